From an optimization exercise on the open Yosys and OpenROAD flow, aimed at small area; shortcuts taken in it are not production practice.
Only simulation tests tie the RTL to the original design; equivalence was not proved.
Runs are listed by start time; runs that overlapped did not see each other's results, and the first one shown may already differ from the original design.
Some runs may be left out. An edit can pass the tests and still lose a function that they never use.
No driver is modelled on the clock port, so clocking that relies on it looks cheaper here than on a real chip.
Power figures rest on the tool's default switching activity, not on a simulated workload.

`flow/run.sh`:
```
#!/bin/bash
# synth_recipe.tcl (not shown) runs the flow's synth.tcl, then flattens the netlist and writes it again
# the make line also repeats each setting of config.mk as NAME=value (left out here)
make -C /OpenROAD-flow-scripts/flow DESIGN_CONFIG=/design/flow/config.mk WORK_HOME=/design/flow/orfs CLKGATE_MAP_FILE= SYNTH_SCRIPT=/design/flow/synth_recipe.tcl finish
```
`flow/config.mk`:
```
export PLATFORM = sky130hd
export DESIGN_NAME = BASYS3
export DESIGN_NICKNAME = BASYS3
export VERILOG_FILES = /design/flow/design.v
export SDC_FILE = /design/flow/constraint.sdc
export NUM_CORES = 4
export LEC_CHECK = 0
export CAP_MARGIN = 20
export CORE_MARGIN = 2
export CORE_UTILIZATION = 40
export SLEW_MARGIN = 20
```
`flow/constraint.sdc`:
```
create_clock -name core_clock -period 10.0 [get_ports {CLK}]
set_input_delay 2.0000 -clock core_clock [delete_from_list [all_inputs] [get_ports {CLK}]]
set_output_delay 2.0000 -clock core_clock [all_outputs]
set_load 0.01 [all_outputs]
```
`flow/design.v`:
```
module BASYS3(CLK,rst,OCP,IPS,IR,COLOR,SQUARE, RESET, ENCOL,ENPWM, CTRLF, CTRLR, CLICK_LEFT, CLICK_RIGHT,
    RED,GRN,BLU,S0,S1,S2,S3, LED, PWMA,PWMB,PWMSERVO, DIR1,DIR2,DIR3,DIR4, RELAY, ENABLE,seg,
    REG_LEDS);
input CLK, rst, OCP, IPS, IR, COLOR,SQUARE, RESET, ENCOL, ENPWM, CTRLF, CTRLR, CLICK_LEFT, CLICK_RIGHT;
output RED,GRN,BLU,S0,S1,S2,S3, PWMA,PWMB,PWMSERVO, RELAY, DIR1,DIR2,DIR3,DIR4;
output [3:0] ENABLE;
output [6:0] seg;
output wire [6:0] LED;
output wire [8:0] REG_LEDS;
wire OCSIG,IPSSIG,IRSIG, OUTA,OUTB, REDDIG,GRNDIG,BLUDIG,REDTCS,GRNTCS,BLUTCS,REDin,GRNin,BLUin, FOUND,FINISH, kHzTICK;
wire ENABLECOL;
PULLDOWN_INVERTER MASTER_BOARD(OCP, OCSIG, IPS, IPSSIG, IR, IRSIG);    
OCRES RES(CLK, rst, OCSIG, RELAY);                 
PWM_GENERATOR MOTORA(CLK, rst, OUTA,FOUND,FINISH);  
PWM_GENERATOR MOTORB(CLK, rst, OUTB,FOUND,FINISH);  
DIRECTION_CONTROLLER CONTROLLER(CLK, rst, IPSSIG,IRSIG, CTRLF, CTRLR,DIR1,DIR2,DIR3,DIR4, CLICK_LEFT, CLICK_RIGHT);     
assign ENABLECOL = ENCOL;
HZ_COUNTER TCS3200(ENABLECOL,CLK, rst, SQUARE, S0,S1,S2,S3, REDTCS,GRNTCS,BLUTCS);
COLORSEN DIGICOL(ENABLECOL, CLK, rst, COLOR, RED,GRN,BLU, REDDIG,GRNDIG,BLUDIG);
assign REDin = REDTCS & REDDIG;
assign GRNin = GRNTCS & GRNDIG;
assign BLUin = BLUTCS & BLUDIG;
SHIFT_REG FLIP_CHAIN(CLK, rst, REDin,GRNin,BLUin,FOUND,FINISH, REG_LEDS, RESET);  
SERVO CLOCK_TOW(FOUND,CLK, rst, REDin,GRNin,BLUin,PWMSERVO);     
CLK_WIZ100K kCLK(CLK, rst, kHzTICK);
SEVENSEG DISPLAY(CLK, rst, kHzTICK, REDin, GRNin, BLUin, ENABLE, seg, FOUND);    
assign PWMA = ((OUTA & ENPWM) | ((CTRLF | CTRLR) & OUTA)) & ~OCSIG;    
assign PWMB = ((OUTB & ENPWM) | ((CTRLF | CTRLR) & OUTB)) & ~OCSIG;    
assign LED = {FOUND,FINISH,SQUARE,IRSIG,IPSSIG,OCSIG,COLOR};
endmodule
module PULLDOWN_INVERTER(OCIN, OCOUT, IPSIN,IPSOUT, IRIN,IROUT);
    input OCIN, IPSIN, IRIN;
    output OCOUT, IPSOUT,IROUT;
    assign OCOUT = ~OCIN;
    assign IPSOUT= ~IPSIN;
    assign IROUT = IRIN;
endmodule
module OCRES(CLK, rst, OCsig, RES);
input OCsig, CLK, rst;
output reg RES;
reg [15:0] DELAY;
reg [15:0] d;
always @(posedge CLK) begin
    if (rst) begin
        DELAY <= 0;
        RES <= 0;
    end else begin
        d = DELAY;
        if (OCsig) begin
            d = d +1;    
        end
        if (d >= 18311)  begin 
           RES <= 1;  
           d = d +1;  
        end
        else begin
           RES <= 0;  
        end
        DELAY <= d;
    end
end
endmodule
module PWM_GENERATOR(CLK, rst, PWM, FOUND, FINISH);
    input CLK, rst, FOUND, FINISH;
    output reg PWM;
    reg [11:0] COUNTER;
    reg [11:0] c;
    localparam WIDTH = 2000;
    always @(posedge CLK) begin
        if (rst)
            COUNTER <= 0;
        else begin
            c = COUNTER +1;
            if (c >= 4000)
                c = 0;
            COUNTER <= c;
        end
    end
    always @(posedge CLK) begin
        if (rst)
            PWM <= 0;
        else if (FOUND || FINISH)
            PWM <= 0;
        else if (COUNTER <= WIDTH)
            PWM <= 1;
        else
            PWM <= 0;
    end
endmodule
module COLORSEN(EN, CLK, rst, EXT,RED,GRN,BLU,R_out,G_out,B_out);
    input CLK, rst, EXT, EN;
    output reg RED,GRN,BLU, R_out,G_out,B_out;
    reg [2:0] COLOROUT;  
    reg [11:0] DELAY;    
    reg [11:0] d;
    always @(posedge CLK) begin
        if (rst) begin
            COLOROUT <= 0;
            DELAY <= 0;
        end
        else if (EN) begin
            d = DELAY +1;
            if (d >= 1831) begin
                COLOROUT <= COLOROUT +1;
                d = 0;
            end
            DELAY <= d;
        end
        else begin
            COLOROUT <= 0;
            DELAY <= 0;
        end
    end
    always @(posedge CLK) begin
        if (rst) begin
            {RED, GRN, BLU} <= 3'B000;
            {R_out, G_out, B_out} <= 3'B000;
        end
        else case (COLOROUT)
            3'B000: begin
            {RED, GRN, BLU} <= 3'B000;
            {R_out, G_out, B_out} <= 3'B000;
            end
            3'B001: begin
            {RED, GRN, BLU} <= 3'B100;
            if (EXT)
               R_out <= 1;
            end
            3'B011: begin
            {RED, GRN, BLU} <= 3'B010;
            if (EXT)
               G_out <= 1;
            end
            3'B101: begin
            {RED, GRN, BLU} <= 3'B001;
            if (EXT)
               B_out <= 1;
            end
            3'B111: begin
            {RED, GRN, BLU} <= 3'B000;
            end
            default:{RED, GRN, BLU} <= 3'B000;
        endcase
    end
endmodule
module CLK_WIZ100K(CLKin, rst, TICK);
    input CLKin, rst;
    output reg TICK;
    reg CLKOUT;
    reg [4:0] oscillator;
    reg [4:0] o;
    always @(posedge CLKin) begin
        if (rst) begin
            oscillator <= 0;
            CLKOUT <= 0;
            TICK <= 0;
        end else begin
            o = oscillator +1;
            TICK <= 0;
            if (o >= 16) begin
                CLKOUT <= ~CLKOUT;
                TICK <= ~CLKOUT;
                o = 0;
            end
            oscillator <= o;
        end
    end
endmodule
module SEVENSEG(CLK, rst, TICK, RED, GRN, BLU, ENABLE, seg, FOUND);
    input CLK, rst, TICK, FOUND;
    input RED, BLU, GRN;
    output reg[3:0] ENABLE;
    output reg [6:0] seg;
 reg [7:0] dig_delay;
 reg [7:0] dd;
 localparam dash = 7'b0111111;
 localparam H=  7'b0001001;
 localparam R = 7'b1001110;
 localparam E = 7'b0000110;
 localparam D = 7'b0100001;
 localparam B = 7'b0000011;
 localparam L = 7'b1000111;
 localparam U = 7'b1000001;
 localparam G = 7'b0010000;
 localparam N = 7'b1001000;
 localparam first = 4'B1110;
 localparam second =4'B1101;
 localparam third = 4'B1011;
 localparam fourth =4'B0111;
 always @(posedge CLK) begin
    if (rst)
        dig_delay <= 0;
    else if (TICK) begin
        dd = dig_delay +1;
        if (dd >=196)
            dd =0;
        dig_delay <= dd;
    end
 end
 always @(posedge CLK) begin
    if (rst) begin
        ENABLE <= 4'B1111;    
        seg <= dash;
    end
    else if (TICK) begin
        case({FOUND, RED, GRN, BLU})
            4'b0100: begin
             if (dig_delay <=49) begin
                 ENABLE <= fourth;
                 seg <= R;
             end
             else if (dig_delay <=98) begin
                 ENABLE <= third;
                 seg <= E;
             end
             else if (dig_delay <=147) begin
                 ENABLE <= second;
                 seg <= D;
             end
             else begin
                 ENABLE <= first;
                 seg <= dash;
             end
            end
            4'b0010:  begin
             if (dig_delay <=49) begin
                 ENABLE <= fourth;
                 seg <= G;
             end
             else if (dig_delay <= 98) begin
                 ENABLE <= third;
                 seg <= R;
             end
             else if (dig_delay <= 147) begin
                 ENABLE <= second;
                 seg <= N;
             end
             else begin
                 ENABLE <= first;
                 seg <= dash;
             end
            end
            4'b0001:   begin
             if (dig_delay <=49) begin
                 ENABLE <= fourth;
                 seg <= B;
             end
             else if (dig_delay <= 98) begin
                 ENABLE <= third;
                 seg <= L;
             end
             else if (dig_delay <= 147) begin
                 ENABLE <= second;
                 seg <= U;
             end
             else begin
                 ENABLE <= first;
                 seg <= E;
             end
            end
            4'b1100, 4'b1010, 4'b1001:   begin
             if (dig_delay <=49) begin
                 ENABLE <= fourth;
                 seg <= H;
             end
             else if (dig_delay <= 98) begin
                 ENABLE <= third;
                 seg <= E;
             end
             else if (dig_delay <= 147) begin
                 ENABLE <= second;
                 seg <= R;
             end
             else begin
                 ENABLE <= first;
                 seg <= E;
             end
            end
            default: begin
             ENABLE <= 4'B0000;   
             seg <= dash;     
            end
        endcase
    end
 end
endmodule
module SERVO(EN, CLK, rst, RED,GRN,BLU, PWMSERVO);
    input EN, CLK, rst, RED,GRN,BLU;
    output reg PWMSERVO;
    reg [14:0] COUNT;
    reg [14:0] c;
    reg [12:0] WIDTH;
    always @(*) begin
        case ({EN, RED, GRN, BLU})
            4'B1100: WIDTH = 3906; 
            4'B1010: WIDTH = 1484; 
            4'B1001: WIDTH = 703;  
            default: WIDTH = 0; 
        endcase
    end
    always @(posedge CLK) begin
        if (rst) begin
            COUNT <= 0;
            PWMSERVO <= 0;
        end else begin
            c = COUNT +1;
            if (c < {2'b00, WIDTH}) begin
                PWMSERVO <= 1;
            end
            else begin
                PWMSERVO <= 0;
                if (c >= 31250)
                    c = 0;   
            end
            COUNT <= c;
        end
    end
endmodule
module SHIFT_REG(CLK, rst, RED,GRN,BLU,FOUND,FINISH, FF_OUT, RESET);
    input CLK, rst, RED, GRN, BLU, RESET;  
    output reg FOUND, FINISH;  
    output reg [8:0] FF_OUT;  
    reg [2:0] FF2;
    reg [2:0] FF3;
    reg [2:0] FF4;   
    reg [2:0] FILL;  
    reg [15:0] WAIT;
    reg [15:0] w;
    reg [2:0] f1, f2, f3, f4, fl;
    reg fo, fi;
    always @(posedge CLK) begin
        if (rst)
            WAIT <= 0;
        else begin
            if (FOUND)
                w = WAIT +1;
            else
                w = 0;
            if (w >= 61035)
                w = 0;
            WAIT <= w;
        end
    end
    always @(posedge CLK) begin
        if (rst) begin
            FF2 <= 0; FF3 <= 0; FF4 <= 0; FILL <= 0;
            FOUND <= 0; FINISH <= 0; FF_OUT <= 0;
        end else begin
        f2 = FF2; f3 = FF3; f4 = FF4; fl = FILL; fo = FOUND; fi = FINISH;
        case({RED, GRN, BLU})
            3'b100: f1 = 3'b100;
            3'b010: f1 = 3'b010;
            3'b001: f1 = 3'b001;
            default:f1 = 3'b000;
        endcase
        if (RESET) begin
            f4 = 0;
            f3 = 0;
            f2 = 0;
            f1 = 0;
            fl = 0;
            fi = 0;
            fo = 0;
            end
        if (fl<3 && f1 != f2 && f1 != f3 && f1 !=f4) begin
            fl = fl +1;
            f4 = f3;
            f3 = f2;
            f2 = f1;
        end
        else if (fl>=3) begin
            if(f1 == f4 && f1 !=0) begin
                fo=1;
                fl = fl+1;
                f4 = f3;
                f3 = f2;
                f2 = 0;
            end
            if (WAIT >= 54932)
                fo = 0;
            if (fl >=6) begin
                fl = 6;    
                fi = 1;  
            end
        end
        FF2 <= f2; FF3 <= f3; FF4 <= f4; FILL <= fl; FOUND <= fo; FINISH <= fi;
        FF_OUT <= {f2, f3, f4};
        end
    end
endmodule
module DIRECTION_CONTROLLER(CLK, rst, IPS,IR, btnu, btnd, DIR1,DIR2,DIR3,DIR4, LEFTBUMP, RIGHTBUMP);
    input CLK, rst, IPS, IR, btnu,btnd, LEFTBUMP, RIGHTBUMP;
    output reg DIR1, DIR2, DIR3, DIR4;
    reg STARTA, STARTB;
    reg [15:0] DELAY;
    reg sa, sb;
    reg [15:0] d;
    always @(posedge CLK) begin
        if (rst) begin
            DELAY <= 0;
            STARTA <= 0;
            STARTB <= 0;
        end else begin
            sa = STARTA; sb = STARTB; d = DELAY;
            if (IPS | ~LEFTBUMP)
                sa = 1;
            if (IR | ~RIGHTBUMP)
                sb = 1;
            if (sa || sb)
                d = d+1;
            if (d >= 61035) begin
                d =0;
                sa = 0;
                sb = 0;
            end
            STARTA <= sa; STARTB <= sb; DELAY <= d;
        end
    end
    always @(posedge CLK) begin
        if (rst)
            {DIR1,DIR2,DIR3,DIR4} <= 4'B1001;     
        else case ({STARTA, STARTB, btnu, btnd})
            4'B1000: begin
                if (DELAY<=24414)
                {DIR1,DIR2,DIR3,DIR4} <= 4'B0110;         
                else if (DELAY <= 51880)
                {DIR1,DIR2,DIR3,DIR4} <= 4'B1010;         
                else
                {DIR1,DIR2,DIR3,DIR4} <= 4'B1001;         
            end
            4'B1100: begin
                if (DELAY<=24414)
                {DIR1,DIR2,DIR3,DIR4} <= 4'B0110;         
                else if (DELAY <= 51880)
                {DIR1,DIR2,DIR3,DIR4} <= 4'B0101;         
                else
                {DIR1,DIR2,DIR3,DIR4} <= 4'B1001;         
            end
            4'B1001: {DIR1,DIR2,DIR3,DIR4} <= 4'B0110;     
            4'B0010: {DIR1,DIR2,DIR3,DIR4} <= 4'B1001;     
            4'B0001: {DIR1,DIR2,DIR3,DIR4} <= 4'B0110;     
            4'B0100: begin
                if (DELAY<=18311)
                {DIR1,DIR2,DIR3,DIR4} <= 4'B0110;         
                else if (DELAY <= 54932)
                {DIR1,DIR2,DIR3,DIR4} <= 4'B0101;         
                else
                {DIR1,DIR2,DIR3,DIR4} <= 4'B1001;         
            end
            default: {DIR1,DIR2,DIR3,DIR4} <= 4'B1001;     
        endcase
    end
endmodule
module HZ_COUNTER(EN, CLK, rst, TOGGLE, S0,S1,S2,S3, RED,GRN,BLU);
    input CLK, rst, TOGGLE, EN;
    output reg S0,S1,S2,S3;  
    output reg RED, GRN, BLU;   
    reg old_sig;         
    reg [11:0] DELAY;    
    reg [11:0] d;
    reg [2:0] COLOROUT;  
    reg [15:0] red;      
    reg [15:0] grn;      
    reg [15:0] blu;      
    always @(posedge CLK) begin
        if (rst) begin
            DELAY <= 0;
            old_sig <= 0;
            COLOROUT <= 0;
        end
        else if (EN) begin
            d = DELAY +1;
            if (d >=1831) begin
                COLOROUT <= COLOROUT +1;
                d = 0;
            end
            DELAY <= d;
            old_sig <= TOGGLE;
        end
        else begin
            DELAY <= 0;
            old_sig <= 0;
            COLOROUT <= 0;
        end
    end
    always @(posedge CLK) begin
        if (rst) begin
            red <= 0;
            grn <= 0;
            blu <= 0;
            {S0, S1} <= 2'B00;    
            {S2, S3} <= 2'B00;    
            {RED, GRN, BLU} <= 3'B000;
        end
        else case (COLOROUT)
            3'B000: begin
                red <= 0;
                grn <= 0;
                blu <= 0;
                {S0, S1} <= 2'B00;  
                {RED, GRN, BLU} <= 3'B000;
            end
            3'B001: begin
                {S2, S3} <= 2'B00;    
                {S0, S1} <= 2'B10;    
                if (TOGGLE != old_sig)
                    red <= red +1;
            end
            3'B011: begin
                {S2, S3} <= 2'B11;    
                {S0, S1} <= 2'B10;    
                if (TOGGLE != old_sig)
                    grn <= grn +1;
            end
            3'B101: begin
                {S2, S3} <= 2'B01;    
                {S0, S1} <= 2'B10;    
                if (TOGGLE != old_sig)
                    blu <= blu +1;
            end
            3'B111: begin
                if(red > grn && red > blu && red >1000 && grn<800) begin
                    {RED, GRN, BLU} <= 3'B100;
                end
                else if(blu > grn && blu > 650) begin
                    {RED, GRN, BLU} <= 3'B001;
                end
                else if(grn> 500 && grn>blu && red <1000) begin
                    {RED, GRN, BLU} <= 3'B010;
                end
                else
                    {RED, GRN, BLU} <= 3'B000;
            end
            default: {S0, S1} <= 2'B00;   
            endcase
    end
endmodule
```
==> flow_metrics.py, run 1 <==
metrics = {
    "detailed_routing": {
        "wl_per_cell_um": 15.0,
        "drt_first_pass_iters": 6,
        "route.antenna.remaining_nets": 0,
        "initialDrtViolationCount": 720,
        "viasPerCell": 5.47,
        "wirelength_um": 33600,
        "vias": 12200,
        "drc": 0,
    },
    "grt": {
        "grt_overflow_total": 0,
        "grt_pass1_wl_um": 56200,
        "track_usage_pct": 18.3,
        "antenna_found_initial": 0,
        "grt_pass1_vias": 11400,
        "grtUsageMet1_pct": 24.9,
        "top_usage_layer": "met2",
        "use_met3_pct": 2.59,
        "grt_max_degree": 69,
        "met2_usage_pct": 30.1,
    },
    "yosys": {
        "synthCells": 1754,
        "synth_warnings": 9,
        "synth_top_flop_cell": "dfxtp_1",
        "yosys.area.top_type": "dfxtp_1",
        "syn_area_um2": 14000,
        "yosysSeqAreaShare_pct": 32.6,
        "synth_seq_cells": 228,
        "yosys.area.top_type_share_pct": 32.6,
        "synth.area.top_cells": "dfxtp_1 33%, ha_1 8.5%, nor2_1 5.8%",
        "avgSynthCellArea_um2": 7.98,
        "yosysUniqueCellTypes": 93,
        "async_reset_ff_share_pct": 0,
        "synth_edf_count": 0,
    },
    "timing": {
        "min_period_over_period_pct": 56.2,
        "setup_viol": 0,
        "slew_violations": 0,
        "tightestPinTransition_ps": 1010,
        "period_needed_ps": 5620,
        "finalHoldViolCount": 0,
        "max_freq_mhz": 178,
        "fin_tns_setup_ps": 0,
        "rsz0062_at_grt": "no",
        "finClkSkew_ps": 14.6,
        "relSlewSlack_pct": 32.0,
        "hold_slack_ps": 444,
    },
    "worst_setup_path": {
        "worstPathArrival_ps": 3620,
        "crit_required_ps": 8000,
        "worstPathMaxFanout": 14,
        "start_kind": "primary input",
        "worstSetupPathType": "primary input to output port",
        "cpMostUsedCell": "clkdlybuf4s50_1",
        "cp-end-kind": "output port",
        "cpMaxStageDelayCell": "clkdlybuf4s50_1",
        "path_cells": "clkdlybuf4s50_1, o311a_1, clkdlybuf4s50_1",
        "r2r_slack_ps": 6860,
        "cpPeakStageDelay_ps": 750,
    },
    "floorplanning": {
        "initial_core_util_pct": 40.5,
        "die_w_um": 191,
        "coreArea_um2": 34500,
        "io_pins": 56,
        "rows": 68,
        "die_h_um": 191,
        "dieArea_um2": 36500,
    },
    "cells_and_area": {
        "drive_gt1_share_pct": 4.94,
        "syn2layout_area_growth_pct": 12.6,
        "finalNetCount": 1870,
    },
    "placed_design": {
        "place_congestion": 0.847,
        "port_buffers": 54,
        "hpwl_um": 24400,
    },
    "clock_tree": {
        "cts_root_buf": "clkbuf_16",
        "clockBufferDepth": 3,
        "ctsResizeCount": 0,
        "cts_buffers": 28,
        "cts_setup_buffers": 0,
        "cts_hold_buf": 0,
        "cts_tree": "done",
        "clkTransAtPathRegs_ps": 60,
        "insertion_delay_ps": 540,
        "htreeDepth": 1,
        "cts_sinks": 228,
    },
    "pwr": {
        "peakVddDrop_mv": 0.174,
        "leakagePower_nw": 5.73,
        "p_per_area_nw_per_um2": 134,
    },
    "run_status": {
        "status": "finished clean",
    },
    "hold_path": {
        "min_path_type": "register to register",
    },
    "flow_run": {
        "maxCapViolations": 0,
    },
}
cells by family (layout without fill, tap and decap cells):
family                   after synthesis  after routing  share of synthesized area, %
AND/OR/NAND/NOR                      728            728                          25.9
AO/OA/AOI/OAI                        369            369                          17.8
flip-flops                           228            228                          32.6
buffers and inverters                179            203                          5.26
XOR/XNOR                             130            130                          8.19
adder cells (fa/ha/maj)               97             97                          8.63
multiplexers                          22             22                          1.64
other                                  1              5                        0.0268
power breakdown:
part	switching, W	internal (W)	total (W)
clock network	0.000398	0.000673	0.00107
logic	0.0000576	0.0000412	0.0000989
registers	0.0000154	0.000922	0.000938
total	0.000471	0.00164	0.00211
metal layers:
layer	routed length, um	vias to the layer above
met5	0	-
met1	16100	5693
met2	15100	234
li1	-	6258
met3	1580	50
met4	828	0
cells in the mapped netlist, types with 30 or more instances:
master	count
dfxtp_1	228
nor2_1	217
nand2_1	142
nand3_1	104
ha_1	95
a21oi_1	94
inv_1	94
xnor2_1	81
o21ai_0	76
clkbuf_1	53
xor2_1	48
nor3_1	46
nand4_1	36
and3_1	30
stage by stage:
step,utilization [%],setup slack (ps),std cells,cell area [um2],power [W]
2_1_floorplan,-,5590,1757,14000,0.00102
3_3_place_gp,42.7,4360,2185,14800,0.00105
3_5_place_dp,42.7,4360,2185,14800,0.00106
4_1_cts,45.6,4350,2235,15800,0.00214
5_1_grt,45.6,4280,2236,15800,0.00219
6_report,45.6,4380,2237,15800,0.00211
registers in the layout (all words and copies together), names as in the netlist, 15 cells and up:
| register | flops |
|---|---|
| CLOCK_TOW.COUNT | 15 |
| CONTROLLER.DELAY | 16 |
| FLIP_CHAIN.WAIT | 16 |
| RES.DELAY | 16 |
| TCS3200.blu | 16 |
| TCS3200.grn | 16 |
| TCS3200.red | 16 |
path summary, 6_finish.rpt:
path,from,endpoint,depth (start not counted)
worst max register to register,RES.DELAY[0],RES.DELAY[4],9
worst min register to register,kCLK.CLKOUT,kCLK.TICK,1
worst min-delay path,kCLK.CLKOUT,kCLK.TICK,1
worst max-delay path,OCP,PWMB,3
critical path, delay by kind of cell:
kind | cells | cell delay [ps]
buffers and inverters | 2 | 1330
AOI/OAI and AO/OA | 1 | 300
final cells by class:
cell class / count / area [um2]
fillers: 3451 / 18800
multi-input cells: 1350 / 8710
flip-flops and latches: 228 / 4560
clock buffers: 39 / 823
repair buffers: 59 / 576
well taps: 455 / 569
inverters: 94 / 353
clock inverters: 11 / 163
diodes: 1 / 2.50
cell usage in the layout (no fill, tap or decap), types with 19 or more instances in the layout:
cell type	count
clkbuf_16	29
a21o_1	22
nand3_1	104
ha_1	95
nand4_1	36
xor2_1	48
xnor2_1	81
a21oi_1	94
nor2b_1	19
nand2_1	142
o211ai_1	19
or3_1	22
and3_1	30
o21ai_0	76
clkdlybuf4s50_1	53
nor3_1	46
inv_1	94
nor2_1	217
dfxtp_1	228
==> inputs of run 2 (changes only) <==
==> flow/design.v (replaced) <==
module BASYS3(CLK,rst,OCP,IPS,IR,COLOR,SQUARE, RESET, ENCOL,ENPWM, CTRLF, CTRLR, CLICK_LEFT, CLICK_RIGHT,
    RED,GRN,BLU,S0,S1,S2,S3, LED, PWMA,PWMB,PWMSERVO, DIR1,DIR2,DIR3,DIR4, RELAY, ENABLE,seg,
    REG_LEDS);
input CLK, rst, OCP, IPS, IR, COLOR,SQUARE, RESET, ENCOL, ENPWM, CTRLF, CTRLR, CLICK_LEFT, CLICK_RIGHT;
output RED,GRN,BLU,S0,S1,S2,S3, PWMA,PWMB,PWMSERVO, RELAY, DIR1,DIR2,DIR3,DIR4;
output [3:0] ENABLE;
output [6:0] seg;
output [6:0] LED;
output [8:0] REG_LEDS;
wire OCSIG = ~OCP;
wire IPSSIG = ~IPS;
reg FOUND, FINISH;
reg [7:0] tb_r;
reg [3:0] tb_h;
reg [6:0] tb_s;
wire tb_rw = (tb_r == 8'd249);
always @(posedge CLK) begin
    if (rst) begin
        tb_r <= 0; tb_h <= 0; tb_s <= 0;
    end else begin
        tb_r <= tb_rw ? 8'd0 : tb_r + 8'd1;
        if (tb_rw) begin
            tb_h <= tb_h + 4'd1;
            tb_s <= (tb_s == 7'd124) ? 7'd0 : tb_s + 7'd1;
        end
    end
end
wire [4:0] tb_m32 = tb_r[4:0] - {tb_h, 1'b0} - {tb_h[2:0], 2'b00};
wire TICK = (tb_m32 == 5'd16);
reg PWM;
always @(posedge CLK) begin
    if (rst | FOUND | FINISH)
        PWM <= 0;
    else
        PWM <= ~tb_h[3] | (tb_h == 4'd8 && tb_r == 8'd0);
end
wire pwm_out = PWM & (ENPWM | CTRLF | CTRLR) & ~OCSIG;
assign PWMA = pwm_out;
assign PWMB = pwm_out;
reg [15:0] oc_d;
reg RELAY;
wire [15:0] oc_d1 = oc_d + {15'd0, OCSIG};
wire oc_above = (oc_d1 >= 16'd18311);
always @(posedge CLK) begin
    if (rst) begin
        oc_d <= 0; RELAY <= 0;
    end else begin
        oc_d <= oc_d1 + {15'd0, oc_above};
        RELAY <= oc_above;
    end
end
reg [11:0] c_del;
reg [2:0] c_out;
reg [2:0] c_prev;    
wire c_wrap = (c_del == 12'd1830);
always @(posedge CLK) begin
    if (rst | ~ENCOL) begin
        c_del <= 0; c_out <= 0;
    end else begin
        c_del <= c_wrap ? 12'd0 : c_del + 12'd1;
        if (c_wrap) c_out <= c_out + 3'd1;
    end
end
always @(posedge CLK) begin
    if (rst) c_prev <= 0;
    else c_prev <= c_out;
end
wire ph1 = (c_prev == 3'd1), ph3 = (c_prev == 3'd3), ph5 = (c_prev == 3'd5);
assign RED = ph1;
assign GRN = ph3;
assign BLU = ph5;
assign S0 = ph1 | ph3 | ph5;
assign S1 = 1'b0;
reg S2, S3;
always @(posedge CLK) begin
    if (rst) begin
        S2 <= 0; S3 <= 0;
    end else if (c_out == 3'd1) begin
        S2 <= 0; S3 <= 0;
    end else if (c_out == 3'd3) begin
        S2 <= 1; S3 <= 1;
    end else if (c_out == 3'd5) begin
        S2 <= 0; S3 <= 1;
    end
end
reg R_dig, G_dig, B_dig;
always @(posedge CLK) begin
    if (rst | (c_out == 3'd0)) begin
        R_dig <= 0; G_dig <= 0; B_dig <= 0;
    end else begin
        if (c_out == 3'd1 && COLOR) R_dig <= 1;
        if (c_out == 3'd3 && COLOR) G_dig <= 1;
        if (c_out == 3'd5 && COLOR) B_dig <= 1;
    end
end
reg old_sig;
reg [10:0] cnt_r, cnt_g, cnt_b;
wire edge_sq = SQUARE ^ old_sig;
always @(posedge CLK) old_sig <= SQUARE;
always @(posedge CLK) begin
    if (rst | (c_out == 3'd0)) begin
        cnt_r <= 0; cnt_g <= 0; cnt_b <= 0;
    end else if (edge_sq) begin
        if (c_out == 3'd1) cnt_r <= cnt_r + 11'd1;
        if (c_out == 3'd3) cnt_g <= cnt_g + 11'd1;
        if (c_out == 3'd5) cnt_b <= cnt_b + 11'd1;
    end
end
wire dec_r = (cnt_r > cnt_g) && (cnt_r > cnt_b) && (cnt_r > 11'd1000) && (cnt_g < 11'd800);
wire dec_b = (cnt_b > cnt_g) && (cnt_b > 11'd650);
wire dec_g = (cnt_g > 11'd500) && (cnt_g > cnt_b) && (cnt_r < 11'd1000);
wire ph7 = (c_prev == 3'd7);
wire REDin = ph7 & dec_r & R_dig;
wire BLUin = ph7 & ~dec_r & dec_b & B_dig;
wire GRNin = ph7 & ~dec_r & ~dec_b & dec_g & G_dig;
reg [1:0] FF2, FF3, FF4;
reg [2:0] FILL;
reg [15:0] WAIT;
always @(posedge CLK) begin
    if (rst | ~FOUND) WAIT <= 0;
    else WAIT <= WAIT + 16'd1;
end
reg [1:0] f1, f2, f3, f4;
reg [2:0] fl;
reg fo, fi;
always @(*) begin
    f1 = {GRNin | BLUin, REDin | BLUin};
    f2 = FF2; f3 = FF3; f4 = FF4; fl = FILL; fo = FOUND; fi = FINISH;
    if (RESET) begin
        f1 = 0; f2 = 0; f3 = 0; f4 = 0; fl = 0; fo = 0; fi = 0;
    end
    if (fl < 3 && f1 != f2 && f1 != f3 && f1 != f4) begin
        fl = fl + 3'd1;
        f4 = f3; f3 = f2; f2 = f1;
    end else if (fl >= 3) begin
        if (f1 == f4 && f1 != 0) begin
            fo = 1;
            fl = fl + 3'd1;
            f4 = f3; f3 = f2; f2 = 0;
        end
        if (WAIT >= 16'd54932)
            fo = 0;
        if (fl >= 6) begin
            fl = 6;
            fi = 1;
        end
    end
end
always @(posedge CLK) begin
    if (rst) begin
        FF2 <= 0; FF3 <= 0; FF4 <= 0; FILL <= 0; FOUND <= 0; FINISH <= 0;
    end else begin
        FF2 <= f2; FF3 <= f3; FF4 <= f4; FILL <= fl; FOUND <= fo; FINISH <= fi;
    end
end
function [2:0] onehot;
    input [1:0] c;
    onehot = {c == 2'd1, c == 2'd2, c == 2'd3};
endfunction
assign REG_LEDS = {onehot(FF2), onehot(FF3), onehot(FF4)};
assign LED = {FOUND, FINISH, SQUARE, IR, IPSSIG, OCSIG, COLOR};
reg PWMSERVO;
wire sv_r = FOUND & REDin, sv_g = FOUND & GRNin, sv_b = FOUND & BLUin;
always @(posedge CLK) begin
    if (rst)
        PWMSERVO <= 0;
    else
        PWMSERVO <= (sv_r && (tb_s < 7'd15 || (tb_s == 7'd15 && tb_r < 8'd155)))
                  | (sv_g && (tb_s < 7'd5  || (tb_s == 7'd5  && tb_r < 8'd233)))
                  | (sv_b && (tb_s < 7'd2  || (tb_s == 7'd2  && tb_r < 8'd202)));
end
localparam M_OFF = 3'd0, M_DEF = 3'd1, M_RED = 3'd2, M_GRN = 3'd3, M_BLU = 3'd4, M_HERE = 3'd5;
reg [2:0] mode;
reg [7:0] dg;
always @(posedge CLK) begin
    if (rst) begin
        mode <= M_OFF; dg <= 8'd195;
    end else if (TICK) begin
        dg <= (dg == 8'd195) ? 8'd0 : dg + 8'd1;
        if (FOUND)
            mode <= (REDin | GRNin | BLUin) ? M_HERE : M_DEF;
        else
            mode <= REDin ? M_RED : GRNin ? M_GRN : BLUin ? M_BLU : M_DEF;
    end
end
localparam dash = 7'b0111111;
localparam H=  7'b0001001;
localparam R = 7'b1001110;
localparam E = 7'b0000110;
localparam D = 7'b0100001;
localparam B = 7'b0000011;
localparam L = 7'b1000111;
localparam U = 7'b1000001;
localparam G = 7'b0010000;
localparam N = 7'b1001000;
wire [1:0] quad = (dg <= 8'd49) ? 2'd0 : (dg <= 8'd98) ? 2'd1 : (dg <= 8'd147) ? 2'd2 : 2'd3;
reg [3:0] ENABLE;
reg [6:0] seg;
always @(*) begin
    case (quad)
        2'd0: ENABLE = 4'b0111;
        2'd1: ENABLE = 4'b1011;
        2'd2: ENABLE = 4'b1101;
        default: ENABLE = 4'b1110;
    endcase
    seg = dash;
    case (mode)
        M_OFF: ENABLE = 4'b1111;
        M_RED: case (quad) 2'd0: seg = R; 2'd1: seg = E; 2'd2: seg = D; default: seg = dash; endcase
        M_GRN: case (quad) 2'd0: seg = G; 2'd1: seg = R; 2'd2: seg = N; default: seg = dash; endcase
        M_BLU: case (quad) 2'd0: seg = B; 2'd1: seg = L; 2'd2: seg = U; default: seg = E; endcase
        M_HERE: case (quad) 2'd0: seg = H; 2'd1: seg = E; 2'd2: seg = R; default: seg = E; endcase
        default: ENABLE = 4'b0000;
    endcase
end
reg STARTA, STARTB;
reg [15:0] DDEL;
reg sa, sb;
reg [15:0] dd;
always @(*) begin
    sa = STARTA | IPSSIG | ~CLICK_LEFT;
    sb = STARTB | IR | ~CLICK_RIGHT;
    dd = DDEL + {15'd0, sa | sb};
    if (dd >= 16'd61035) begin
        dd = 0; sa = 0; sb = 0;
    end
end
always @(posedge CLK) begin
    if (rst) begin
        DDEL <= 0; STARTA <= 0; STARTB <= 0;
    end else begin
        DDEL <= dd; STARTA <= sa; STARTB <= sb;
    end
end
reg d1r, d4r;
always @(posedge CLK) begin
    if (rst)
        {d1r, d4r} <= 2'b11;
    else case ({STARTA, STARTB, CTRLF, CTRLR})
        4'b1000: {d1r, d4r} <= (DDEL <= 16'd24414) ? 2'b00 : (DDEL <= 16'd51880) ? 2'b10 : 2'b11;
        4'b1100: {d1r, d4r} <= (DDEL <= 16'd24414) ? 2'b00 : (DDEL <= 16'd51880) ? 2'b01 : 2'b11;
        4'b1001: {d1r, d4r} <= 2'b00;
        4'b0001: {d1r, d4r} <= 2'b00;
        4'b0100: {d1r, d4r} <= (DDEL <= 16'd18311) ? 2'b00 : (DDEL <= 16'd54932) ? 2'b01 : 2'b11;
        default: {d1r, d4r} <= 2'b11;
    endcase
end
assign DIR1 = d1r;
assign DIR2 = ~d1r;
assign DIR3 = ~d4r;
assign DIR4 = d4r;
endmodule
==> run 2 against run 1 <==
Clock skew down 2.1 ps. Total power down 37%. Core utilization up 0.67 points. First-iteration DRC count down 44%. Still clean on timing, DRC and antenna. Highest routed layer unchanged. Global-route usage down 1.3 points. Non-clock buffer count up 2. Clock-buffer cell count down 22.
==> flow_metrics.py, run 2 <==
metrics = {
    "cells_and_area": {
        "finalNetCount": 1267,
        "final_common_cell": "nor2_1",
        "drive_gt1_share_pct": 6.76,
        "syn2layout_area_growth_pct": 14.7,
        "fin_cells": 1504,
        "final_cell_mix": "165 x nor2_1, 153 x dfxtp_1, 86 x nand2_1, 79 x ha_1, 64 x inv_1",
        "reg.largest.list": "DDEL (16), WAIT (16), oc_d (16)",
        "post-route-util_pct": 46.3,
        "regArea_um2": 3060,
        "multiInputGateArea_um2": 5870,
        "fill_cells": 2303,
    },
    "placed_design": {
        "hpwl_um": 14800,
        "placed_cells": 1472,
        "place_congestion": 0.816,
        "post-place-ws_ps": 4410,
        "port_buffers": 54,
    },
    "floorplanning": {
        "dieArea_um2": 24700,
        "io_pins": 56,
        "rows": 56,
        "die_h_um": 157,
        "coreArea_um2": 23300,
        "initial_core_util_pct": 40.3,
        "die_w_um": 157,
    },
    "yosys": {
        "async_reset_ff_share_pct": 0,
        "synth_top_flop_cell": "dfxtp_1",
        "yosys.area.top_type": "dfxtp_1",
        "yosysSeqAreaShare_pct": 32.6,
        "synth_warnings": 1,
        "synthCells": 1138,
        "yosys.area.top_type_share_pct": 32.6,
        "synth_commonest_cells": "165 x nor2_1, 153 x dfxtp_1, 86 x nand2_1",
        "yosysUniqueCellTypes": 86,
        "synth.area.top_cells": "dfxtp_1 33%, ha_1 11%, nor2_1 6.6%",
        "synth_edf_count": 0,
        "synth_seq_cells": 153,
        "yosysMostFrequentCell": "nor2_1",
        "syn_area_um2": 9390,
        "avgSynthCellArea_um2": 8.25,
    },
    "timing": {
        "setup_slack_ps": 4700,
        "tightestPinTransition_ps": 676,
        "finClkSkew_ps": 12.6,
        "fin_tns_setup_ps": 0,
        "setup_viol": 0,
        "max_freq_mhz": 189,
        "relSlewSlack_pct": 54.5,
        "slew_violations": 0,
        "finalHoldViolCount": 0,
        "period_needed_ps": 5300,
        "min_period_over_period_pct": 53.0,
        "rsz0062_at_grt": "no",
    },
    "detailed_routing": {
        "vias": 7692,
        "drc": 0,
        "route.antenna.remaining_nets": 0,
        "wirelength_um": 20100,
        "drt_first_pass_iters": 5,
        "wl_per_cell_um": 13.3,
        "viasPerCell": 5.11,
        "initialDrtViolationCount": 400,
    },
    "clock_tree": {
        "htreeDepth": 4,
        "cts_root_buf": "clkbuf_16",
        "insertion_delay_ps": 420,
        "cts_tree": "done",
        "cts_setup_buffers": 0,
        "cts_buffers": 17,
        "cts_sinks": 153,
        "cts_hold_buf": 0,
        "clkTransAtPathRegs_ps": 60,
        "clockBufferDepth": 2,
        "ctsResizeCount": 0,
    },
    "pwr": {
        "leakagePower_nw": 3.95,
        "pwr-share-comb_pct": 3.7,
        "p_int_w": 0.00103,
        "peakVddDrop_mv": 0.104,
        "p_per_area_nw_per_um2": 123,
        "power_w": 0.00133,
        "p_seq_share_pct": 46.8,
        "switchingPower_w": 0.000299,
        "switching_share_pct": 22.5,
        "clkPwrFrac_pct": 49.5,
    },
    "grt": {
        "grt_pass1_wl_um": 34300,
        "grt_max_degree": 43,
        "antenna_found_initial": 0,
        "track_usage_pct": 16.9,
        "grt_pass1_vias": 7140,
        "grt_overflow_total": 0,
    },
    "worst_setup_path": {
        "start_kind": "primary input",
        "r2r-start": "STARTB",
        "crit_required_ps": 8000,
        "rr_endpoint": "DDEL[9]",
        "reg2reg_depth": 14,
        "worstPathArrival_ps": 3300,
        "worstPathMaxFanout": 4,
        "worstSetupPathType": "primary input to output port",
        "cp-end-kind": "output port",
        "r2r_slack_ps": 6440,
    },
    "flow_run": {
        "maxCapViolations": 0,
    },
    "hold_path": {
        "min-delay-start": "WAIT[0]",
        "min_to": "WAIT[0]",
        "min_path_type": "register to register",
        "hold_depth": 1,
    },
    "run_status": {
        "status": "finished clean",
    },
}
[run 2: changes by cell type after synthesis, sizes merged, moves of 24 or more]
cell / before / now
dfxtp: 228 / 153
nand2: 142 / 86
nor2: 217 / 166
nand3: 104 / 56
o21ai: 80 / 33
a21oi: 94 / 59
inv: 94 / 67
clkbuf: 55 / 31
[run 2: through the flow]
step	hold WS, ps	instance area (um2)
2_1_floorplan	426	9390
6_report	455	10800
3_5_place_dp	448	10200
4_1_cts	462	10800
5_1_grt	481	10800
3_3_place_gp	440	10200
[run 2: worst max path at each step]
stage	from	cells after the start	slack [ps]	to
global route	dg[2]	10	4400	seg[2]
floorplan	OCP	18	5200	oc_d[15]
CTS	CTRLR	3	4700	PWMA
finish	CTRLR	3	4700	PWMA
detailed placement	OCP	18	4410	oc_d[15]
global placement	CLICK_RIGHT	15	4510	DDEL[9]
[run 2: logic make-up after synthesis]
logic type	Yosys count	share of synthesized area, %
simple gates	474	25.1
xor+xnor	118	11.1
mux	14	1.49
fa+ha+maj	81	11.0
compound gates	184	13.8
other cells	1	0.0400
buf+inv	113	4.91
flops	153	32.6
[run 2: cell type report]
type | instances | share of cell area [%]
clock buffers | 17 | 3.95
multi-input cells | 872 | 54.5
diodes | 1 | 0.0232
clock inverters | 14 | 1.59
repair buffers | 61 | 5.46
flip-flops and latches | 153 | 28.4
inverters | 67 | 2.34
well taps | 319 | 3.71
[run 2: worst max-delay path, cell delays in order]
cell and delay (ps):
clkdlybuf4s50_1 450, o311a_1 360, clkdlybuf4s50_1 480
[run 2: layer usage]
layer	wire length [um]	global-route usage, %
met5	0	0
met4	290	5.58
met1	10400	23.6
met3	670	2.95
met2	8740	26.5
[run 2: power groups by stage]
stage,Clock (W),Sequential [W],Combinational [W]
2_1_floorplan,0,0.000631,0.0000344
3_3_place_gp,0,0.000635,0.0000496
3_5_place_dp,0,0.000635,0.0000498
4_1_cts,0.000679,0.000622,0.0000502
5_1_grt,0.000704,0.000622,0.0000549
6_report,0.000658,0.000622,0.0000495
==> inputs of run 3 (changes only) <==
--- a/flow/config.mk
+++ b/flow/config.mk
@@ -5,6 +5,7 @@
 export SDC_FILE = /design/flow/constraint.sdc
 export NUM_CORES = 4
 export LEC_CHECK = 0
+export ABC_AREA = 1
 export CAP_MARGIN = 20
 export CORE_MARGIN = 2
 export CORE_UTILIZATION = 40
==> run 3 against run 2 <==
Final area increased by 2.0%. Hold slack worse by 9.8 ps. Largest cell class unchanged. Sequential share of layout area decreased by 0.54 points. Cell count rose by 15%. First-iteration DRC count grew 1.3%. Sequential power fell by 0.6%. Core utilization rose by 0.48 points. Critical path depth rose by 27. Total power shrank 0.99%. Setup slack got worse by 330 ps. Flip-flop and latch count unchanged.
==> flow_metrics.py, run 3 <==
metrics = {
    "clock_tree": {
        "cts_sinks": 153,
        "cts_hold_buf": 0,
        "cts_setup_buffers": 0,
        "clockBufferDepth": 2,
        "htreeDepth": 4,
        "cts_tree": "done",
        "cts_buffers": 17,
        "clkTransAtPathRegs_ps": 70,
        "insertion_delay_ps": 440,
        "cts_root_buf": "clkbuf_16",
        "ctsResizeCount": 0,
    },
    "timing": {
        "slew_violations": 0,
        "finalHoldViolCount": 0,
        "hold_slack_ps": 445,
        "fin_tns_setup_ps": 0,
        "finClkSkew_ps": 16.7,
        "rsz0062_at_grt": "no",
        "tightestPinTransition_ps": 598,
        "period_needed_ps": 5630,
        "min_period_over_period_pct": 56.3,
        "relSlewSlack_pct": 60.0,
        "setup_viol": 0,
        "max_freq_mhz": 178,
    },
    "grt": {
        "grt_pass1_wl_um": 36500,
        "grt_pass1_vias": 7920,
        "grt_overflow_total": 0,
        "track_usage_pct": 17.9,
        "antenna_found_initial": 0,
        "grt_max_degree": 37,
    },
    "detailed_routing": {
        "wirelength_um": 21100,
        "viasPerCell": 4.88,
        "initialDrtViolationCount": 405,
        "drt_first_pass_iters": 5,
        "route.antenna.remaining_nets": 0,
        "wl_per_cell_um": 12.2,
        "vias": 8446,
        "drc": 0,
    },
    "cells_and_area": {
        "drive_gt1_share_pct": 7.16,
        "fill_cells": 2329,
        "fin_cells": 1729,
        "syn2layout_area_growth_pct": 15.0,
        "reg.largest.list": "DDEL (16), WAIT (16), oc_d (16)",
        "final_common_cell": "inv_1",
        "finalNetCount": 1492,
        "final_cell_mix": "204 x inv_1, 200 x nand2_1, 176 x nor2_1, 153 x dfxtp_1, 102 x a21oi_1",
        "num_antenna_cells": 0,
    },
    "yosys": {
        "yosys.area.top_type": "dfxtp_1",
        "synth_warnings": 1,
        "synthCells": 1346,
        "synth_top_flop_cell": "dfxtp_1",
        "yosys.area.top_type_share_pct": 32.1,
        "syn_area_um2": 9550,
        "avgSynthCellArea_um2": 7.10,
        "synth.area.top_cells": "dfxtp_1 32%, ha_1 10%, inv_1 8.0%",
        "synth_seq_cells": 153,
        "yosysSeqAreaShare_pct": 32.1,
        "yosysUniqueCellTypes": 60,
        "async_reset_ff_share_pct": 0,
        "synth_commonest_cells": "204 x inv_1, 200 x nand2_1, 176 x nor2_1",
        "yosysMostFrequentCell": "inv_1",
        "synth_edf_count": 0,
    },
    "run_status": {
        "status": "finished clean",
    },
    "worst_setup_path": {
        "start_kind": "primary input",
        "cpPeakStageDelay_ps": 400,
        "worstPathMaxFanout": 5,
        "r2r-start": "oc_d[0]",
        "worstSetupPathType": "primary input to register",
        "worstPathArrival_ps": 5990,
        "crit_path_start": "OCP",
        "cpMaxStageDelayCell": "clkdlybuf4s50_1",
        "reg2reg_depth": 28,
        "r2r_slack_ps": 6150,
        "cp-end-kind": "register",
        "cpMostUsedCell": "nand2_1",
        "crit_required_ps": 10360,
        "rr_endpoint": "oc_d[14]",
    },
    "hold_path": {
        "min-delay-start": "WAIT[0]",
        "hold_depth": 1,
        "min_to": "WAIT[0]",
        "min_path_type": "register to register",
    },
    "pwr": {
        "p_per_area_nw_per_um2": 120,
        "peakVddDrop_mv": 0.0701,
        "power_w": 0.00132,
        "leakagePower_nw": 4.48,
    },
    "placed_design": {
        "placed_cells": 1697,
        "place_congestion": 0.890,
        "port_buffers": 54,
        "hpwl_um": 16100,
    },
    "floorplanning": {
        "dieArea_um2": 25100,
        "io_pins": 56,
        "die_h_um": 159,
        "coreArea_um2": 23500,
        "rows": 56,
        "die_w_um": 159,
        "initial_core_util_pct": 40.7,
    },
    "flow_run": {
        "maxCapViolations": 0,
    },
}
## run 3: worst max path at each step
stage	endpoint	slack (ps)	cells after the start
after CTS	oc_d[14]	4350	30
after detailed placement	oc_d[14]	3890	30
after global routing	oc_d[14]	3740	30
final	oc_d[14]	4370	30
after floorplan	oc_d[14]	4850	29
after global placement	oc_d[14]	3930	30
## run 3: final cells by class
| class | instances | area [um2] | area share (%) |
|---|---|---|---|
| clock buffers | 17 | 425 | 3.87 |
| repair buffers | 57 | 563 | 5.13 |
| inverters | 223 | 837 | 7.62 |
| flip-flops and latches | 153 | 3060 | 27.9 |
| clock inverters | 15 | 174 | 1.58 |
| multi-input cells | 945 | 5520 | 50.3 |
| well taps | 319 | 399 | 3.64 |
## run 3: where the power goes
| part | total, W | leakage (nW) | internal (W) | switching, W |
|---|---|---|---|---|
| logic | 0.0000497 | 2.95 | 0.0000207 | 0.0000290 |
| clock network | 0.000648 | 0.287 | 0.000338 | 0.000310 |
| registers | 0.000618 | 1.24 | 0.000614 | 0.00000413 |
| total | 0.00132 | 4.48 | 0.000972 | 0.000343 |
## run 3: logic make-up (layout without fill, tap and decap cells)
group	count (synthesis)	in the layout	synth area share [%]
other	1	1	0.0393
buffers and inverters	248	312	10.2
AOI/OAI and AO/OA	247	247	14.7
xor gates and xnor gates	36	36	3.30
DFF	153	153	32.1
adders and majority gates	81	81	10.8
and+or+nand+nor	580	580	28.9
## run 3: stage by stage
stage	instance area [um2]	setup slack [ps]	util, %
2_1_floorplan	9550	4850	-
3_3_place_gp	10400	3930	44.2
3_5_place_dp	10400	3890	44.2
4_1_cts	11000	4350	46.8
5_1_grt	11000	3740	46.8
6_report	11000	4370	46.8
## run 3: critical path, delay by kind of cell
kind / cells / cell delay, ps
adder cells (fa/ha/maj): 4 / 670
AND/OR/NAND/NOR: 18 / 2180
AO/OA/AOI/OAI: 3 / 310
XOR/XNOR: 1 / 190
buffers and inverters: 4 / 640
## run 3: metal layers
metal	GRT usage (%)	vias up	wire length, um	share of wire [%]
met1	23.7	3782	10500	50
met5	0	-	0	0
li1	-	4513	-	-
met2	29.2	125	9380	45
met4	5.58	0	342	1.6
met3	3.76	26	822	3.9
==> inputs of run 4 (changes only) <==
--- a/flow/design.v
+++ b/flow/design.v
@@ -39,25 +39,26 @@
 assign PWMB = pwm_out;
 reg [15:0] oc_d;
 reg RELAY;
-wire [15:0] oc_d1 = oc_d + {15'd0, OCSIG};
-wire oc_above = (oc_d1 >= 16'd18311);
+wire oc_above = (OCSIG & (oc_d == 16'd18310)) | ((oc_d >= 16'd18311) & ~(OCSIG & (&oc_d)));
+wire oc_c1 = (oc_d[0] & OCSIG) | (oc_d[0] & oc_above) | (OCSIG & oc_above);
+wire [14:0] oc_up = oc_d[15:1] + {14'd0, oc_c1};
 always @(posedge CLK) begin
     if (rst) begin
         oc_d <= 0; RELAY <= 0;
     end else begin
-        oc_d <= oc_d1 + {15'd0, oc_above};
+        oc_d <= {oc_up, oc_d[0] ^ OCSIG ^ oc_above};
         RELAY <= oc_above;
     end
 end
 reg [11:0] c_del;
 reg [2:0] c_out;
 reg [2:0] c_prev;    
-wire c_wrap = (c_del == 12'd1830);
+wire c_wrap = (c_del == 12'h3d0);    
 always @(posedge CLK) begin
     if (rst | ~ENCOL) begin
         c_del <= 0; c_out <= 0;
     end else begin
-        c_del <= c_wrap ? 12'd0 : c_del + 12'd1;
+        c_del <= c_wrap ? 12'd0 : {c_del[10:0], ~(c_del[11] ^ c_del[5] ^ c_del[3] ^ c_del[0])};
         if (c_wrap) c_out <= c_out + 3'd1;
     end
 end
@@ -118,7 +119,7 @@
 reg [15:0] WAIT;
 always @(posedge CLK) begin
     if (rst | ~FOUND) WAIT <= 0;
-    else WAIT <= WAIT + 16'd1;
+    else WAIT <= {WAIT[14:0], ~(WAIT[15] ^ WAIT[14] ^ WAIT[12] ^ WAIT[3])};
 end
 reg [1:0] f1, f2, f3, f4;
 reg [2:0] fl;
@@ -138,7 +139,7 @@
             fl = fl + 3'd1;
             f4 = f3; f3 = f2; f2 = 0;
         end
-        if (WAIT >= 16'd54932)
+        if (FOUND ? (WAIT == 16'hf75f) : WAIT[1])
             fo = 0;
         if (fl >= 6) begin
             fl = 6;
@@ -214,34 +215,41 @@
     endcase
 end
 reg STARTA, STARTB;
-reg [15:0] DDEL;
-reg sa, sb;
-reg [15:0] dd;
-always @(*) begin
-    sa = STARTA | IPSSIG | ~CLICK_LEFT;
-    sb = STARTB | IR | ~CLICK_RIGHT;
-    dd = DDEL + {15'd0, sa | sb};
-    if (dd >= 16'd61035) begin
-        dd = 0; sa = 0; sb = 0;
-    end
-end
-always @(posedge CLK) begin
-    if (rst) begin
+reg [15:0] DDEL;     
+reg gt18311, gt24414, gt51880, gt54932;
+wire sa0 = STARTA | IPSSIG | ~CLICK_LEFT;
+wire sb0 = STARTB | IR | ~CLICK_RIGHT;
+wire d_inc = sa0 | sb0;
+wire d_end = d_inc && (DDEL == 16'h6812);    
+always @(posedge CLK) begin
+    if (rst | d_end) begin
         DDEL <= 0; STARTA <= 0; STARTB <= 0;
-    end else begin
-        DDEL <= dd; STARTA <= sa; STARTB <= sb;
-    end
-end
+        gt18311 <= 0; gt24414 <= 0; gt51880 <= 0; gt54932 <= 0;
+    end else begin
+        if (d_inc) begin
+            DDEL <= {DDEL[14:0], ~(DDEL[15] ^ DDEL[14] ^ DDEL[12] ^ DDEL[3])};
+            if (DDEL == 16'hf630) gt18311 <= 1;
+            if (DDEL == 16'h2e32) gt24414 <= 1;
+            if (DDEL == 16'hb0bc) gt51880 <= 1;
+            if (DDEL == 16'hf75f) gt54932 <= 1;
+        end
+        STARTA <= sa0; STARTB <= sb0;
+    end
+end
+wire le24414 = ~gt24414;
+wire le51880 = ~gt51880;
+wire le18311 = ~gt18311;
+wire le54932 = ~gt54932;
 reg d1r, d4r;
 always @(posedge CLK) begin
     if (rst)
         {d1r, d4r} <= 2'b11;
     else case ({STARTA, STARTB, CTRLF, CTRLR})
-        4'b1000: {d1r, d4r} <= (DDEL <= 16'd24414) ? 2'b00 : (DDEL <= 16'd51880) ? 2'b10 : 2'b11;
-        4'b1100: {d1r, d4r} <= (DDEL <= 16'd24414) ? 2'b00 : (DDEL <= 16'd51880) ? 2'b01 : 2'b11;
+        4'b1000: {d1r, d4r} <= le24414 ? 2'b00 : le51880 ? 2'b10 : 2'b11;
+        4'b1100: {d1r, d4r} <= le24414 ? 2'b00 : le51880 ? 2'b01 : 2'b11;
         4'b1001: {d1r, d4r} <= 2'b00;
         4'b0001: {d1r, d4r} <= 2'b00;
-        4'b0100: {d1r, d4r} <= (DDEL <= 16'd18311) ? 2'b00 : (DDEL <= 16'd54932) ? 2'b01 : 2'b11;
+        4'b0100: {d1r, d4r} <= le18311 ? 2'b00 : le54932 ? 2'b01 : 2'b11;
         default: {d1r, d4r} <= 2'b11;
     endcase
 end
==> flow/flow/run.sh (new file) <==
#!/bin/bash
# The standard ORFS layout with area-saving changes:
#  - synthesis mapped for area (flow/synth_area.tcl, flow/area.abc),
#  - minimum-size port buffers,
#  - CTS with small clock buffers and no dummy loads,
#  - power recovery (downsizing of gates with slack) after global routing.
# Each step's full output goes to its own log file here and under orfs/logs.
set -euo pipefail
cd "$(dirname "$0")/.."
W=$PWD
export AREA_ABC_SCRIPT=$W/flow/area.abc
bash standard.sh synth SYNTH_SCRIPT=$W/flow/synth_area.tcl > $W/flow_synth.log 2>&1
bash standard.sh finish \
  BUFFER_PORTS_ARGS="-buffer_cell sky130_fd_sc_hd__buf_1" \
  CTS_ARGS="-sink_clustering_enable -repair_clock_nets -dont_use_dummy_load -buf_list sky130_fd_sc_hd__clkbuf_4 -sink_clustering_size 20" \
  RECOVER_POWER=100 > $W/flow_finish.log 2>&1
==> flow/flow/area.abc (new file) <==
strash; &get -n; &fraig -x; &put; scorr; dc2; strash; &get -n; &synch2; &nf -R 1000; &put; strash; &get -n; &dch -f; &nf -R 1000; &put
==> flow/flow/synth_area.tcl (new file) <==
# The standard synthesis (synth_recipe.tcl), mapped for area: full adders are
# not extracted into ha/fa cells and ABC maps with flow/area.abc instead of the
# delay-driven speed script. Registers are mapped exactly as in the standard run.
proc synth {args} { yosys synth -nofsm -noshare {*}$args }
proc extract_fa {args} { puts "extract_fa skipped" }
proc abc {args} {
  set keep {}
  set skip 0
  foreach a $args {
    if {$skip} { set skip 0; continue }
    if {$a eq "-script" || $a eq "-constr" || $a eq "-D"} { set skip 1; continue }
    lappend keep $a
  }
  yosys abc -script $::env(AREA_ABC_SCRIPT) {*}$keep
}
source $::env(SCRIPTS_DIR)/synth.tcl
# left out here: clear keep_hierarchy, flatten, clean up, hide names made inside functions, write 1_2_yosys.v
==> flow/standard.sh (new file) <==
#!/bin/bash
# synth_recipe.tcl (not shown) runs the flow's synth.tcl, then flattens the netlist and writes it again
# the make line also repeats each setting of config.mk as NAME=value (left out here)
make -C /OpenROAD-flow-scripts/flow DESIGN_CONFIG=/design/flow/config.mk WORK_HOME=/design/flow/orfs CLKGATE_MAP_FILE= SYNTH_SCRIPT=/design/flow/synth_recipe.tcl "${@:-finish}"
--- a/flow/config.mk
+++ b/flow/config.mk
@@ -5,7 +5,6 @@
 export SDC_FILE = /design/flow/constraint.sdc
 export NUM_CORES = 4
 export LEC_CHECK = 0
-export ABC_AREA = 1
 export CAP_MARGIN = 20
 export CORE_MARGIN = 2
 export CORE_UTILIZATION = 40
removed: flow/run.sh
==> run 4 against run 3 <==
Now fails the layout checks on max-capacitance violations, max-slew violations. Sequential share of layout area is 14 points higher. Final area fell by 32%. Clock-buffer cell count did not move. Clock power decreased by about 60%. First-iteration DRC count down 28%.
==> flow_metrics.py, run 4 <==
metrics = {
    "run_status": {
        "status": "finished with violations",
        "so.violations": "max-capacitance violations, max-slew violations",
    },
    "grt": {
        "antenna_found_initial": 1,
        "grtUsageMet1_pct": 22.8,
        "use_met3_pct": 4.23,
        "grt_overflow_total": 0,
        "met2_usage_pct": 26.1,
        "top_usage_layer": "met2",
        "grt_pass1_vias": 5389,
        "grt_max_degree": 37,
        "track_usage_pct": 16.6,
        "grt_pass1_wl_um": 24900,
    },
    "yosys": {
        "synth_seq_cells": 157,
        "synth_commonest_cells": "157 x dfxtp_1, 106 x nor2_1, 79 x a21oi_1",
        "yosysMostFrequentCell": "dfxtp_1",
        "yosys.area.top_type_share_pct": 45.7,
        "avgSynthCellArea_um2": 8.22,
        "syn_area_um2": 6880,
        "synth.area.top_cells": "dfxtp_1 46%, nor2_1 5.8%, a21oi_1 5.7%",
        "synth_edf_count": 0,
        "yosysUniqueCellTypes": 50,
        "yosys.area.top_type": "dfxtp_1",
        "synthCells": 837,
        "synth_warnings": 1,
        "async_reset_ff_share_pct": 0,
        "yosysSeqAreaShare_pct": 45.7,
        "synth_top_flop_cell": "dfxtp_1",
    },
    "worst_setup_path": {
        "cpMaxStageDelayCell": "clkbuf_1",
        "cp-end-kind": "register",
        "path_cells": "clkbuf_2, clkbuf_1, nor2b_1, nor3_2, clkbuf_1, o21bai_1, a21oi_1",
        "crit_required_ps": 10390,
        "cpMostUsedCell": "clkbuf_1",
        "worstPathArrival_ps": 5180,
        "worstSetupPathType": "primary input to register",
        "start_kind": "primary input",
        "worstPathMaxFanout": 36,
        "cpPeakStageDelay_ps": 1200,
    },
    "cells_and_area": {
        "final_common_cell": "dfxtp_1",
        "post-route-util_pct": 44.6,
        "fin_cells": 1124,
        "syn2layout_area_growth_pct": 8.27,
        "finalNetCount": 919,
        "reg.largest.list": "DDEL (16), WAIT (16), oc_d (16)",
        "drive_gt1_share_pct": 2.33,
        "fill_cells": 1729,
        "final_cell_mix": "157 x dfxtp_1, 106 x nor2_1, 79 x a21oi_1, 72 x nand2_1, 61 x nor3_1",
        "final_area_um2": 7450,
    },
    "clock_tree": {
        "cts_setup_buffers": 0,
        "clkTransAtPathRegs_ps": 120,
        "htreeDepth": 4,
        "cts_hold_buf": 0,
        "ctsResizeCount": 0,
        "cts_buffers": 17,
        "cts_sinks": 157,
        "clockBufferDepth": 2,
        "cts_root_buf": "clkbuf_4",
        "cts_tree": "done",
        "insertion_delay_ps": 530,
    },
    "floorplanning": {
        "io_pins": 56,
        "dieArea_um2": 18300,
        "coreArea_um2": 16700,
        "die_w_um": 135,
        "die_h_um": 135,
        "rows": 47,
        "initial_core_util_pct": 41.2,
    },
    "detailed_routing": {
        "drc": 0,
        "route.antenna.remaining_nets": 0,
        "wl_per_cell_um": 12.8,
        "viasPerCell": 5.20,
        "initialDrtViolationCount": 292,
        "drt_first_pass_iters": 4,
        "wirelength_um": 14400,
        "vias": 5842,
    },
    "pwr": {
        "peakVddDrop_mv": 0.0899,
        "p_per_area_nw_per_um2": 124,
        "leakagePower_nw": 2.57,
    },
    "timing": {
        "finalHoldViolCount": 0,
        "min_period_over_period_pct": 48.0,
        "relSlewSlack_pct": -12.8,
        "max_freq_mhz": 209,
        "period_needed_ps": 4800,
        "setup_viol": 0,
        "rsz0062_at_grt": "no",
        "fin_tns_setup_ps": 0,
        "finClkSkew_ps": 37.1,
        "slew_violations": 73,
        "tightestPinTransition_ps": 1690,
    },
    "placed_design": {
        "placed_cells": 1106,
        "port_buffers": 54,
        "hpwl_um": 10200,
        "place_area_um2": 7330,
        "place_congestion": 0.815,
    },
    "flow_run": {
        "maxCapViolations": 2,
    },
    "hold_path": {
        "min_path_type": "register to register",
    },
}
[run 4: worst max-delay path: cells and delay by family]
family | cells | cell delay, ps
AO/OA/AOI/OAI | 2 | 300
AND/OR/NAND/NOR | 2 | 440
buffers and inverters | 3 | 2410
[run 4: where the power goes]
group | internal, W | total (W) | switching [W]
registers | 0.000629 | 0.000634 | 0.00000484
logic | 0.00000866 | 0.0000264 | 0.0000177
clock network | 0.0000779 | 0.000261 | 0.000183
total | 0.000716 | 0.000921 | 0.000205
[run 4: cells by family (layout without fill, tap and decap cells)]
logic type	count (synthesis)	count (layout)	share of synthesized area, %
and+or+nand+nor	420	420	30.7
AOI/OAI and AO/OA	190	190	16.6
DFF	157	157	45.7
buffers and inverters	33	99	2.29
xor gates and xnor gates	30	30	3.82
muxes	4	4	0.582
adders and majority gates	2	2	0.291
other	1	2	0.0545
[run 4: area by class of cell]
class,count,area (um2),share of cell area (%)
repair buffers,58,226,3.04
multi-input cells,647,3590,48.1
well taps,220,275,3.69
flip-flops and latches,157,3140,42.2
diodes,1,2.50,0.0336
inverters,24,90.1,1.21
clock buffers,17,128,1.71
[run 4: per-stage QoR]
| stage | total power (W) | hold WS (ps) | setup WS (ps) |
|---|---|---|---|
| global placement | 0.000675 | 440 | 5180 |
| global route | 0.000970 | 481 | 4840 |
| finish | 0.000921 | 454 | 5200 |
| detailed placement | 0.000675 | 444 | 5100 |
| CTS | 0.000937 | 464 | 5390 |
| floorplan | 0.000665 | 422 | 5460 |
[run 4: layer usage]
| layer | vias to the layer above | part of all wire, % | wire [um] |
|---|---|---|---|
| met2 | 92 | 45 | 6440 |
| met4 | 0 | 0.88 | 126 |
| met3 | 6 | 3.6 | 523 |
| li1 | 3122 | - | - |
| met5 | - | 0 | 0 |
| met1 | 2622 | 51 | 7310 |
[run 4: final timing paths]
check,start,endpoint,slack (ps),cells after the start
max,rst,cnt_b[9],5200,7
min,WAIT[4],WAIT[5],450,1
max reg2reg,cnt_b[2],FF2[1],5460,18
min reg2reg,WAIT[4],WAIT[5],450,1
==> inputs of run 5 (changes only) <==
--- a/flow/design.v
+++ b/flow/design.v
@@ -115,43 +115,39 @@
 wire BLUin = ph7 & ~dec_r & dec_b & B_dig;
 wire GRNin = ph7 & ~dec_r & ~dec_b & dec_g & G_dig;
 reg [1:0] FF2, FF3, FF4;
-reg [2:0] FILL;
 reg [15:0] WAIT;
 always @(posedge CLK) begin
     if (rst | ~FOUND) WAIT <= 0;
     else WAIT <= {WAIT[14:0], ~(WAIT[15] ^ WAIT[14] ^ WAIT[12] ^ WAIT[3])};
 end
 reg [1:0] f1, f2, f3, f4;
-reg [2:0] fl;
-reg fo, fi;
+reg fo, fi, early;
 always @(*) begin
     f1 = {GRNin | BLUin, REDin | BLUin};
-    f2 = FF2; f3 = FF3; f4 = FF4; fl = FILL; fo = FOUND; fi = FINISH;
+    f2 = FF2; f3 = FF3; f4 = FF4; fo = FOUND; fi = FINISH;
+    early = (FF4 == 2'd0) & ~FINISH;
     if (RESET) begin
-        f1 = 0; f2 = 0; f3 = 0; f4 = 0; fl = 0; fo = 0; fi = 0;
-    end
-    if (fl < 3 && f1 != f2 && f1 != f3 && f1 != f4) begin
-        fl = fl + 3'd1;
-        f4 = f3; f3 = f2; f2 = f1;
-    end else if (fl >= 3) begin
+        f1 = 0; f2 = 0; f3 = 0; f4 = 0; fo = 0; fi = 0; early = 1;
+    end
+    if (early) begin
+        if (f1 != f2 && f1 != f3 && f1 != 2'd0) begin
+            f4 = f3; f3 = f2; f2 = f1;
+        end
+    end else begin
         if (f1 == f4 && f1 != 0) begin
             fo = 1;
-            fl = fl + 3'd1;
+            if (f2 == 2'd0 && f3 == 2'd0) fi = 1;
             f4 = f3; f3 = f2; f2 = 0;
         end
         if (FOUND ? (WAIT == 16'hf75f) : WAIT[1])
             fo = 0;
-        if (fl >= 6) begin
-            fl = 6;
-            fi = 1;
-        end
-    end
-end
-always @(posedge CLK) begin
-    if (rst) begin
-        FF2 <= 0; FF3 <= 0; FF4 <= 0; FILL <= 0; FOUND <= 0; FINISH <= 0;
-    end else begin
-        FF2 <= f2; FF3 <= f3; FF4 <= f4; FILL <= fl; FOUND <= fo; FINISH <= fi;
+    end
+end
+always @(posedge CLK) begin
+    if (rst) begin
+        FF2 <= 0; FF3 <= 0; FF4 <= 0; FOUND <= 0; FINISH <= 0;
+    end else begin
+        FF2 <= f2; FF3 <= f3; FF4 <= f4; FOUND <= fo; FINISH <= fi;
     end
 end
 function [2:0] onehot;
@@ -215,41 +211,34 @@
     endcase
 end
 reg STARTA, STARTB;
-reg [15:0] DDEL;     
-reg gt18311, gt24414, gt51880, gt54932;
-wire sa0 = STARTA | IPSSIG | ~CLICK_LEFT;
-wire sb0 = STARTB | IR | ~CLICK_RIGHT;
-wire d_inc = sa0 | sb0;
-wire d_end = d_inc && (DDEL == 16'h6812);    
-always @(posedge CLK) begin
-    if (rst | d_end) begin
+reg [15:0] DDEL;
+reg sa, sb;
+reg [15:0] dd;
+always @(*) begin
+    sa = STARTA | IPSSIG | ~CLICK_LEFT;
+    sb = STARTB | IR | ~CLICK_RIGHT;
+    dd = DDEL + {15'd0, sa | sb};
+    if (dd >= 16'd61035) begin
+        dd = 0; sa = 0; sb = 0;
+    end
+end
+always @(posedge CLK) begin
+    if (rst) begin
         DDEL <= 0; STARTA <= 0; STARTB <= 0;
-        gt18311 <= 0; gt24414 <= 0; gt51880 <= 0; gt54932 <= 0;
-    end else begin
-        if (d_inc) begin
-            DDEL <= {DDEL[14:0], ~(DDEL[15] ^ DDEL[14] ^ DDEL[12] ^ DDEL[3])};
-            if (DDEL == 16'hf630) gt18311 <= 1;
-            if (DDEL == 16'h2e32) gt24414 <= 1;
-            if (DDEL == 16'hb0bc) gt51880 <= 1;
-            if (DDEL == 16'hf75f) gt54932 <= 1;
-        end
-        STARTA <= sa0; STARTB <= sb0;
-    end
-end
-wire le24414 = ~gt24414;
-wire le51880 = ~gt51880;
-wire le18311 = ~gt18311;
-wire le54932 = ~gt54932;
+    end else begin
+        DDEL <= dd; STARTA <= sa; STARTB <= sb;
+    end
+end
 reg d1r, d4r;
 always @(posedge CLK) begin
     if (rst)
         {d1r, d4r} <= 2'b11;
     else case ({STARTA, STARTB, CTRLF, CTRLR})
-        4'b1000: {d1r, d4r} <= le24414 ? 2'b00 : le51880 ? 2'b10 : 2'b11;
-        4'b1100: {d1r, d4r} <= le24414 ? 2'b00 : le51880 ? 2'b01 : 2'b11;
+        4'b1000: {d1r, d4r} <= (DDEL <= 16'd24414) ? 2'b00 : (DDEL <= 16'd51880) ? 2'b10 : 2'b11;
+        4'b1100: {d1r, d4r} <= (DDEL <= 16'd24414) ? 2'b00 : (DDEL <= 16'd51880) ? 2'b01 : 2'b11;
         4'b1001: {d1r, d4r} <= 2'b00;
         4'b0001: {d1r, d4r} <= 2'b00;
-        4'b0100: {d1r, d4r} <= le18311 ? 2'b00 : le54932 ? 2'b01 : 2'b11;
+        4'b0100: {d1r, d4r} <= (DDEL <= 16'd18311) ? 2'b00 : (DDEL <= 16'd54932) ? 2'b01 : 2'b11;
         default: {d1r, d4r} <= 2'b11;
     endcase
 end
==> flow/flow/run.sh (replaced) <==
#!/bin/bash
# The standard ORFS layout with area-saving changes:
#  - synthesis mapped for area (flow/synth_area.tcl, flow/area.abc),
#  - minimum-size port buffers,
#  - CTS with clkbuf_4/clkbuf_8 buffers and no dummy loads.
# Each step's full output goes to its own log file here and under orfs/logs.
set -euo pipefail
cd "$(dirname "$0")/.."
W=$PWD
export AREA_ABC_SCRIPT=$W/flow/area.abc
bash standard.sh synth SYNTH_SCRIPT=$W/flow/synth_area.tcl > $W/flow_synth.log 2>&1
bash standard.sh finish \
  BUFFER_PORTS_ARGS="-buffer_cell sky130_fd_sc_hd__buf_1" \
  CTS_ARGS="-sink_clustering_enable -repair_clock_nets -dont_use_dummy_load -buf_list {sky130_fd_sc_hd__clkbuf_4 sky130_fd_sc_hd__clkbuf_8} -sink_clustering_size 20"
==> flow/flow/area.abc (replaced) <==
strash; &get -n; &fraig -x; &put; scorr; dc2; strash; &get -n; &synch2; &nf -R 1000; &put; strash; &get -n; &dch -f; &nf -R 1000; &put; strash; &get -n; &dch -f; &nf -R 1000; &put; strash; &get -n; &dch -f; &nf -R 1000; &put; strash; &get -n; &dch -f; &nf -R 1000; &put;
==> run 5 against run 4 <==
The run now finishes clean. Flip-flop and latch count is 7 lower. Clock power increased by about 30%. Global-route usage rose by 0.26 points. Die area fell by 2.8%. Cell count decreased by 2.3%. Non-clock buffer count unchanged. Clock skew fell by 11 ps. Register-to-register slack improved by 530 ps. Area after synthesis is 2.9% lower. Maximum frequency is 3.9% higher. Combinational power up 4%. Critical path depth decreased by 4. Critical endpoint is now PWMB. Largest cell class unchanged. Largest power group unchanged. Highest routed layer unchanged.
==> flow_metrics.py, run 5 <==
metrics = {
    "run_status": {
        "status": "finished clean",
    },
    "cells_and_area": {
        "drive_gt1_share_pct": 2.62,
        "final_cell_mix": "150 x dfxtp_1, 105 x nor2_1, 81 x a21oi_1, 61 x o21ai_0, 58 x nor3_1",
        "num_antenna_cells": 0,
        "syn2layout_area_growth_pct": 10.2,
        "final_common_cell": "dfxtp_1",
        "finalNetCount": 894,
        "post-route-util_pct": 44.7,
        "reg.largest.list": "DDEL (16), WAIT (16), oc_d (16)",
    },
    "worst_setup_path": {
        "worstPathMaxFanout": 4,
        "reg2reg_depth": 14,
        "crit_required_ps": 8000,
        "worstPathArrival_ps": 2620,
        "r2r_slack_ps": 5990,
        "worstSetupPathType": "primary input to output port",
        "start_kind": "primary input",
        "rr_endpoint": "FF3[0]",
        "r2r-start": "cnt_r[7]",
        "cp-end-kind": "output port",
    },
    "hold_path": {
        "min_path_type": "register to register",
        "hold_depth": 1,
        "min-delay-start": "c_del[10]",
        "min_to": "c_del[11]",
    },
    "detailed_routing": {
        "initialDrtViolationCount": 418,
        "drt_first_pass_iters": 4,
        "drc": 0,
        "vias": 5888,
        "viasPerCell": 5.36,
        "route.antenna.remaining_nets": 0,
        "wirelength_um": 14700,
        "wl_per_cell_um": 13.4,
    },
    "pwr": {
        "p_per_area_nw_per_um2": 132,
        "leakagePower_nw": 2.69,
        "peakVddDrop_mv": 0.0802,
    },
    "clock_tree": {
        "cts_root_buf": "clkbuf_8",
        "cts_setup_buffers": 0,
        "cts_sinks": 150,
        "ctsResizeCount": 0,
        "insertion_delay_ps": 440,
        "clockBufferDepth": 2,
        "cts_buffers": 17,
        "cts_tree": "done",
        "htreeDepth": 4,
        "clkTransAtPathRegs_ps": 70,
        "cts_hold_buf": 0,
    },
    "timing": {
        "setup_viol": 0,
        "tightestPinTransition_ps": 973,
        "slew_violations": 0,
        "relSlewSlack_pct": 34.6,
        "rsz0062_at_grt": "no",
        "period_needed_ps": 4620,
        "max_freq_mhz": 217,
        "finClkSkew_ps": 26.3,
        "fin_tns_setup_ps": 0,
        "finalHoldViolCount": 0,
        "min_period_over_period_pct": 46.2,
    },
    "grt": {
        "grt_pass1_vias": 5245,
        "antenna_found_initial": 0,
        "grt_pass1_wl_um": 24700,
        "grt_max_degree": 37,
        "track_usage_pct": 16.8,
        "grt_overflow_total": 0,
    },
    "yosys": {
        "synth_top_flop_cell": "dfxtp_1",
        "syn_area_um2": 6680,
        "yosys.area.top_type_share_pct": 44.9,
        "synthXorXnorAreaFrac_pct": 3.41,
        "yosysUniqueCellTypes": 53,
        "async_reset_ff_share_pct": 0,
        "synth_warnings": 1,
        "synth.area.top_cells": "dfxtp_1 45%, a21oi_1 6.1%, nor2_1 5.9%",
        "synth_commonest_cells": "150 x dfxtp_1, 105 x nor2_1, 81 x a21oi_1",
        "synth_top_family_by_area": "simple AND/OR/NAND/NOR gates",
        "synth-adder-area-share_pct": 0,
        "synth_compound_area_share_pct": 20.6,
        "avgSynthCellArea_um2": 8.23,
        "yosysMostFrequentCell": "dfxtp_1",
        "yosys.area.top_type": "dfxtp_1",
        "yosysSeqAreaShare_pct": 44.9,
        "synth_seq_cells": 150,
        "synth_edf_count": 0,
        "synthCells": 812,
        "yosys.area_share.simple_pct": 28.1,
        "synthMuxAreaShare_pct": 0.169,
    },
    "floorplanning": {
        "dieArea_um2": 17800,
        "die_w_um": 133,
        "die_h_um": 133,
        "rows": 47,
        "io_pins": 56,
        "coreArea_um2": 16500,
        "initial_core_util_pct": 40.6,
    },
    "placed_design": {
        "place_congestion": 0.839,
        "port_buffers": 54,
        "hpwl_um": 10500,
    },
    "flow_run": {
        "maxCapViolations": 0,
    },
}
==> run 5: final cells by class <==
class / instances / area (um2)
timing repair buffer: 58 / 234
fill: 1677 / 9100
multi-input combinational: 623 / 3500
inverter: 30 / 113
sequential: 150 / 3000
tap: 220 / 275
clock buffer: 17 / 234
==> run 5: report_power, final <==
group | leakage [nW] | switching (W) | total, W | internal [W]
Combinational | 1.36 | 0.0000178 | 0.0000275 | 0.00000976
Sequential | 1.21 | 0.00000555 | 0.000607 | 0.000602
Clock | 0.122 | 0.000189 | 0.000339 | 0.000150
Total | 2.69 | 0.000213 | 0.000974 | 0.000761
==> run 5: kinds of logic after synthesis <==
logic type	Yosys count
simple gates	368
compound gates	227
flops	150
buf+inv	39
xor+xnor	26
mux	1
other cells	1
==> run 5: worst max-delay path by stage <==
stage	from	to	slack, ps	depth (start not counted)
2_1_floorplan	CTRLF	PWMB	5460	2
3_3_place_gp	OCP	oc_d[15]	5180	14
3_5_place_dp	OCP	oc_d[15]	5080	14
4_1_cts	CTRLF	PWMB	5390	3
5_1_grt	OCP	oc_d[15]	5240	14
6_report	CTRLF	PWMB	5380	3
==> run 5: routing by layer <==
metal / GRT usage, % / wire (um) / up-vias
met5: 0 / 0 / -
met3: 3.46 / 539 / 20
met4: 6.09 / 246 / 0
met2: 26.4 / 6390 / 119
li1: - / - / 3107
met1: 23.0 / 7490 / 2642
==> run 5: worst max-delay path: stages <==
cell	delay (ps)
buf_1	120
o311a_1	370
buf_1	130
==> run 5: through the flow <==
stage / worst slack [ps] / total power, W / instance area [um2] / cells / hold slack (ps)
after floorplan: 5460 / 0.000638 / 6680 / 812 / 431
after global placement: 5180 / 0.000649 / 7130 / 1081 / 436
after detailed placement: 5080 / 0.000649 / 7130 / 1081 / 449
after CTS: 5390 / 0.000989 / 7360 / 1098 / 464
after global routing: 5240 / 0.00101 / 7360 / 1098 / 483
final: 5380 / 0.000974 / 7360 / 1098 / 462
==> inputs of run 6 (changes only) <==
--- a/flow/design.v
+++ b/flow/design.v
@@ -50,21 +50,23 @@
         RELAY <= oc_above;
     end
 end
-reg [11:0] c_del;
-reg [2:0] c_out;
-reg [2:0] c_prev;    
+reg [11:0] c_del;     
+reg [2:0] c_prev;     
+reg c_en;             
+wire [2:0] c_out = ~c_en ? 3'd0 : (c_del == 12'd0) ? c_prev + 3'd1 : c_prev;
 wire c_wrap = (c_del == 12'h3d0);    
 always @(posedge CLK) begin
-    if (rst | ~ENCOL) begin
-        c_del <= 0; c_out <= 0;
-    end else begin
+    if (rst | ~ENCOL)
+        c_del <= 0;
+    else
         c_del <= c_wrap ? 12'd0 : {c_del[10:0], ~(c_del[11] ^ c_del[5] ^ c_del[3] ^ c_del[0])};
-        if (c_wrap) c_out <= c_out + 3'd1;
-    end
-end
-always @(posedge CLK) begin
-    if (rst) c_prev <= 0;
-    else c_prev <= c_out;
+end
+always @(posedge CLK) begin
+    if (rst) begin
+        c_prev <= 0; c_en <= 0;
+    end else begin
+        c_prev <= c_out; c_en <= ENCOL;
+    end
 end
 wire ph1 = (c_prev == 3'd1), ph3 = (c_prev == 3'd3), ph5 = (c_prev == 3'd5);
 assign RED = ph1;
==> flow/flow/area.abc (replaced) <==
strash; &get -n; &fraig -x; &put; scorr; dc2; strash; &get -n; &deepsyn -T 20; &synch2; &nf -R 1000; &put; strash; &get -n; &dch -f; &nf -R 1000; &put; strash; &get -n; &dch -f; &nf -R 1000; &put; strash; &get -n; &dch -f; &nf -R 1000; &put; strash; &get -n; &dch -f; &nf -R 1000; &put;
==> run 6 against run 5 <==
Flip-flop and latch count decreased by 2. Area after synthesis decreased by 4.3%. Via count is 7.8% lower. Critical path depth increased by 13. Final area fell by 3.9%. Synthesized cell count shrank 6.2%. Maximum frequency fell by 3.6%. Register-to-register slack got worse by 590 ps. Highest routed layer unchanged. Hold slack lost 34 ps. Clock-buffer cell count is the same. Critical path type is now primary input to register. Critical endpoint is now oc_d[0]. Global-route usage fell by 0.66 points.
==> flow_metrics.py, run 6 <==
metrics = {
    "run_status": {
        "status": "finished clean",
    },
    "worst_setup_path": {
        "start_kind": "primary input",
        "cpPeakStageDelay_ps": 390,
        "cpMaxStageDelayCell": "or4_1",
        "path_cells": "buf_1, clkinv_1, o211ai_1, a21oi_1, or4_1, a21oi_1, nand2b_1, o21ai_0, and3_1, and3_1, and3_1, nor2b_1, and2_0, and3_1, a31oi_1, and3_1",
        "crit_required_ps": 10380,
        "worstSetupPathType": "primary input to register",
        "rr_endpoint": "FF3[0]",
        "worstPathMaxFanout": 6,
        "crit_path_end": "oc_d[0]",
        "crit_path_start": "OCP",
        "r2r-start": "cnt_b[0]",
        "reg2reg_depth": 20,
        "cp-end-kind": "register",
        "r2r_slack_ps": 5400,
        "cpMostUsedCell": "and3_1",
        "worstPathArrival_ps": 5170,
    },
    "cells_and_area": {
        "post-route-util_pct": 44.9,
        "fill_cells": 1581,
        "reg.largest.list": "DDEL (16), WAIT (16), oc_d (16)",
        "drive_gt1_share_pct": 2.78,
        "finalNetCount": 844,
        "final_cell_mix": "148 x dfxtp_1, 93 x nor2_1, 70 x a21oi_1, 69 x nor3_1, 53 x buf_1",
        "num_antenna_cells": 0,
        "syn2layout_area_growth_pct": 10.6,
        "final_common_cell": "dfxtp_1",
    },
    "floorplanning": {
        "io_pins": 56,
        "die_w_um": 130,
        "dieArea_um2": 17000,
        "initial_core_util_pct": 40.6,
        "coreArea_um2": 15800,
        "rows": 46,
        "die_h_um": 130,
    },
    "grt": {
        "grt_pass1_wl_um": 22600,
        "grt_pass1_vias": 4955,
        "grt_max_degree": 38,
        "track_usage_pct": 16.2,
        "antenna_found_initial": 0,
        "grt_overflow_total": 0,
    },
    "clock_tree": {
        "insertion_delay_ps": 440,
        "cts_root_buf": "clkbuf_8",
        "clockBufferDepth": 2,
        "cts_tree": "done",
        "cts_buffers": 17,
        "clkTransAtPathRegs_ps": 70,
        "htreeDepth": 4,
        "ctsResizeCount": 0,
        "cts_sinks": 148,
        "cts_setup_buffers": 0,
        "cts_hold_buf": 0,
    },
    "detailed_routing": {
        "vias": 5429,
        "wl_per_cell_um": 12.4,
        "initialDrtViolationCount": 304,
        "viasPerCell": 5.20,
        "drc": 0,
        "wirelength_um": 12900,
        "route.antenna.remaining_nets": 0,
        "drt_first_pass_iters": 4,
    },
    "yosys": {
        "async_reset_ff_share_pct": 0,
        "synth_edf_count": 0,
        "synth_warnings": 1,
        "yosysSeqAreaShare_pct": 46.3,
        "yosysMostFrequentCell": "dfxtp_1",
        "yosys.area.top_type_share_pct": 46.3,
        "yosys.area.top_type": "dfxtp_1",
        "avgSynthCellArea_um2": 8.40,
        "synth_top_flop_cell": "dfxtp_1",
        "synth_commonest_cells": "148 x dfxtp_1, 93 x nor2_1, 70 x a21oi_1, 70 x nor3_1, 48 x and2_0",
        "yosysUniqueCellTypes": 52,
        "synth_seq_cells": 148,
        "synth.area.top_cells": "dfxtp_1 46%, a21oi_1 5.5%, nor3_1 5.5%",
        "synthCells": 762,
        "syn_area_um2": 6400,
    },
    "timing": {
        "tightestPinTransition_ps": 932,
        "period_needed_ps": 4790,
        "min_period_over_period_pct": 47.9,
        "slew_violations": 0,
        "rsz0062_at_grt": "no",
        "finClkSkew_ps": 20.7,
        "max_freq_mhz": 209,
        "fin_tns_setup_ps": 0,
        "relSlewSlack_pct": 37.3,
        "finalHoldViolCount": 0,
        "setup_viol": 0,
    },
    "pwr": {
        "leakagePower_nw": 2.47,
        "p_per_area_nw_per_um2": 137,
        "peakVddDrop_mv": 0.0899,
        "power_w": 0.000972,
    },
    "hold_path": {
        "min_path_type": "register to register",
    },
    "placed_design": {
        "place_congestion": 0.819,
        "port_buffers": 54,
        "hpwl_um": 9040,
    },
    "flow_run": {
        "maxCapViolations": 0,
    },
}
==> run 6: how the worst min path moves through the flow <==
stage                        from  cells after the start  endpoint  slack, ps
after floorplan           WAIT[1]                      1     FOUND        410
after global placement    WAIT[1]                      1     FOUND        420
after detailed placement  WAIT[1]                      1     FOUND        430
after CTS                 WAIT[1]                      1     FOUND        430
after global routing      WAIT[1]                      1     FOUND        450
final                     WAIT[1]                      1     FOUND        430
==> run 6: area by class of cell <==
class | instances | area (um2) | share of cell area, %
timing repair buffer | 58 | 234 | 3.31
tap | 216 | 270 | 3.82
clock buffer | 17 | 234 | 3.31
sequential | 148 | 2960 | 41.9
inverter | 28 | 105 | 1.49
multi-input combinational | 577 | 3270 | 46.2
==> run 6: stage by stage <==
step | hold WS (ps) | setup WS [ps] | std cells | area, um2
4_1_cts | 431 | 5210 | 1044 | 7070
3_5_place_dp | 425 | 4760 | 1027 | 6840
6_report | 428 | 5210 | 1044 | 7070
3_3_place_gp | 425 | 4850 | 1027 | 6840
2_1_floorplan | 407 | 5000 | 762 | 6400
5_1_grt | 455 | 4870 | 1044 | 7070
==> run 6: layer usage <==
metal	vias up	GRT usage, %	wire (um)
met3	15	4.23	340
met5	-	0	0
met1	2446	21.4	6640
li1	2906	-	-
met4	0	5.69	185
met2	62	25.7	5760
==> run 6: cells by family (layout without fill, tap and decap cells) <==
logic type | after synthesis | in the layout | synth area share (%)
other | 1 | 1 | 0.0586
adders and majority gates | 2 | 2 | 0.313
buffers and inverters | 37 | 103 | 2.70
xor gates and xnor gates | 23 | 23 | 3.15
and+or+nand+nor | 353 | 353 | 28.0
AOI/OAI and AO/OA | 198 | 198 | 19.4
DFF | 148 | 148 | 46.3
==> run 6: worst max-delay path: cells and delay by family <==
kind / cells / cell delay (ps)
AOI/OAI and AO/OA: 5 / 850
and+or+nand+nor: 9 / 2030
buffers and inverters: 2 / 290
==> run 6: report_power, final <==
group / total, W / switching [W] / leakage [nW] / internal, W
Clock: 0.000337 / 0.000187 / 0.122 / 0.000150
Combinational: 0.0000342 / 0.0000217 / 1.16 / 0.0000124
Sequential: 0.000602 / 0.00000651 / 1.20 / 0.000595
Total: 0.000972 / 0.000215 / 2.47 / 0.000757
==> inputs of run 7 (changes only) <==
--- a/flow/design.v
+++ b/flow/design.v
@@ -213,34 +213,41 @@
     endcase
 end
 reg STARTA, STARTB;
-reg [15:0] DDEL;
-reg sa, sb;
-reg [15:0] dd;
-always @(*) begin
-    sa = STARTA | IPSSIG | ~CLICK_LEFT;
-    sb = STARTB | IR | ~CLICK_RIGHT;
-    dd = DDEL + {15'd0, sa | sb};
-    if (dd >= 16'd61035) begin
-        dd = 0; sa = 0; sb = 0;
-    end
-end
-always @(posedge CLK) begin
-    if (rst) begin
+reg [15:0] DDEL;     
+reg gt18311, gt24414, gt51880, gt54932;
+wire sa0 = STARTA | IPSSIG | ~CLICK_LEFT;
+wire sb0 = STARTB | IR | ~CLICK_RIGHT;
+wire d_inc = sa0 | sb0;
+wire d_end = d_inc && (DDEL == 16'h6812);    
+always @(posedge CLK) begin
+    if (rst | d_end) begin
         DDEL <= 0; STARTA <= 0; STARTB <= 0;
-    end else begin
-        DDEL <= dd; STARTA <= sa; STARTB <= sb;
-    end
-end
+        gt18311 <= 0; gt24414 <= 0; gt51880 <= 0; gt54932 <= 0;
+    end else begin
+        if (d_inc) begin
+            DDEL <= {DDEL[14:0], ~(DDEL[15] ^ DDEL[14] ^ DDEL[12] ^ DDEL[3])};
+            if (DDEL == 16'hf630) gt18311 <= 1;
+            if (DDEL == 16'h2e32) gt24414 <= 1;
+            if (DDEL == 16'hb0bc) gt51880 <= 1;
+            if (DDEL == 16'hf75f) gt54932 <= 1;
+        end
+        STARTA <= sa0; STARTB <= sb0;
+    end
+end
+wire le24414 = ~gt24414;
+wire le51880 = ~gt51880;
+wire le18311 = ~gt18311;
+wire le54932 = ~gt54932;
 reg d1r, d4r;
 always @(posedge CLK) begin
     if (rst)
         {d1r, d4r} <= 2'b11;
     else case ({STARTA, STARTB, CTRLF, CTRLR})
-        4'b1000: {d1r, d4r} <= (DDEL <= 16'd24414) ? 2'b00 : (DDEL <= 16'd51880) ? 2'b10 : 2'b11;
-        4'b1100: {d1r, d4r} <= (DDEL <= 16'd24414) ? 2'b00 : (DDEL <= 16'd51880) ? 2'b01 : 2'b11;
+        4'b1000: {d1r, d4r} <= le24414 ? 2'b00 : le51880 ? 2'b10 : 2'b11;
+        4'b1100: {d1r, d4r} <= le24414 ? 2'b00 : le51880 ? 2'b01 : 2'b11;
         4'b1001: {d1r, d4r} <= 2'b00;
         4'b0001: {d1r, d4r} <= 2'b00;
-        4'b0100: {d1r, d4r} <= (DDEL <= 16'd18311) ? 2'b00 : (DDEL <= 16'd54932) ? 2'b01 : 2'b11;
+        4'b0100: {d1r, d4r} <= le18311 ? 2'b00 : le54932 ? 2'b01 : 2'b11;
         default: {d1r, d4r} <= 2'b11;
     endcase
 end
==> flow/flow/area.abc (replaced) <==
strash; &get -n; &fraig -x; &put; scorr; dc2; strash; &get -n; &deepsyn -T 60; &synch2; &nf -R 1000; &put; strash; &get -n; &dch -f; &nf -R 1000; &put; strash; &get -n; &dch -f; &nf -R 1000; &put; strash; &get -n; &dch -f; &nf -R 1000; &put; strash; &get -n; &dch -f; &nf -R 1000; &put;
==> run 7 against run 6 <==
Hold slack better by 23 ps. Sequential power up 2%. Highest routed layer unchanged. Clock skew rose by 0.59 ps. Routed wire length is 5.2% higher. Via count is 0.72% higher. Critical path depth rose by 4. Core utilization barely moved. Largest power group unchanged. Non-clock buffer count fell by 1.
==> flow_metrics.py, run 7 <==
metrics = {
    "run_status": {
        "status": "finished clean",
    },
    "worst_setup_path": {
        "worstPathMaxFanout": 5,
        "start_kind": "primary input",
        "worstPathArrival_ps": 5490,
        "cp-end-kind": "register",
        "worstSetupPathType": "primary input to register",
        "crit_required_ps": 10310,
    },
    "yosys": {
        "synth_warnings": 1,
        "yosys.area.top_type": "dfxtp_1",
        "yosysUniqueCellTypes": 52,
        "synth_edf_count": 0,
        "yosys.area.top_type_share_pct": 47.3,
        "yosysMostFrequentCell": "dfxtp_1",
        "synth_seq_cells": 152,
        "syn_area_um2": 6430,
        "synth_top_flop_cell": "dfxtp_1",
        "synth_commonest_cells": "152 x dfxtp_1, 87 x nor2_1, 66 x a21oi_1",
        "synth.area.top_cells": "dfxtp_1 47%, a21oi_1 5.1%, nor2_1 5.1%",
        "async_reset_ff_share_pct": 0,
        "yosysSeqAreaShare_pct": 47.3,
        "synthCells": 742,
        "avgSynthCellArea_um2": 8.67,
    },
    "timing": {
        "setup_viol": 0,
        "rsz0062_at_grt": "no",
        "hold_slack_ps": 451,
        "period_needed_ps": 5170,
        "min_period_over_period_pct": 51.7,
        "fin_tns_setup_ps": 0,
        "finClkSkew_ps": 21.3,
        "finalHoldViolCount": 0,
        "tightestPinTransition_ps": 907,
        "setup_slack_ps": 4830,
        "relSlewSlack_pct": 39.3,
        "max_freq_mhz": 193,
        "slew_violations": 0,
    },
    "floorplanning": {
        "rows": 46,
        "initial_core_util_pct": 40.6,
        "die_h_um": 131,
        "io_pins": 56,
        "coreArea_um2": 15800,
        "die_w_um": 131,
        "dieArea_um2": 17100,
    },
    "clock_tree": {
        "clockBufferDepth": 2,
        "clkTransAtPathRegs_ps": 80,
        "insertion_delay_ps": 440,
        "cts_sinks": 152,
        "cts_root_buf": "clkbuf_8",
        "cts_tree": "done",
        "ctsResizeCount": 0,
        "htreeDepth": 4,
        "cts_hold_buf": 0,
        "cts_setup_buffers": 0,
        "cts_buffers": 17,
    },
    "cells_and_area": {
        "drive_gt1_share_pct": 2.85,
        "reg.largest.list": "DDEL (16), WAIT (16), oc_d (16)",
        "syn2layout_area_growth_pct": 10.5,
        "final_common_cell": "dfxtp_1",
        "num_antenna_cells": 0,
        "final_cell_mix": "152 x dfxtp_1, 87 x nor2_1, 65 x a21oi_1, 62 x nor3_1, 53 x buf_1",
        "finalNetCount": 823,
    },
    "grt": {
        "use_met3_pct": 4.40,
        "grt_pass1_vias": 5089,
        "track_usage_pct": 16.6,
        "top_usage_layer": "met2",
        "grt_overflow_total": 0,
        "met2_usage_pct": 26.5,
        "antenna_found_initial": 0,
        "grt_pass1_wl_um": 22900,
        "grt_max_degree": 53,
        "grtUsageMet1_pct": 21.5,
    },
    "detailed_routing": {
        "route.antenna.remaining_nets": 0,
        "drt_first_pass_iters": 5,
        "drc": 0,
        "vias": 5468,
        "wirelength_um": 13600,
        "viasPerCell": 5.35,
        "wl_per_cell_um": 13.3,
        "initialDrtViolationCount": 360,
    },
    "flow_run": {
        "maxCapViolations": 0,
    },
    "placed_design": {
        "post-place-ws_ps": 4370,
        "hpwl_um": 9750,
        "place_congestion": 0.803,
        "port_buffers": 54,
    },
    "pwr": {
        "peakVddDrop_mv": 0.0990,
        "p_per_area_nw_per_um2": 140,
        "leakagePower_nw": 2.52,
    },
    "hold_path": {
        "min_path_type": "register to register",
    },
}
-- run 7: cell count changes after synthesis, moves of 5 or more --
| cell | before | now |
|---|---|---|
| a22o_1 | 6 | 19 |
| o21ai_0 | 35 | 24 |
| and3_1 | 37 | 29 |
| nand2_1 | 40 | 33 |
| nor3_1 | 70 | 63 |
| nor2_1 | 93 | 87 |
| a211oi_1 | 12 | 7 |
| xnor2_1 | 18 | 13 |
-- run 7: layout make-up --
type	count	area [um2]
fill	1574	8720
tap	216	270
inverter	31	116
multi-input combinational	550	3210
timing repair buffer	57	226
sequential	152	3040
clock buffer	17	234
-- run 7: critical path, stage by stage --
cell	delay (ps)
buf_1	130
clkinv_1	100
nor2_1	170
o21ai_0	120
nand3_1	100
nor2_1	50
nor3_1	240
o21bai_1	110
and2_0	220
and3_1	250
and3_1	220
and2_0	220
and3_1	250
and3_1	240
and3_1	220
and2_0	220
and3_1	220
a21oi_1	210
xnor2_1	140
nor2_1	60
-- run 7: metal layers --
layer / vias up / wire length (um)
met1: 2528 / 6520
met4: 0 / 200
met3: 16 / 524
met5: - / 0
met2: 100 / 6350
li1: 2824 / -
-- run 7: report_power, final --
group / internal, W / switching (W)
clock: 0.000150 / 0.000190
sequential: 0.000611 / 0.00000537
combinational: 0.0000126 / 0.0000229
-- run 7: cell families (layout without fill, tap and decap cells) --
family / after synthesis / count (layout) / synth area share [%]
multiplexers: 3 / 3 / 0.467
adder cells (fa/ha/maj): 3 / 3 / 0.467
flip-flops: 152 / 152 / 47.3
buffers and inverters: 40 / 105 / 2.86
AND/OR/NAND/NOR: 335 / 335 / 27.0
XOR/XNOR: 20 / 20 / 2.72
other: 1 / 1 / 0.0583
AO/OA/AOI/OAI: 188 / 188 / 19.1
-- run 7: final timing paths --
check | from | to | slack [ps] | cells after the start
max reg2reg | cnt_b[1] | FF3[1] | 5460 | 18
min reg2reg | WAIT[1] | FOUND | 450 | 1
min | WAIT[1] | FOUND | 450 | 1
max | OCP | oc_d[0] | 4830 | 20
-- run 7: through the flow --
step / std cells / total power, W / area, um2 / util (%)
3_3_place_gp: 1006 / 0.000665 / 6870 / 43.4
6_report: 1023 / 0.000991 / 7100 / 44.9
2_1_floorplan: 742 / 0.000653 / 6430 / -
3_5_place_dp: 1006 / 0.000666 / 6870 / 43.4
4_1_cts: 1023 / 0.00101 / 7100 / 44.9
5_1_grt: 1023 / 0.00103 / 7100 / 44.9
==> inputs of run 8 (changes only) <==
--- a/flow/design.v
+++ b/flow/design.v
@@ -50,16 +50,16 @@
         RELAY <= oc_above;
     end
 end
-reg [11:0] c_del;     
+reg [10:0] c_del;     
 reg [2:0] c_prev;     
 reg c_en;             
-wire [2:0] c_out = ~c_en ? 3'd0 : (c_del == 12'd0) ? c_prev + 3'd1 : c_prev;
-wire c_wrap = (c_del == 12'h3d0);    
+wire [2:0] c_out = ~c_en ? 3'd0 : (c_del == 11'd0) ? c_prev + 3'd1 : c_prev;
+wire c_wrap = (c_del == 11'h213);    
 always @(posedge CLK) begin
     if (rst | ~ENCOL)
         c_del <= 0;
     else
-        c_del <= c_wrap ? 12'd0 : {c_del[10:0], ~(c_del[11] ^ c_del[5] ^ c_del[3] ^ c_del[0])};
+        c_del <= c_wrap ? 11'd0 : {c_del[9:0], ~(c_del[10] ^ c_del[8])};
 end
 always @(posedge CLK) begin
     if (rst) begin
==> flow/flow/area.abc (replaced) <==
strash; &get -n; &fraig -x; &put; scorr; dc2; strash; &get -n; &deepsyn -J 100 -T 200; &synch2; &nf -R 1000; &put; strash; &get -n; &dch -f; &nf -R 1000; &put; strash; &get -n; &dch -f; &nf -R 1000; &put; strash; &get -n; &dch -f; &nf -R 1000; &put; strash; &get -n; &dch -f; &nf -R 1000; &put;
==> run 8 against run 7 <==
Still clean. Sequential share of layout area up 0.27 points. Flip-flop and latch count down 1. Final area down 1.3%. Total power down 0.90%. Critical path type is now register to register. Critical endpoint is now FF3[1].
==> flow_metrics.py, run 8 <==
metrics = {
    "cells_and_area": {
        "syn2layout_area_growth_pct": 10.6,
        "final_area_um2": 7010,
        "final_cell_mix": "151 x dfxtp_1, 74 x nor2_1, 64 x a21oi_1, 60 x nor3_1, 53 x buf_1",
        "reg.largest.list": "DDEL (16), WAIT (16), oc_d (16)",
        "num_antenna_cells": 0,
        "drive_gt1_share_pct": 2.93,
        "finalNetCount": 801,
        "final_common_cell": "dfxtp_1",
    },
    "clock_tree": {
        "clkTransAtPathRegs_ps": 80,
        "cts_buffers": 17,
        "insertion_delay_ps": 440,
        "cts_root_buf": "clkbuf_8",
        "cts_hold_buf": 0,
        "cts_setup_buffers": 0,
        "cts_sinks": 151,
        "cts_tree": "done",
        "ctsResizeCount": 0,
        "clockBufferDepth": 2,
        "htreeDepth": 4,
    },
    "detailed_routing": {
        "route.antenna.remaining_nets": 0,
        "drc": 0,
        "wl_per_cell_um": 13.2,
        "drt_first_pass_iters": 5,
        "viasPerCell": 5.30,
        "vias": 5308,
        "initialDrtViolationCount": 341,
        "wirelength_um": 13200,
    },
    "timing": {
        "fin_tns_setup_ps": 0,
        "min_period_over_period_pct": 57.9,
        "hold_slack_ps": 455,
        "setup_viol": 0,
        "finalHoldViolCount": 0,
        "relSlewSlack_pct": 37.0,
        "setup_slack_ps": 4210,
        "max_freq_mhz": 173,
        "finClkSkew_ps": 18.0,
        "tightestPinTransition_ps": 943,
        "period_needed_ps": 5790,
        "slew_violations": 0,
        "rsz0062_at_grt": "no",
    },
    "floorplanning": {
        "rows": 46,
        "die_h_um": 130,
        "die_w_um": 130,
        "initial_core_util_pct": 40.4,
        "dieArea_um2": 16900,
        "coreArea_um2": 15700,
        "io_pins": 56,
    },
    "grt": {
        "grt_overflow_total": 0,
        "antenna_found_initial": 0,
        "grt_max_degree": 56,
        "grt_pass1_vias": 4799,
        "grt_pass1_wl_um": 22400,
        "track_usage_pct": 16.4,
    },
    "worst_setup_path": {
        "cpMostUsedCell": "maj3_1",
        "reg2reg_depth": 19,
        "worstPathArrival_ps": 6180,
        "r2r-start": "cnt_b[0]",
        "cpPeakStageDelay_ps": 770,
        "cp-end-kind": "register",
        "crit_required_ps": 10390,
        "path_cells": "nor2b_1, maj3_1, maj3_1, maj3_1, maj3_1, maj3_1, maj3_1, maj3_1, maj3_1, a21oi_1, nor3_1, nand2b_1, nor4bb_1, nor2_1, o21ai_0, nand4_1, nor2b_1, nor3_1, a22o_1",
        "critPathBufInv": 0,
        "r2r_slack_ps": 4210,
        "worstPathMaxFanout": 7,
        "cpMaxStageDelayCell": "nor4bb_1",
        "critPathTopFamily": "adder cells",
        "start_kind": "register",
        "worstSetupPathType": "register to register",
        "rr_endpoint": "FF3[1]",
    },
    "pwr": {
        "p_per_area_nw_per_um2": 140,
        "p_seq_share_pct": 62.3,
        "p_int_w": 0.000768,
        "switching_share_pct": 21.8,
        "switchingPower_w": 0.000214,
        "pwr-share-comb_pct": 3.4,
        "clkPwrFrac_pct": 34.2,
        "peakVddDrop_mv": 0.0713,
        "leakagePower_nw": 2.47,
    },
    "flow_run": {
        "maxCapViolations": 0,
    },
    "hold_path": {
        "min-delay-start": "gt18311",
        "min_path_type": "register to register",
        "hold_depth": 2,
        "min_to": "gt18311",
    },
    "yosys": {
        "async_reset_ff_share_pct": 0,
        "synth_seq_cells": 151,
        "avgSynthCellArea_um2": 8.81,
        "syn_area_um2": 6340,
        "synthCells": 720,
        "synth_edf_count": 0,
        "synth_top_flop_cell": "dfxtp_1",
        "synth_warnings": 1,
        "yosysUniqueCellTypes": 54,
        "synth_commonest_cells": "151 x dfxtp_1, 74 x nor2_1, 65 x a21oi_1",
        "synth.area.top_cells": "dfxtp_1 48%, a21oi_1 5.1%, nor3_1 4.8%",
        "yosysSeqAreaShare_pct": 47.7,
        "yosys.area.top_type": "dfxtp_1",
        "yosys.area.top_type_share_pct": 47.7,
        "yosysMostFrequentCell": "dfxtp_1",
    },
    "placed_design": {
        "place_area_um2": 6780,
        "post-place-ws_ps": 4250,
        "port_buffers": 54,
        "place_congestion": 0.844,
        "hpwl_um": 9480,
    },
    "run_status": {
        "status": "finished clean",
    },
}
run 8: worst reg2reg max path, stage by stage (launching register included):
cell      delay (ps)
dfxtp_1          410
nor2b_1           80
maj3_1           350
maj3_1           360
maj3_1           360
maj3_1           360
maj3_1           360
maj3_1           360
maj3_1           360
maj3_1           350
a21oi_1          150
nor3_1            90
nand2b_1         160
nor4bb_1         770
nor2_1           190
o21ai_0          130
nand4_1          130
nor2b_1          230
nor3_1           360
a22o_1           190
run 8: how the worst max path moves through the flow:
stage              from      to  cells past startpoint
2_1_floorplan  cnt_b[1]  FF3[0]                     18
3_3_place_gp   cnt_b[1]  FF4[0]                     18
3_5_place_dp   cnt_b[1]  FF3[1]                     19
4_1_cts        cnt_b[1]  FF4[1]                     19
5_1_grt        cnt_b[1]  FF3[0]                     19
6_report       cnt_b[0]  FF3[1]                     19
run 8: kinds of logic after synthesis:
| logic type | synth area share (%) |
|---|---|
| buf+inv | 2.60 |
| other cells | 0.0591 |
| mux | 0.631 |
| xor+xnor | 2.49 |
| flops | 47.7 |
| fa+ha+maj | 1.26 |
| simple gates | 25.9 |
| compound gates | 19.4 |
run 8: through the flow:
stage	std cells	util, %	total power [W]
3_5_place_dp	984	43.1	0.000660
4_1_cts	1001	44.6	0.000998
2_1_floorplan	720	-	0.000647
5_1_grt	1001	44.6	0.00103
3_3_place_gp	984	43.1	0.000659
6_report	1001	44.6	0.000982
run 8: layer usage:
| layer | GRT usage [%] | wire length (um) | vias up |
|---|---|---|---|
| met4 | 7.15 | 212 | 0 |
| met1 | 22.2 | 6650 | 2424 |
| met3 | 3.69 | 456 | 19 |
| li1 | - | - | 2776 |
| met5 | 0 | 0 | - |
| met2 | 25.3 | 5910 | 89 |
run 8: area by class of cell:
cell class              instances  area (um2)
inverters                      26        97.6
multi-input cells             534        3160
flip-flops and latches        151        3020
fillers                      1581        8700
clock buffers                  17         234
well taps                     216         270
repair buffers                 57         226
run 8: power by group through the flow:
stage                     registers, W   logic, W  clock network (W)
after floorplan               0.000625  0.0000223                  0
after global placement        0.000626  0.0000332                  0
after detailed placement      0.000626  0.0000338                  0
after CTS                     0.000612  0.0000339           0.000352
after global routing          0.000613  0.0000381           0.000376
final                         0.000612  0.0000337           0.000336
==> inputs of run 9 (changes only) <==
--- a/flow/design.v
+++ b/flow/design.v
@@ -213,41 +213,34 @@
     endcase
 end
 reg STARTA, STARTB;
-reg [15:0] DDEL;     
-reg gt18311, gt24414, gt51880, gt54932;
-wire sa0 = STARTA | IPSSIG | ~CLICK_LEFT;
-wire sb0 = STARTB | IR | ~CLICK_RIGHT;
-wire d_inc = sa0 | sb0;
-wire d_end = d_inc && (DDEL == 16'h6812);    
-always @(posedge CLK) begin
-    if (rst | d_end) begin
+reg [15:0] DDEL;
+reg sa, sb;
+reg [15:0] dd;
+always @(*) begin
+    sa = STARTA | IPSSIG | ~CLICK_LEFT;
+    sb = STARTB | IR | ~CLICK_RIGHT;
+    dd = DDEL + {15'd0, sa | sb};
+    if (dd >= 16'd61035) begin
+        dd = 0; sa = 0; sb = 0;
+    end
+end
+always @(posedge CLK) begin
+    if (rst) begin
         DDEL <= 0; STARTA <= 0; STARTB <= 0;
-        gt18311 <= 0; gt24414 <= 0; gt51880 <= 0; gt54932 <= 0;
-    end else begin
-        if (d_inc) begin
-            DDEL <= {DDEL[14:0], ~(DDEL[15] ^ DDEL[14] ^ DDEL[12] ^ DDEL[3])};
-            if (DDEL == 16'hf630) gt18311 <= 1;
-            if (DDEL == 16'h2e32) gt24414 <= 1;
-            if (DDEL == 16'hb0bc) gt51880 <= 1;
-            if (DDEL == 16'hf75f) gt54932 <= 1;
-        end
-        STARTA <= sa0; STARTB <= sb0;
-    end
-end
-wire le24414 = ~gt24414;
-wire le51880 = ~gt51880;
-wire le18311 = ~gt18311;
-wire le54932 = ~gt54932;
+    end else begin
+        DDEL <= dd; STARTA <= sa; STARTB <= sb;
+    end
+end
 reg d1r, d4r;
 always @(posedge CLK) begin
     if (rst)
         {d1r, d4r} <= 2'b11;
     else case ({STARTA, STARTB, CTRLF, CTRLR})
-        4'b1000: {d1r, d4r} <= le24414 ? 2'b00 : le51880 ? 2'b10 : 2'b11;
-        4'b1100: {d1r, d4r} <= le24414 ? 2'b00 : le51880 ? 2'b01 : 2'b11;
+        4'b1000: {d1r, d4r} <= (DDEL <= 16'd24414) ? 2'b00 : (DDEL <= 16'd51880) ? 2'b10 : 2'b11;
+        4'b1100: {d1r, d4r} <= (DDEL <= 16'd24414) ? 2'b00 : (DDEL <= 16'd51880) ? 2'b01 : 2'b11;
         4'b1001: {d1r, d4r} <= 2'b00;
         4'b0001: {d1r, d4r} <= 2'b00;
-        4'b0100: {d1r, d4r} <= le18311 ? 2'b00 : le54932 ? 2'b01 : 2'b11;
+        4'b0100: {d1r, d4r} <= (DDEL <= 16'd18311) ? 2'b00 : (DDEL <= 16'd54932) ? 2'b01 : 2'b11;
         default: {d1r, d4r} <= 2'b11;
     endcase
 end
==> flow/flow/area.abc (replaced) <==
strash; &get -n; &fraig -x; &put; scorr; dc2; strash; &get -n; &deepsyn -J 100 -T 600; &synch2; &nf -R 1000; &put; strash; &get -n; &dch -f; &nf -R 1000; &put; strash; &get -n; &dch -f; &nf -R 1000; &put; strash; &get -n; &dch -f; &nf -R 1000; &put; strash; &get -n; &dch -f; &nf -R 1000; &put;
==> run 9 against run 8 <==
Still clean on timing, DRC and antenna. Die area fell by 0.57%. Global-route usage up 0.35 points. Clock power fell by 1%. Total power decreased by 2.0%. Via count increased by 2.5%. Non-clock buffer count up 1. Sequential share of layout area is 0.90 points lower. Final area fell by 0.57%. Synthesized cell count grew 3.8%. First-iteration DRC count is 9.7% lower. Combinational power is 2% lower. Critical endpoint is now oc_d[0]. Largest power group unchanged.
==> flow_metrics.py, run 9 <==
metrics = {
    "run_status": {
        "status": "finished clean",
    },
    "yosys": {
        "synth_seq_cells": 147,
        "yosysMostFrequentCell": "dfxtp_1",
        "synth_top_flop_cell": "dfxtp_1",
        "yosysUniqueCellTypes": 49,
        "synth_commonest_cells": "147 x dfxtp_1, 98 x nor2_1, 70 x a21oi_1",
        "synth.area.top_cells": "dfxtp_1 47%, nor2_1 5.8%, a21oi_1 5.6%",
        "yosysSeqAreaShare_pct": 46.7,
        "synth_warnings": 1,
        "async_reset_ff_share_pct": 0,
        "yosys.area.top_type": "dfxtp_1",
        "synthCells": 747,
        "avgSynthCellArea_um2": 8.44,
        "synth_edf_count": 0,
        "syn_area_um2": 6300,
        "yosys.area.top_type_share_pct": 46.7,
    },
    "hold_path": {
        "min-delay-start": "WAIT[1]",
        "hold_depth": 1,
        "min_path_type": "register to register",
        "min_to": "FOUND",
    },
    "cells_and_area": {
        "drive_gt1_share_pct": 2.83,
        "final_common_cell": "dfxtp_1",
        "fill_cells": 1546,
        "num_antenna_cells": 0,
        "multiInputGateArea_um2": 3200,
        "syn2layout_area_growth_pct": 10.6,
        "regArea_um2": 2940,
        "fin_cells": 1024,
        "final_cell_mix": "147 x dfxtp_1, 98 x nor2_1, 70 x a21oi_1, 67 x nor3_1, 53 x buf_1",
        "post-route-util_pct": 45.5,
        "reg.largest.list": "DDEL (16), WAIT (16), oc_d (16)",
        "finalNetCount": 829,
        "final_area_um2": 6970,
    },
    "pwr": {
        "p_per_area_nw_per_um2": 138,
        "peakVddDrop_mv": 0.107,
        "leakagePower_nw": 2.45,
    },
    "worst_setup_path": {
        "crit_required_ps": 10290,
        "critPathBufInv": 2,
        "cp-end-kind": "register",
        "start_kind": "primary input",
        "worstPathArrival_ps": 5730,
        "reg2reg_depth": 17,
        "cpMaxStageDelayCell": "or4_1",
        "cpPeakStageDelay_ps": 400,
        "worstSetupPathType": "primary input to register",
        "cpMostUsedCell": "and3_1",
        "r2r_slack_ps": 5920,
        "critPathTopFamily": "simple AND/OR/NAND/NOR gates",
        "rr_endpoint": "oc_d[0]",
        "path_cells": "buf_1, clkinv_1, o211ai_1, a21oi_1, or4_1, a21oi_1, xnor2_1, and2_0, o21a_1, and3_1, and3_1, and2_0, nor2b_1, and3_1, and2_0, and3_1, nor2_1, nor2_1, nor3_1",
        "r2r-start": "oc_d[5]",
        "worstPathMaxFanout": 6,
    },
    "timing": {
        "min_period_over_period_pct": 54.4,
        "slew_violations": 0,
        "rsz0062_at_grt": "no",
        "finalHoldViolCount": 0,
        "setup_viol": 0,
        "tightestPinTransition_ps": 840,
        "max_freq_mhz": 184,
        "relSlewSlack_pct": 43.9,
        "period_needed_ps": 5440,
        "fin_tns_setup_ps": 0,
        "finClkSkew_ps": 17.6,
    },
    "placed_design": {
        "placed_cells": 1007,
        "place_area_um2": 6740,
        "port_buffers": 54,
        "place_congestion": 0.826,
        "hpwl_um": 9610,
    },
    "clock_tree": {
        "cts_tree": "done",
        "cts_root_buf": "clkbuf_8",
        "cts_hold_buf": 0,
        "insertion_delay_ps": 430,
        "cts_buffers": 17,
        "ctsResizeCount": 0,
        "cts_setup_buffers": 0,
        "htreeDepth": 4,
        "clkTransAtPathRegs_ps": 80,
        "clockBufferDepth": 2,
        "cts_sinks": 147,
    },
    "grt": {
        "antenna_found_initial": 0,
        "track_usage_pct": 16.8,
        "grt_max_degree": 54,
        "grt_overflow_total": 0,
        "grt_pass1_vias": 5015,
        "grt_pass1_wl_um": 22700,
    },
    "floorplanning": {
        "die_h_um": 130,
        "initial_core_util_pct": 41.2,
        "die_w_um": 130,
        "rows": 45,
        "io_pins": 56,
        "coreArea_um2": 15300,
        "dieArea_um2": 16800,
    },
    "detailed_routing": {
        "route.antenna.remaining_nets": 0,
        "drc": 0,
        "initialDrtViolationCount": 308,
        "drt_first_pass_iters": 5,
        "wirelength_um": 13400,
        "viasPerCell": 5.31,
        "wl_per_cell_um": 13.1,
        "vias": 5439,
    },
    "flow_run": {
        "maxCapViolations": 0,
    },
}
## run 9: worst max-delay path by stage
stage / startpoint / to / slack, ps / cells after the start
after global placement: OCP / oc_d[0] / 4270 / 19
after floorplan: OCP / oc_d[0] / 4730 / 18
after CTS: OCP / oc_d[0] / 4580 / 19
final: OCP / oc_d[0] / 4560 / 19
after global routing: OCP / oc_d[0] / 4180 / 19
after detailed placement: OCP / oc_d[0] / 4130 / 19
## run 9: per-layer routing
layer | global-route usage, % | routed length (um) | up-vias
met1 | 21.9 | 6770 | 2498
met2 | 26.0 | 5890 | 90
met5 | 0 | 0 | -
met4 | 6.20 | 260 | 0
met3 | 5.53 | 501 | 19
li1 | - | - | 2832
## run 9: power by group
group           total, W  switching (W)  internal (W)
clock network   0.000332       0.000182      0.000150
logic          0.0000331      0.0000213     0.0000119
registers       0.000597     0.00000631      0.000591
## run 9: final cells by class
cell class / instances / share of cell area [%]
clock buffers: 17 / 3.36
inverters: 27 / 1.45
flip-flops and latches: 147 / 42.2
repair buffers: 58 / 3.36
well taps: 211 / 3.79
multi-input cells: 564 / 45.8
## run 9: worst reg2reg max path: cells and delay by family, from the launching register on
family | cells | cell delay, ps
flops | 1 | 320
xor+xnor | 1 | 180
compound gates | 3 | 570
simple gates | 13 | 2870
## run 9: per-stage QoR
| step | hold WS (ps) | power [W] | worst slack [ps] |
|---|---|---|---|
| after global placement | 438 | 0.000643 | 4270 |
| after floorplan | 407 | 0.000631 | 4730 |
| after detailed placement | 432 | 0.000644 | 4130 |
| after global routing | 475 | 0.00101 | 4180 |
| final | 449 | 0.000962 | 4560 |
| after CTS | 456 | 0.000977 | 4580 |
## run 9: logic make-up (layout without fill, tap and decap cells)
kind of cell / after synthesis / after routing / synth area share [%]
flip-flops: 147 / 147 / 46.7
multiplexers: 1 / 1 / 0.159
XOR/XNOR: 23 / 23 / 3.20
AO/OA/AOI/OAI: 198 / 198 / 19.8
AND/OR/NAND/NOR: 341 / 341 / 27.5
other: 1 / 1 / 0.0595
buffers and inverters: 36 / 102 / 2.68
==> inputs of run 10 (changes only) <==
==> flow/flow/run.sh (replaced) <==
#!/bin/bash
# The standard ORFS layout with area-saving changes:
#  - synthesis mapped for area (flow/synth_area.tcl, flow/area.abc),
#  - minimum-size port buffers,
#  - CTS with clkbuf_4 buffers in small clusters and no dummy loads.
# Each step's full output goes to its own log file here and under orfs/logs.
set -euo pipefail
cd "$(dirname "$0")/.."
W=$PWD
export AREA_ABC_SCRIPT=$W/flow/area.abc
bash standard.sh synth SYNTH_SCRIPT=$W/flow/synth_area.tcl > $W/flow_synth.log 2>&1
bash standard.sh finish \
  BUFFER_PORTS_ARGS="-buffer_cell sky130_fd_sc_hd__buf_1" \
  CTS_ARGS="-sink_clustering_enable -repair_clock_nets -dont_use_dummy_load -buf_list sky130_fd_sc_hd__clkbuf_4 -sink_clustering_size 8 -sink_clustering_max_diameter 25"
==> run 10 against run 9 <==
Final area decreased by 1.5%. Largest power group unchanged. Maximum frequency increased by 1.6%. Sequential share of layout area increased by 0.65 points. Flip-flop and latch count unchanged. Register-to-register slack about the same. Global-route usage about the same. Setup slack improved by 88 ps. Clock-buffer cell count unchanged.
==> flow_metrics.py, run 10 <==
metrics = {
    "grt": {
        "grt_max_degree": 54,
        "antenna_found_initial": 0,
        "grt_pass1_wl_um": 22800,
        "grt_pass1_vias": 5020,
        "grt_overflow_total": 0,
        "track_usage_pct": 16.7,
    },
    "placed_design": {
        "place_congestion": 0.826,
        "hpwl_um": 9610,
        "port_buffers": 54,
    },
    "yosys": {
        "synthCells": 747,
        "synth_commonest_cells": "147 x dfxtp_1, 98 x nor2_1, 70 x a21oi_1",
        "async_reset_ff_share_pct": 0,
        "yosys.area.top_type": "dfxtp_1",
        "yosysMostFrequentCell": "dfxtp_1",
        "synth.area.top_cells": "dfxtp_1 47%, nor2_1 5.8%, a21oi_1 5.6%",
        "avgSynthCellArea_um2": 8.44,
        "syn_area_um2": 6300,
        "synth_seq_cells": 147,
        "synth_edf_count": 0,
        "synth_top_flop_cell": "dfxtp_1",
        "yosys.area.top_type_share_pct": 46.7,
        "synth_warnings": 1,
        "yosysSeqAreaShare_pct": 46.7,
        "yosysUniqueCellTypes": 49,
    },
    "clock_tree": {
        "ctsResizeCount": 0,
        "cts_buffers": 17,
        "clockBufferDepth": 2,
        "cts_root_buf": "clkbuf_4",
        "cts_tree": "done",
        "htreeDepth": 4,
        "cts_setup_buffers": 0,
        "clkTransAtPathRegs_ps": 120,
        "insertion_delay_ps": 510,
        "cts_hold_buf": 0,
        "cts_sinks": 147,
    },
    "cells_and_area": {
        "final_common_cell": "dfxtp_1",
        "post-route-util_pct": 44.8,
        "num_antenna_cells": 0,
        "drive_gt1_share_pct": 2.83,
        "fill_cells": 1564,
        "finalNetCount": 829,
        "reg.largest.list": "DDEL (16), WAIT (16), oc_d (16)",
        "syn2layout_area_growth_pct": 8.93,
        "final_cell_mix": "147 x dfxtp_1, 98 x nor2_1, 70 x a21oi_1, 67 x nor3_1, 53 x buf_1",
    },
    "pwr": {
        "peakVddDrop_mv": 0.0845,
        "p_per_area_nw_per_um2": 128,
        "power_w": 0.000880,
        "leakagePower_nw": 2.41,
    },
    "detailed_routing": {
        "vias": 5451,
        "drt_first_pass_iters": 5,
        "route.antenna.remaining_nets": 0,
        "wirelength_um": 13400,
        "drc": 0,
        "viasPerCell": 5.32,
        "wl_per_cell_um": 13.1,
        "initialDrtViolationCount": 307,
    },
    "worst_setup_path": {
        "worstPathMaxFanout": 6,
        "rr_endpoint": "oc_d[0]",
        "crit_required_ps": 10370,
        "r2r_slack_ps": 5920,
        "worstPathArrival_ps": 5720,
        "r2r-start": "oc_d[5]",
        "start_kind": "primary input",
        "reg2reg_depth": 17,
        "cp-end-kind": "register",
        "worstSetupPathType": "primary input to register",
    },
    "timing": {
        "slew_violations": 0,
        "finClkSkew_ps": 29.5,
        "finalHoldViolCount": 0,
        "min_period_over_period_pct": 53.5,
        "setup_viol": 0,
        "relSlewSlack_pct": 45.2,
        "period_needed_ps": 5350,
        "rsz0062_at_grt": "no",
        "tightestPinTransition_ps": 820,
        "max_freq_mhz": 187,
        "fin_tns_setup_ps": 0,
    },
    "floorplanning": {
        "coreArea_um2": 15300,
        "rows": 45,
        "dieArea_um2": 16800,
        "die_w_um": 130,
        "die_h_um": 130,
        "initial_core_util_pct": 41.2,
        "io_pins": 56,
    },
    "flow_run": {
        "maxCapViolations": 0,
    },
    "hold_path": {
        "min_path_type": "register to register",
        "min_to": "WAIT[12]",
        "min-delay-start": "WAIT[11]",
        "hold_depth": 1,
    },
    "run_status": {
        "status": "finished clean",
    },
}
## run 10: changes by cell type in the layout (fill, tap and decap cells not counted)
| cell | change |
|---|---|
| clkbuf_4 | +17 |
| clkbuf_8 | -17 |
## run 10: report_power, final
part,switching (W),total [W],internal [W]
registers,0.00000634,0.000597,0.000591
logic,0.0000213,0.0000332,0.0000119
clock network,0.000172,0.000250,0.0000779
## run 10: kinds of logic (layout without fill, tap and decap cells)
family	after synthesis	after routing	share of synthesized area [%]
flops	147	147	46.7
xor+xnor	23	23	3.20
compound gates	198	198	19.8
simple gates	341	341	27.5
other cells	1	1	0.0595
mux	1	1	0.159
buf+inv	36	102	2.68
## run 10: how the worst max path moves through the flow
| stage | startpoint | to | cells past startpoint |
|---|---|---|---|
| 6_report | OCP | oc_d[0] | 19 |
| 5_1_grt | OCP | oc_d[0] | 19 |
| 4_1_cts | OCP | oc_d[0] | 19 |
| 3_5_place_dp | OCP | oc_d[0] | 19 |
| 3_3_place_gp | OCP | oc_d[0] | 19 |
| 2_1_floorplan | OCP | oc_d[0] | 18 |
## run 10: per-layer routing
metal	share of wire, %	GRT usage (%)	vias up
met3	4.4	5.41	14
met2	44	25.9	101
met1	50	21.9	2498
met5	0	0	-
met4	1.7	6.39	0
li1	-	-	2838
## run 10: critical path: stages
cell and delay (ps):
buf_1 120, clkinv_1 130, o211ai_1 190, a21oi_1 80, or4_1 400, a21oi_1 280, xnor2_1 180, and2_0 210
o21a_1 180, and3_1 240, and3_1 210, and2_0 260, nor2b_1 320, and3_1 240, and2_0 250, and3_1 230
nor2_1 50, nor2_1 90, nor3_1 50
## run 10: cell type report
class	count	area, um2	area share (%)
Multi-Input combinational cell	564	3200	46.6
Sequential cell	147	2940	42.9
Tap cell	211	264	3.84
Timing Repair Buffer	58	234	3.41
Clock buffer	17	128	1.86
Inverter	27	101	1.48
## run 10: through the flow
step	cell area (um2)	instances	setup slack, ps	hold WS, ps
final	6870	1024	4650	448
after detailed placement	6740	1007	4130	432
after CTS	6870	1024	4680	455
after global routing	6870	1024	4300	476
after global placement	6740	1007	4270	438
after floorplan	6300	747	4730	407
==> inputs of run 11 (changes only) <==
==> flow/flow/run.sh (replaced) <==
#!/bin/bash
# The standard ORFS layout with area-saving changes:
#  - synthesis mapped for area (flow/synth_area.tcl, flow/area.abc),
#  - minimum-size port buffers,
#  - CTS with clkbuf_4 buffers and no dummy loads; leaf buffers with a slow
#    clock slew are then upsized to clkbuf_8 (flow/clk_fix.tcl).
# Each step's full output goes to its own log file here and under orfs/logs.
set -euo pipefail
cd "$(dirname "$0")/.."
W=$PWD
export AREA_ABC_SCRIPT=$W/flow/area.abc
export CLKFIX_RESULTS=$W/orfs/results/sky130hd/BASYS3/base
ARGS=(BUFFER_PORTS_ARGS="-buffer_cell sky130_fd_sc_hd__buf_1"
      CTS_ARGS="-sink_clustering_enable -repair_clock_nets -dont_use_dummy_load -buf_list sky130_fd_sc_hd__clkbuf_4 -sink_clustering_size 8 -sink_clustering_max_diameter 25")
bash standard.sh synth SYNTH_SCRIPT=$W/flow/synth_area.tcl > $W/flow_synth.log 2>&1
bash standard.sh cts "${ARGS[@]}" > $W/flow_cts.log 2>&1
openroad -no_init -exit $W/flow/clk_fix.tcl > $W/flow_clk_fix.log 2>&1
bash standard.sh finish "${ARGS[@]}" > $W/flow_finish.log 2>&1
==> flow/flow/area.abc (replaced) <==
strash; &get -n; &fraig -x; &put; scorr; dc2; strash; &get -n; &deepsyn -J 100 -T 600; &synch2; &nf -R 1000; &put; strash; &get -n; &dch -f; &nf -R 1000; &put; strash; &get -n; &dch -f; &nf -R 1000; &put; strash; &get -n; &dch -f; &nf -R 1000; &put; strash; &get -n; &dch -f; &nf -R 1000; &put; topo; mfs3 -ae; 
==> flow/flow/clk_fix.tcl (new file) <==
# After CTS: clock-tree leaf buffers whose flip-flop clock pins see a slow
# slew (placement estimate over 115 ps) are upsized from clkbuf_4 to clkbuf_8,
# then the placement is legalized again. Reads and rewrites 4_cts.odb.
set R $::env(CLKFIX_RESULTS)
set P $::env(FLOW_HOME)/platforms/sky130hd
read_db $R/4_cts.odb
read_liberty $P/lib/sky130_fd_sc_hd__tt_025C_1v80.lib
read_sdc $R/4_cts.sdc
source $P/setRC.tcl
set_propagated_clock [all_clocks]
estimate_parasitics -placement
set worst {}
foreach pin [all_registers -clock_pins] {
  set net [get_nets -of_objects $pin]
  set drvpin [get_pins -of_objects $net -filter "direction==output"]
  set d [get_full_name [get_cells -of_objects $drvpin]]
  set s [get_property $pin slew_max]
  if {![dict exists $worst $d] || [dict get $worst $d] < $s} { dict set worst $d $s }
}
set n 0
dict for {d s} $worst {
  set cell [get_cells $d]
  puts "leaf $d [get_property $cell ref_name] slew $s"
  if {$s > 0.115 && [get_property $cell ref_name] eq "sky130_fd_sc_hd__clkbuf_4"} {
    replace_cell $cell sky130_fd_sc_hd__clkbuf_8
    incr n
  }
}
puts "upsized $n clock buffers"
if {$n > 0} {
  detailed_placement
  check_placement -verbose
  estimate_parasitics -placement
  foreach pin [all_registers -clock_pins] {
    set s [get_property $pin slew_max]
    if {$s > 0.115} { puts "still slow: [get_full_name $pin] $s" }
  }
  write_db $R/4_cts.odb
}
==> run 11 against run 10 <==
Hold slack worse by 1.8 ps. Cell count about the same. Sequential power about the same. Still clean.
==> flow_metrics.py, run 11 <==
metrics = {
    "run_status": {
        "status": "finished clean",
    },
    "placed_design": {
        "placed_cells": 1005,
        "place_congestion": 0.819,
        "port_buffers": 54,
        "hpwl_um": 9290,
        "place_area_um2": 6700,
    },
    "pwr": {
        "peakVddDrop_mv": 0.115,
        "p_per_area_nw_per_um2": 129,
        "leakagePower_nw": 2.41,
    },
    "worst_setup_path": {
        "cpPeakStageDelay_ps": 400,
        "worstSetupPathType": "primary input to register",
        "reg2reg_depth": 17,
        "worstPathArrival_ps": 5790,
        "cpMaxStageDelayCell": "or4_1",
        "worstPathMaxFanout": 6,
        "path_cells": "buf_1, clkinv_1, o211ai_1, a21oi_1, or4_1, a21oi_1, xnor2_1, and2_0, o21a_1, and3_1, and3_1, and2_0, nor2b_1, and3_1, and2_0, and3_1, nor2_1, nor2_1, nor3_1",
        "cp-end-kind": "register",
        "crit_required_ps": 10380,
        "start_kind": "primary input",
        "cpMostUsedCell": "and3_1",
    },
    "floorplanning": {
        "coreArea_um2": 15300,
        "dieArea_um2": 16700,
        "die_w_um": 129,
        "rows": 45,
        "die_h_um": 129,
        "io_pins": 56,
        "initial_core_util_pct": 41.0,
    },
    "clock_tree": {
        "cts_sinks": 147,
        "insertion_delay_ps": 520,
        "clockBufferDepth": 2,
        "clkTransAtPathRegs_ps": 100,
        "cts_tree": "done",
        "htreeDepth": 4,
        "cts_hold_buf": 0,
        "ctsResizeCount": 0,
        "cts_root_buf": "clkbuf_4",
        "cts_buffers": 17,
        "cts_setup_buffers": 0,
    },
    "detailed_routing": {
        "drt_first_pass_iters": 4,
        "viasPerCell": 5.35,
        "vias": 5473,
        "drc": 0,
        "wl_per_cell_um": 12.8,
        "wirelength_um": 13000,
        "route.antenna.remaining_nets": 0,
        "initialDrtViolationCount": 375,
    },
    "cells_and_area": {
        "drive_gt1_share_pct": 2.84,
        "finalNetCount": 827,
        "reg.largest.list": "DDEL (16), WAIT (16), oc_d (16)",
        "syn2layout_area_growth_pct": 9.15,
        "final_common_cell": "dfxtp_1",
        "regArea_um2": 2940,
        "final_area_um2": 6840,
        "fin_cells": 1023,
        "final_cell_mix": "147 x dfxtp_1, 98 x nor2_1, 72 x a21oi_1, 68 x nor3_1, 53 x buf_1",
        "fill_cells": 1530,
        "multiInputGateArea_um2": 3150,
    },
    "timing": {
        "period_needed_ps": 5410,
        "setup_viol": 0,
        "min_period_over_period_pct": 54.1,
        "finClkSkew_ps": 24.6,
        "tightestPinTransition_ps": 815,
        "rsz0062_at_grt": "no",
        "slew_violations": 0,
        "relSlewSlack_pct": 45.5,
        "max_freq_mhz": 185,
        "fin_tns_setup_ps": 0,
        "finalHoldViolCount": 0,
    },
    "grt": {
        "use_met3_pct": 4.91,
        "met2_usage_pct": 25.2,
        "top_usage_layer": "met2",
        "grt_max_degree": 54,
        "grt_pass1_wl_um": 22300,
        "grt_overflow_total": 0,
        "grtUsageMet1_pct": 22.2,
        "grt_pass1_vias": 4887,
        "track_usage_pct": 16.3,
        "antenna_found_initial": 1,
    },
    "yosys": {
        "async_reset_ff_share_pct": 0,
        "synth_top_flop_cell": "dfxtp_1",
        "synth_commonest_cells": "147 x dfxtp_1, 98 x nor2_1, 72 x a21oi_1",
        "synth_edf_count": 0,
        "synthCells": 745,
        "synth.area.top_cells": "dfxtp_1 47%, nor2_1 5.9%, a21oi_1 5.8%",
        "syn_area_um2": 6260,
        "synth_warnings": 1,
        "yosysUniqueCellTypes": 48,
        "yosysSeqAreaShare_pct": 47.0,
        "avgSynthCellArea_um2": 8.41,
        "synth_seq_cells": 147,
        "yosys.area.top_type_share_pct": 47.0,
        "yosys.area.top_type": "dfxtp_1",
        "yosysMostFrequentCell": "dfxtp_1",
    },
    "flow_run": {
        "maxCapViolations": 0,
    },
    "hold_path": {
        "min_path_type": "register to register",
        "hold_depth": 1,
    },
}
run 11: area by class of cell:
cell class | count | share of cell area, %
clock buffers | 17 | 1.96
repair buffers | 58 | 3.42
well taps | 211 | 3.86
multi-input cells | 561 | 46.1
diodes | 1 | 0.0366
inverters | 28 | 1.54
flip-flops and latches | 147 | 43.0
run 11: final timing paths:
kind                start  slack [ps]       to
setup / recovery      OCP        4590  oc_d[0]
hold / removal    WAIT[1]         450    FOUND
setup reg to reg  oc_d[5]        5900  oc_d[0]
hold reg to reg   WAIT[1]         450    FOUND
run 11: layer usage:
| metal | wire length, um | share of wire (%) | up-vias |
|---|---|---|---|
| met2 | 5660 | 43 | 108 |
| met4 | 138 | 1.1 | 0 |
| met1 | 6700 | 51 | 2526 |
| li1 | - | - | 2826 |
| met3 | 555 | 4.3 | 13 |
| met5 | 0 | 0 | - |
run 11: worst max-delay path: cells and delay by family:
| kind | cells | cell delay (ps) |
|---|---|---|
| and+or+nand+nor | 12 | 2610 |
| AOI/OAI and AO/OA | 4 | 780 |
| buffers and inverters | 2 | 250 |
| xor gates and xnor gates | 1 | 170 |
run 11: cell families (layout without fill, tap and decap cells):
group | Yosys count | after routing | share of synthesized area, %
mux | 1 | 1 | 0.160
xor+xnor | 23 | 23 | 3.22
flops | 147 | 147 | 47.0
compound gates | 200 | 200 | 19.9
other cells | 1 | 2 | 0.0599
simple gates | 336 | 336 | 27.0
buf+inv | 37 | 103 | 2.76
run 11: power by group:
part | switching (W) | internal (W)
Sequential | 0.00000648 | 0.000591
Combinational | 0.0000214 | 0.0000118
Clock | 0.000172 | 0.0000820
run 11: stage by stage:
step	worst slack (ps)	total power (W)	hold WS [ps]	util, %
2_1_floorplan	4730	0.000631	407	-
3_3_place_gp	4270	0.000643	428	43.9
3_5_place_dp	4080	0.000644	431	43.9
4_1_cts	4630	0.000896	449	44.7
5_1_grt	4170	0.000931	472	44.8
6_report	4590	0.000884	446	44.8

## afterwards: timing with drivers on the ports
How much do the figures lean on ideal ports? The routed layouts below were timed once more, with nothing changed but the port constraints. Step 1, drivers: a clkbuf_16 drives CLK and a buf_2 each remaining input, both assumed. Step 2 also shifts input and output timing later by t, the mid clock arrival at the registers, as if the neighbouring blocks saw the same clock. a / b / c = ideal ports / drivers / drivers and shift; a / b = the first two.
| run | shift t [ns] | setup slack, ns | worst setup path at the end |
|---|---|---|---|
| run 1 | 0.583 | 4.379 / 4.354 / 4.354 | input to output |
| run 2 | 0.466 | 4.703 / 4.671 / 4.371 | input to register |
| run 3 | 0.471 | 4.370 / 4.390 / 3.919 | input to register |
| run 4 | 0.552 | 5.205 / 5.223 / 4.671 | input to register |
| run 5 | 0.467 | 5.384 / 5.363 / 5.082 | input to register |
| run 6 | 0.465 | 5.210 / 5.224 / 4.759 | input to register |
| run 7 | 0.466 | 4.828 / 4.840 / 4.374 | input to register |
| run 8 | 0.469 | 4.206 / 4.206 / 4.206 | register to register |
| run 9 | 0.458 | 4.564 / 4.572 / 4.114 | input to register |
| run 10 | 0.534 | 4.652 / 4.659 / 4.125 | input to register |
| run 11 | 0.542 | 4.590 / 4.602 / 4.061 | input to register |
The setup slack of run 4, which loses most, moves by +0.018 ns with the drivers and by -0.534 ns with both steps.
